From an optimization exercise on the open Yosys and OpenROAD flow, aimed at small area; shortcuts taken in it are not production practice. At most, simulation tests tie the RTL to the original design; equivalence was not proved. Runs are listed by start time; runs that overlapped did not see each other's results, and the first one shown may already differ from the original design. Not every run is shown, and edits may drop behaviour that the tests do not exercise. Function not checked in run 1: the RTL went through the layout flow alone. Power figures rest on the tool's default switching activity, not on a simulated workload.

## flow/config.mk

```make
export PLATFORM = sky130hd
export DESIGN_NAME = ula_radas
export DESIGN_NICKNAME = ula_radas
export VERILOG_FILES = /design/flow/design.v
export SDC_FILE = /design/flow/constraint.sdc
export NUM_CORES = 4
export LEC_CHECK = 0
export CAP_MARGIN = 20
export CORE_MARGIN = 2
export CORE_UTILIZATION = 40
export SLEW_MARGIN = 20
```

## flow/constraint.sdc

```tcl
create_clock -name core_clock -period 12.0 [get_ports {sysclk}]
set_input_delay 2.4000 -clock core_clock [delete_from_list [all_inputs] [get_ports {sysclk}]]
set_output_delay 2.4000 -clock core_clock [all_outputs]
set_load 0.01 [all_outputs]
```

## flow/design.v

```verilog
  localparam COREID_STRING = {"EXP27-250820", 8'h00, 8'h00, 8'h00, 8'h00};
  localparam
    VSYNC_OPTION     = 1'b0,    
    FREQ_OPTION      = 3'b000,  
    SCANLINES_OPTION = 1'b0,    
    VIDEO_OPTION     = 1'b1;    
  localparam INITIAL_VIDEO_VALUE = {2'b00, VSYNC_OPTION, FREQ_OPTION, SCANLINES_OPTION, VIDEO_OPTION};
  localparam
    IOADDR = 16'hFC3B,
    IODATA = 16'hFD3B;
  localparam
    ULAPLUSADDR  = 16'hBF3B,
    ULAPLUSDATA  = 16'hFF3B;
  localparam
    TIMEXPORT    = 8'hFF,
    TIMEXMMU     = 8'hF4;
  localparam
    MASTERCONF   = 8'h00,
    MASTERMAPPER = 8'h01;
  localparam
      SPIPORT = 8'h02,      
      CSPIN   = 8'h03;      
  localparam
    SCANCODE = 8'h04,
    KBSTATUS = 8'h05,
    KEYMAP   = 8'h07;
  localparam
   JOYCONFADDR     = 8'h06;
  localparam NMIEVENT = 8'h08;
  localparam MOUSEDATA = 8'h09,
             MOUSESTATUS = 8'h0A;
  localparam
   KEMPSTONADDR    = 8'h1F,
   FULLERADDR      = 8'h7F;
  localparam
      SDCS    = 8'h1F,     
      SDSPI   = 8'h3F,      
      DIVCS   = 8'he7,     
      DIVSPI  = 8'heb;      
  localparam SCANDBLCTRL = 8'h0B;
  localparam PRISMSPEEDCTRL = 16'h8e3b;   
  localparam RASTERLINE = 8'h0C,
             RASTERCTRL = 8'h0D;
  localparam
  	DEVOPTIONS = 8'h0E,
    DEVOPTS2   = 8'h0F;
  localparam MEMREPORT = 8'h10;
  localparam
    RADASCTRL    = 8'h40,
    RADASOFFSET  = 8'h41,
    RADASPADDING = 8'h42,
    RADASPALBANK = 8'h43;
  localparam
    HOFFS48K     = 8'h80,
    VOFFS48K     = 8'h81,
    HOFFS128K    = 8'h82,
    VOFFS128K    = 8'h83,
    HOFFSPEN     = 8'h84,
    VOFFSPEN     = 8'h85;
  localparam
    DMACTRL = 8'hA0,
    DMASRC  = 8'hA1,
    DMADST  = 8'hA2,
    DMAPRE  = 8'hA3,
    DMALEN  = 8'hA4,
    DMAPROB = 8'hA5,
    DMASTAT = 8'hA6;
  localparam UARTDATA = 8'hC6,
             UARTSTAT = 8'hC7;
  localparam SRAMADDR      = 8'hF0,
             SRAMADDRINC   = 8'hF1,
             SRAMDATA      = 8'hF2,
             VDECKCTRL     = 8'hF3;
  localparam CTRLAD724 = 8'hFB;
  localparam ADDR_COREADDR = 8'hFC,
             ADDR_COREBOOT = 8'hFD;
  localparam SCRATCH = 8'hFE;
  localparam
	  IDSTRING = 8'hFF;
  localparam AUDIOMIXER	= 8'hF7;   
`timescale 1ns / 1ps
`default_nettype none
module lut (
    input wire clk,
    input wire load,
    input wire [7:0] din,
    input wire [5:0] a1,
    input wire [5:0] a2,
    input wire [5:0] a3,
    output wire [7:0] do1,
    output wire [7:0] do2,
    output wire [7:0] do3
    );
    reg [7:0] lut[0:63];
    assign do1 = lut[a1];
    assign do2 = lut[a2];
    assign do3 = lut[a3];
    always @(posedge clk) begin
      if (load == 1'b1)
        lut[a3] <= din;
    end
endmodule
`timescale 1ns / 1ps
`default_nettype none
module pal_sync_generator (
    input wire clk,
    input wire clken,
    input wire rst_n,
    input wire [1:0] mode,   
    input wire rasterint_enable,
    input wire vretraceint_disable,
    input wire [8:0] raster_line,
    output wire raster_int_in_progress,
    input wire csync_option,
    input wire [8:0] hinit48k,
    input wire [8:0] vinit48k,
    input wire [8:0] hinit128k,
    input wire [8:0] vinit128k,
    input wire [8:0] hinitpen,
    input wire [8:0] vinitpen,    
    input wire [2:0] ri,
    input wire [2:0] gi,
    input wire [2:0] bi,
    output wire [8:0] hcnt,
    output wire [8:0] vcnt,
    output reg [2:0] ro,
    output reg [2:0] go,
    output reg [2:0] bo,
    output reg hsync,
    output reg vsync,
    output reg csync,
    output wire int_n
    );
  localparam COREID_STRING = {"EXP27-250820", 8'h00, 8'h00, 8'h00, 8'h00};
  localparam
    VSYNC_OPTION     = 1'b0,    
    FREQ_OPTION      = 3'b000,  
    SCANLINES_OPTION = 1'b0,    
    VIDEO_OPTION     = 1'b1;    
  localparam INITIAL_VIDEO_VALUE = {2'b00, VSYNC_OPTION, FREQ_OPTION, SCANLINES_OPTION, VIDEO_OPTION};
  localparam
    IOADDR = 16'hFC3B,
    IODATA = 16'hFD3B;
  localparam
    ULAPLUSADDR  = 16'hBF3B,
    ULAPLUSDATA  = 16'hFF3B;
  localparam
    TIMEXPORT    = 8'hFF,
    TIMEXMMU     = 8'hF4;
  localparam
    MASTERCONF   = 8'h00,
    MASTERMAPPER = 8'h01;
  localparam
      SPIPORT = 8'h02,      
      CSPIN   = 8'h03;      
  localparam
    SCANCODE = 8'h04,
    KBSTATUS = 8'h05,
    KEYMAP   = 8'h07;
  localparam
   JOYCONFADDR     = 8'h06;
  localparam NMIEVENT = 8'h08;
  localparam MOUSEDATA = 8'h09,
             MOUSESTATUS = 8'h0A;
  localparam
   KEMPSTONADDR    = 8'h1F,
   FULLERADDR      = 8'h7F;
  localparam
      SDCS    = 8'h1F,     
      SDSPI   = 8'h3F,      
      DIVCS   = 8'he7,     
      DIVSPI  = 8'heb;      
  localparam SCANDBLCTRL = 8'h0B;
  localparam PRISMSPEEDCTRL = 16'h8e3b;   
  localparam RASTERLINE = 8'h0C,
             RASTERCTRL = 8'h0D;
  localparam
  	DEVOPTIONS = 8'h0E,
    DEVOPTS2   = 8'h0F;
  localparam MEMREPORT = 8'h10;
  localparam
    RADASCTRL    = 8'h40,
    RADASOFFSET  = 8'h41,
    RADASPADDING = 8'h42,
    RADASPALBANK = 8'h43;
  localparam
    HOFFS48K     = 8'h80,
    VOFFS48K     = 8'h81,
    HOFFS128K    = 8'h82,
    VOFFS128K    = 8'h83,
    HOFFSPEN     = 8'h84,
    VOFFSPEN     = 8'h85;
  localparam
    DMACTRL = 8'hA0,
    DMASRC  = 8'hA1,
    DMADST  = 8'hA2,
    DMAPRE  = 8'hA3,
    DMALEN  = 8'hA4,
    DMAPROB = 8'hA5,
    DMASTAT = 8'hA6;
  localparam UARTDATA = 8'hC6,
             UARTSTAT = 8'hC7;
  localparam SRAMADDR      = 8'hF0,
             SRAMADDRINC   = 8'hF1,
             SRAMDATA      = 8'hF2,
             VDECKCTRL     = 8'hF3;
  localparam CTRLAD724 = 8'hFB;
  localparam ADDR_COREADDR = 8'hFC,
             ADDR_COREBOOT = 8'hFD;
  localparam SCRATCH = 8'hFE;
  localparam
	  IDSTRING = 8'hFF;
  localparam AUDIOMIXER	= 8'hF7;   
    reg [8:0] hc;
    reg [8:0] vc;
    reg [8:0] hc_sync;
    reg [8:0] vc_sync;
    reg [8:0] end_count_h;
    reg [8:0] end_count_v;
    reg [8:0] begin_hblank;
    reg [8:0] end_hblank;
    reg [8:0] begin_hsync;
    reg [8:0] end_hsync;
    reg [8:0] begin_vblank;
    reg [8:0] end_vblank;
    reg [8:0] begin_vsync;
    reg [8:0] end_vsync;
    reg [8:0] vcint;
    reg [8:0] begin_hcint;
    reg [8:0] end_hcint;
    assign hcnt = hc;
    assign vcnt = vc;
	always @(posedge clk) begin
      if (rst_n == 1'b0) begin
        hc <= 9'h000;
        vc <= 9'h000;
        hc_sync <= 9'd104;
        vc_sync <= 9'd0;
        end_count_h <= 9'd447;
        end_count_v <= 9'd311;
        begin_hblank <= 9'd320;
        end_hblank <= 9'd415;
        begin_hsync <= 9'd344;
        end_hsync <= 9'd375;
        begin_vblank <= 9'd248;
        end_vblank <= 9'd255;
        begin_vsync <= 9'd248;
        end_vsync <= 9'd251;
        vcint <= 9'd248;
        begin_hcint <= 9'd0;
        end_hcint <= 9'd63;
      end
	  else if (clken) begin
      if (hc_sync == end_count_h) begin
         hc_sync <= 9'd0;
         if (vc_sync == end_count_v) begin
            vc_sync <= 9'd0;
         end
         else begin
            vc_sync <= vc_sync + 9'd1;
         end
      end
      else begin
         hc_sync <= hc_sync + 9'd1;
      end
      if (hc == end_count_h) begin
        hc <= 9'd0;
        if (vc == end_count_v) begin
          vc <= 9'd0;
          case (mode)
					  2'b00: begin  
								  end_count_h <= 9'd447;
								  end_count_v <= 9'd311;
								  hc_sync <= hinit48k;
								  vc_sync <= vinit48k;
								  begin_hblank <= 9'd320;
								  end_hblank <= 9'd415;
								  begin_hsync <= 9'd344;
								  end_hsync <= 9'd375;
								  begin_vblank <= 9'd248;
								  end_vblank <= 9'd255;
								  begin_vsync <= 9'd248;
								  end_vsync <= 9'd251;
								  vcint <= 9'd248;
								  begin_hcint <= 9'd4;
								  end_hcint <= 9'd67;
							  end
            2'b01: begin  
								  end_count_h <= 9'd455;
								  end_count_v <= 9'd310;
								  hc_sync <= hinit128k;
								  vc_sync <= vinit128k;
								  begin_hblank <= 9'd320;
								  end_hblank <= 9'd415;
								  begin_hsync <= 9'd344;
								  end_hsync <= 9'd375;
								  begin_vblank <= 9'd248;
								  end_vblank <= 9'd255;
								  begin_vsync <= 9'd248;
								  end_vsync <= 9'd251;
								  vcint <= 9'd248;
								  begin_hcint <= 9'd6;
								  end_hcint <= 9'd69;
							  end
					  2'b10: begin  
								  end_count_h <= 9'd447;
								  end_count_v <= 9'd319;
								  hc_sync <= hinitpen;
								  vc_sync <= vinitpen;
								  begin_hblank <= 9'd320;
								  end_hblank <= 9'd383;
								  begin_hsync <= 9'd320;
								  end_hsync <= 9'd351;
								  begin_vblank <= 9'd240;
								  end_vblank <= 9'd271;
								  begin_vsync <= 9'd240;
								  end_vsync <= 9'd255;
								  vcint <= 9'd239;
								  begin_hcint <= 9'd326;
								  end_hcint <= 9'd397;
							  end
					  2'b11: begin  
								  end_count_h <= 9'd447;
								  end_count_v <= 9'd261;
								  hc_sync <= 9'd112;
								  vc_sync <= 9'd508;
								  begin_hblank <= 9'd320;
								  end_hblank <= 9'd415;
								  begin_hsync <= 9'd344;
								  end_hsync <= 9'd375;
								  begin_vblank <= 9'd216;
								  end_vblank <= 9'd223;
								  begin_vsync <= 9'd216;
								  end_vsync <= 9'd219;
								  vcint <= 9'd216;
								  begin_hcint <= 9'd4;
								  end_hcint <= 9'd67;
							  end
				  endcase
        end
        else
          vc <= vc + 9'd1;
      end
      else
        hc <= hc + 9'd1;
     end
	 end
    reg vretrace_int_n, raster_int_n;
    assign int_n = vretrace_int_n & raster_int_n;
    assign raster_int_in_progress = ~raster_int_n;
    always @* begin
      vretrace_int_n = 1'b1;
      if (vretraceint_disable == 1'b0) begin
        if (vc == vcint && hc >= begin_hcint && hc <= end_hcint) 
            vretrace_int_n = 1'b0;
      end
    end
    always @* begin
      raster_int_n = 1'b1;
      if (rasterint_enable == 1'b1 && hc >= 256 && hc <= 319) begin
        if (raster_line == 9'd0 && vc == end_count_v) 
          raster_int_n = 1'b0;
        if (raster_line != 9'd0 && vc == (raster_line - 9'd1))
          raster_int_n = 1'b0;
      end
    end
    reg hblank;  
    reg vblank;  
    always @* begin
      if (hc >= begin_hblank && hc <= end_hblank)
        hblank = 1'b1;
      else
        hblank = 1'b0; 
      if (vc >= begin_vblank && vc <= end_vblank)
        vblank = 1'b1;
      else
        vblank = 1'b0;
      if (hc >= begin_hsync && hc <= end_hsync)
        hsync = 1'b0;
      else
        hsync = 1'b1;
      if (vc >= begin_vsync && vc <= end_vsync)
        vsync = 1'b0;
      else
        vsync = 1'b1;
    end
    always @* begin
      if (hblank == 1'b1 || vblank == 1'b1) begin
        ro = 3'b000;
        go = 3'b000;
        bo = 3'b000;
      end
      else begin
        ro = ri;
        go = gi;
        bo = bi;
      end
    end
    always @* begin
      csync = 1'b1;
      if (csync_option == 1'b1 && mode != 2'b11) begin   
         if (vc_sync < 9'd248 || vc_sync > 9'd255) begin
            if (hc_sync >= 9'd0 && hc_sync <= 9'd27)
               csync = 1'b0;
         end
         else if (vc_sync == 9'd248 || vc_sync == 9'd249 || vc_sync == 9'd250 || vc_sync == 9'd254 || vc_sync == 9'd255) begin
            if ((hc_sync >= 9'd0 && hc_sync <= 9'd13) || (hc_sync >= 9'd224 && hc_sync <= 9'd237))
               csync = 1'b0;
         end
         else if (vc_sync == 9'd251 || vc_sync == 9'd252) begin
            if ((hc_sync >= 9'd0 && hc_sync <= 9'd210) || (hc_sync >= 9'd224 && hc_sync <= 9'd433))
               csync = 1'b0;
         end
         else begin  
            if ((hc_sync >= 9'd0 && hc_sync <= 9'd210) || (hc_sync >= 9'd224 && hc_sync <= 9'd237))
               csync = 1'b0;
         end
      end
      else if (mode != 2'b11) begin
         if ((hc_sync >= 9'd0 && hc_sync <= 9'd27) || (vc_sync >= 9'd248 && vc_sync <= 9'd251))   
            csync = 1'b0;
      end
      else begin
         if ((hc_sync >= 9'd0 && hc_sync <= 9'd27) || (vc_sync >= 9'd216 && vc_sync <= 9'd219))   
            csync = 1'b0;
      end
    end    
endmodule
`timescale 1ns / 1ps
`default_nettype none
module ula_radas (
    input wire sysclk,
    input wire clk14en,
    input wire clk7en,
    input wire clk7en_n,
    input wire clk35en,
    input wire clk35en_n,
    input wire clk35en_ca,
    input wire clk35en_ca_n,
    output wire CPUContention,
    input wire rst_n,   
    input wire [15:0] a,
    input wire mreq_n,
    input wire iorq_n,
    input wire rd_n,
    input wire wr_n,
    input wire rfsh_n,
    output wire int_n,
    input wire [7:0] din,
    output reg [7:0] dout,
    input wire rasterint_enable,
    input wire vretraceint_disable,
    input wire [8:0] raster_line,
    output wire raster_int_in_progress,
    output reg [13:0] va,   
    input wire [7:0] vramdata,
    input wire [7:0] zxuno_addr,
    input wire zxuno_regrd,
    input wire zxuno_regwr,
    input wire regaddr_changed,
    input wire ear,
    input wire [4:0] kbd,
    output reg mic,
    output reg spk,
    input wire issue2_keyboard,
    input wire [1:0] mode,
    input wire ioreqbank,
    input wire disable_contention,
    input wire access_to_contmem,
    output wire doc_ext_option,
    input wire enable_timexmmu,
    input wire disable_timexscr,
    input wire disable_ulaplus,    
    input wire disable_radas,
    input wire csync_option,
    output wire [2:0] r,
    output wire [2:0] g,
    output wire [2:0] b,
    output wire [8:0] hcnt,
    output wire [8:0] vcnt,
    output wire hsync,
    output wire vsync,
    output wire csync
    );
  localparam COREID_STRING = {"EXP27-250820", 8'h00, 8'h00, 8'h00, 8'h00};
  localparam
    VSYNC_OPTION     = 1'b0,    
    FREQ_OPTION      = 3'b000,  
    SCANLINES_OPTION = 1'b0,    
    VIDEO_OPTION     = 1'b1;    
  localparam INITIAL_VIDEO_VALUE = {2'b00, VSYNC_OPTION, FREQ_OPTION, SCANLINES_OPTION, VIDEO_OPTION};
  localparam
    IOADDR = 16'hFC3B,
    IODATA = 16'hFD3B;
  localparam
    ULAPLUSADDR  = 16'hBF3B,
    ULAPLUSDATA  = 16'hFF3B;
  localparam
    TIMEXPORT    = 8'hFF,
    TIMEXMMU     = 8'hF4;
  localparam
    MASTERCONF   = 8'h00,
    MASTERMAPPER = 8'h01;
  localparam
      SPIPORT = 8'h02,      
      CSPIN   = 8'h03;      
  localparam
    SCANCODE = 8'h04,
    KBSTATUS = 8'h05,
    KEYMAP   = 8'h07;
  localparam
   JOYCONFADDR     = 8'h06;
  localparam NMIEVENT = 8'h08;
  localparam MOUSEDATA = 8'h09,
             MOUSESTATUS = 8'h0A;
  localparam
   KEMPSTONADDR    = 8'h1F,
   FULLERADDR      = 8'h7F;
  localparam
      SDCS    = 8'h1F,     
      SDSPI   = 8'h3F,      
      DIVCS   = 8'he7,     
      DIVSPI  = 8'heb;      
  localparam SCANDBLCTRL = 8'h0B;
  localparam PRISMSPEEDCTRL = 16'h8e3b;   
  localparam RASTERLINE = 8'h0C,
             RASTERCTRL = 8'h0D;
  localparam
  	DEVOPTIONS = 8'h0E,
    DEVOPTS2   = 8'h0F;
  localparam MEMREPORT = 8'h10;
  localparam
    RADASCTRL    = 8'h40,
    RADASOFFSET  = 8'h41,
    RADASPADDING = 8'h42,
    RADASPALBANK = 8'h43;
  localparam
    HOFFS48K     = 8'h80,
    VOFFS48K     = 8'h81,
    HOFFS128K    = 8'h82,
    VOFFS128K    = 8'h83,
    HOFFSPEN     = 8'h84,
    VOFFSPEN     = 8'h85;
  localparam
    DMACTRL = 8'hA0,
    DMASRC  = 8'hA1,
    DMADST  = 8'hA2,
    DMAPRE  = 8'hA3,
    DMALEN  = 8'hA4,
    DMAPROB = 8'hA5,
    DMASTAT = 8'hA6;
  localparam UARTDATA = 8'hC6,
             UARTSTAT = 8'hC7;
  localparam SRAMADDR      = 8'hF0,
             SRAMADDRINC   = 8'hF1,
             SRAMDATA      = 8'hF2,
             VDECKCTRL     = 8'hF3;
  localparam CTRLAD724 = 8'hFB;
  localparam ADDR_COREADDR = 8'hFC,
             ADDR_COREBOOT = 8'hFD;
  localparam SCRATCH = 8'hFE;
  localparam
	  IDSTRING = 8'hFF;
  localparam AUDIOMIXER	= 8'hF7;   
    localparam
      BHPIXEL =  0,
      EHPIXEL =  255,
      BVPIXEL =  0,
      EVPIXEL =  191,
      BVSYNC  =  248;    
    localparam
      ULA48K   = 2'b00,
      ULA128K  = 2'b01,
      PENTAGON = 2'b10,
      NTSC     = 2'b11;
	 reg [2:0] ri;
	 reg [2:0] gi;
	 reg [2:0] bi;
	 wire [8:0] hc;
	 wire [8:0] vc;
	 assign hcnt = hc;
	 assign vcnt = vc;
    reg radasborderpalettehalf;
    reg [1:0] radaspixelpalettequarter;
    reg [8:0] hinit48k;
    reg [8:0] vinit48k;
    reg [8:0] hinit128k;
    reg [8:0] vinit128k;
    reg [8:0] hinitpen;
    reg [8:0] vinitpen;    
    reg [13:0] radasoffset;
    reg [7:0] radaspadding;
    reg ffbitmapofs;
    reg [7:0] lastdatatoradasoffset;
   wire in_int_line;
   pal_sync_generator syncs (
    .clk(sysclk),
    .clken(clk7en),
    .rst_n(rst_n),
    .mode(mode),
    .rasterint_enable(rasterint_enable),
    .vretraceint_disable(vretraceint_disable),
    .raster_line(raster_line),
    .raster_int_in_progress(raster_int_in_progress),
    .csync_option(csync_option),
    .hinit48k(hinit48k),
    .vinit48k(vinit48k),
    .hinit128k(hinit128k),
    .vinit128k(vinit128k),
    .hinitpen(hinitpen),
    .vinitpen(vinitpen),
    .ri(ri),
    .gi(gi),
    .bi(bi),
    .hcnt(hc),
    .vcnt(vc),
    .ro(r),
    .go(g),
    .bo(b),
    .hsync(hsync),
    .vsync(vsync),
    .csync(csync),
    .int_n(int_n)
    );
    reg BitmapDataLoad;
    reg AttrDataLoad;
    reg WriteToPortFE;
    reg SerializerLoad;
    reg TimexConfigLoad;
    reg AttrOutputLoad;
    reg PaletteRegLoad;
    reg ConfigRegLoad;
    reg PaletteLoad;
    reg BitmapAddr;
    reg AttrAddr;
    reg CALoad;
    reg VideoEnable;
    wire RadasEnabled;   
    reg [7:0] BitmapData;
    always @(posedge sysclk) begin
      if (rst_n == 1'b0)
         BitmapData <= 8'h00;
      else if (BitmapDataLoad && clk7en)
         BitmapData <= vramdata;
    end
    reg [7:0] AttrData;
    always @(posedge sysclk) begin
      if (rst_n == 1'b0)
         AttrData <= 8'h00;
      else if (AttrDataLoad && clk7en)
         AttrData <= vramdata;
    end
    reg [2:0] Border;   
    always @(posedge sysclk) begin
      if (rst_n == 1'b0)
         Border <= 3'b010;
      else if (WriteToPortFE)
         Border <= din[2:0];
    end
    reg [7:0] BitmapSerializer;
    wire SerialOutput = BitmapSerializer[7];
    always @(posedge sysclk) begin
      if (rst_n == 1'b0)
        BitmapSerializer <= 8'h00;
      else if (clk7en == 1'b1) begin
        if (SerializerLoad == 1'b1)
           BitmapSerializer <= BitmapData;
        else
           BitmapSerializer <= {BitmapSerializer[6:0],1'b0};
      end
    end
    reg clkhalf14;
    always @(posedge sysclk)
      if (rst_n == 1'b0)
        clkhalf14 <= 1'b0;
      else if (clk14en == 1'b1)
        clkhalf14 <= ~clkhalf14;    
    reg [15:0] BitmapSerializerHR;
    wire SerialOutputHR = BitmapSerializerHR[15];
    always @(posedge sysclk) begin
      if (rst_n == 1'b0)
        BitmapSerializerHR <= 16'h0000;
      else if (clk14en == 1'b1) begin
        if (SerializerLoad == 1'b1 && clkhalf14 == 1'b1)
          BitmapSerializerHR <= {BitmapData,AttrData};
        else
          BitmapSerializerHR <= {BitmapSerializerHR[14:0],1'b0};
      end
    end
    reg [7:0] TimexConfigReg;
    wire PG  = TimexConfigReg[0];
    wire HCL = TimexConfigReg[1];
    wire HR  = TimexConfigReg[2];
    assign doc_ext_option = enable_timexmmu & TimexConfigReg[7];
    wire [2:0] HRInk = TimexConfigReg[5:3];
    always @(posedge sysclk) begin
      if (rst_n == 1'b0)
         TimexConfigReg <= 8'h00;
      else if (TimexConfigLoad)
         TimexConfigReg <= din;
    end
    reg [7:0] InputToAttrOutput;
    always @* begin
      InputToAttrOutput = AttrData;
      case ({VideoEnable,HR})
         2'b00 : InputToAttrOutput = (RadasEnabled)? {radasborderpalettehalf,Border,radasborderpalettehalf,Border} : {2'b00,Border,3'b000};
         2'b01,
         2'b11 : InputToAttrOutput = {2'b01,~HRInk,HRInk};
         2'b10 : InputToAttrOutput = AttrData;
      endcase
    end
    reg [7:0] AttrOutput;
    reg [7:0] BorderColorDelayed;   
    wire [2:0] StdPaperColour = AttrOutput[5:3];
    wire [2:0] StdInkColour = AttrOutput[2:0];
    wire Bright = AttrOutput[6];
    wire Flash = AttrOutput[7];
    always @(posedge sysclk) begin
      if (rst_n == 1'b0) begin
        BorderColorDelayed <= 8'h00;
        AttrOutput <= 8'h00;
      end
      else if (clk7en) begin
        BorderColorDelayed <= {2'b00,Border,3'b000};   
        if (mode == PENTAGON && (hc<(BHPIXEL+12) || hc>(EHPIXEL+12) || vc<BVPIXEL || vc>EVPIXEL))
           AttrOutput <= BorderColorDelayed;   
        else if (AttrOutputLoad)
           AttrOutput <= InputToAttrOutput;
      end
    end
    reg Pixel;
    always @* begin
      if (HR)
         Pixel = SerialOutputHR;
      else
         Pixel = SerialOutput;
    end
    reg [4:0] FlashCounter;
    wire FlashFF = FlashCounter[4];
    wire PixelWFlash = Pixel ^ (Flash & FlashFF);
    always @(posedge sysclk) begin
		if (rst_n == 1'b0)
			FlashCounter <= 5'h00;
		else if (vc==BVSYNC && hc==0 && clk7en)
			FlashCounter <= FlashCounter + 5'd1;
	  end
   reg [3:0] StdPixelColour;
   always @* begin
      if (PixelWFlash)
         StdPixelColour = {Bright,StdInkColour};
      else
         StdPixelColour = {Bright,StdPaperColour};
   end
   reg [8:0] Std9bitColour;
	always @* begin
 	  case (StdPixelColour)   
				0,8: Std9bitColour = {3'b000,3'b000,3'b000};
				1:   Std9bitColour = {3'b000,3'b000,3'b101};
				2:   Std9bitColour = {3'b000,3'b101,3'b000};
				3:   Std9bitColour = {3'b000,3'b101,3'b101};
				4:   Std9bitColour = {3'b101,3'b000,3'b000};
				5:   Std9bitColour = {3'b101,3'b000,3'b101};
				6:   Std9bitColour = {3'b101,3'b101,3'b000};
				7:   Std9bitColour = {3'b101,3'b101,3'b101};
				9:   Std9bitColour = {3'b000,3'b000,3'b111};
				10:  Std9bitColour = {3'b000,3'b111,3'b000};
				11:  Std9bitColour = {3'b000,3'b111,3'b111};
				12:  Std9bitColour = {3'b111,3'b000,3'b000};
				13:  Std9bitColour = {3'b111,3'b000,3'b111};
				14:  Std9bitColour = {3'b111,3'b111,3'b000};
				15:  Std9bitColour = {3'b111,3'b111,3'b111};
				default: Std9bitColour = {3'b000,3'b000,3'b000};
	  endcase
	end
   reg [6:0] PaletteReg;
   always @(posedge sysclk) begin
      if (rst_n == 1'b0)
        PaletteReg <= 7'h00;
      else if (PaletteRegLoad)
        PaletteReg <= din[6:0];
   end
   reg ConfigReg;
   always @(posedge sysclk) begin
      if (rst_n == 1'b0)
         ConfigReg <= 1'b0;
      else if (ConfigRegLoad)
         ConfigReg <= din[0];
   end
   reg [1:0] RadasCtrl;
   always @(posedge sysclk) begin
      if (rst_n == 1'b0)
         RadasCtrl <= 2'b00;
      else if (zxuno_addr == RADASCTRL && zxuno_regwr == 1'b1 && disable_radas == 1'b0)
         RadasCtrl <= din[1:0];
   end
   assign RadasEnabled = &RadasCtrl[1:0];
   wire ULAplusEnabled = ConfigReg | RadasEnabled;
   wire [7:0] PaletteEntryToCPU;
   wire [7:0] ULAplusPaperColour;
   wire [7:0] ULAplusInkColour;
   wire [5:0] AddressA1 = (RadasEnabled)? {radaspixelpalettequarter,InputToAttrOutput[7:4]} :
                                          {InputToAttrOutput[7:6],1'b1,InputToAttrOutput[5:3]};
   wire [5:0] AddressA2 = (RadasEnabled)? {radaspixelpalettequarter,InputToAttrOutput[3:0]} :
                                          {InputToAttrOutput[7:6],1'b0,InputToAttrOutput[2:0]};
   lut palette (
      .clk(sysclk),
      .load(PaletteLoad),
      .din(din),
      .a1(AddressA1),
      .a2(AddressA2),
      .a3(PaletteReg[5:0]),
      .do1(ULAplusPaperColour),
      .do2(ULAplusInkColour),
      .do3(PaletteEntryToCPU)
      );
   reg [15:0] AttrPlusOutput;
   always @(posedge sysclk) begin
      if (rst_n == 1'b0)
         AttrPlusOutput <= 16'h0000;
      else if (AttrOutputLoad && clk7en)
         AttrPlusOutput <= {ULAplusPaperColour,ULAplusInkColour};
   end
   reg [7:0] ULAplusPixelColour;
   always @* begin
      case ({RadasEnabled,hc[1],Pixel})
         3'b000,
         3'b010 : ULAplusPixelColour = AttrPlusOutput[15:8];
         3'b001,
         3'b011 : ULAplusPixelColour = AttrPlusOutput[7:0];
         3'b100,
         3'b101 : ULAplusPixelColour = AttrPlusOutput[15:8];   
         3'b110,
         3'b111 : ULAplusPixelColour = AttrPlusOutput[7:0];    
         default : ULAplusPixelColour = AttrPlusOutput[15:8];
      endcase
   end
   wire [8:0] ULAplus9bitColour = {ULAplusPixelColour,ULAplusPixelColour[1] | ULAplusPixelColour[0]};
   always @* begin
      if (ULAplusEnabled) begin
         gi = ULAplus9bitColour[8:6];
         ri = ULAplus9bitColour[5:3];
         bi = ULAplus9bitColour[2:0];
      end
      else begin
         gi = Std9bitColour[8:6];
         ri = Std9bitColour[5:3];
         bi = Std9bitColour[2:0];
      end
   end
   reg [4:0] CA;
   always @(posedge sysclk) begin
      if (rst_n == 1'b0)
         CA <= 5'h00;
      else if (CALoad && clk7en)
         CA <= hc[7:3];
   end
   reg [6:0] dram_row_for_ula_snow;
   reg snow_is_about_to_happen;
   reg [6:0] latched_row_from_first_burst;
   always @(posedge sysclk) begin
     if (rst_n == 1'b0) begin
       dram_row_for_ula_snow <= 7'h00;
       snow_is_about_to_happen <= 1'b0;
       latched_row_from_first_burst <= 7'h00;
     end
     else if (clk7en) begin
       if ((hc[3:0] == 4'd7 || hc[3:0] == 4'd8 || hc[3:0] == 4'd11) && rfsh_n == 1'b0 && mreq_n == 1'b0 && a[15:14]==2'b01) begin
         if (snow_is_about_to_happen == 1'b0)
           dram_row_for_ula_snow <= a[6:0];   
         snow_is_about_to_happen <= (mode == ULA48K);   
       end
       else if ((hc[3:0] == 4'd10) && rfsh_n == 1'b0 && mreq_n == 1'b0 && a[15:14]==2'b01) begin
         dram_row_for_ula_snow <= latched_row_from_first_burst;   
         snow_is_about_to_happen <= (mode == ULA48K);   
       end
       else if (hc[3:0] == 4'd15 || (hc[3:0] == 4'd11 && (rfsh_n == 1'b1 || mreq_n == 1'b1 || a[15:14]!=2'b01)))
         snow_is_about_to_happen <= 1'b0;
       if (hc[3:0] == 4'd9)
         latched_row_from_first_burst <= va[6:0];   
     end
   end
   wire [8:0] hcd = hc + 9'hFF8;   
   always @* begin
     if (!RadasEnabled) begin
         if (BitmapAddr) begin
            va = {PG,vc[7:6],vc[2:0],vc[5:3],CA};
            if (snow_is_about_to_happen == 1'b1)   
               va[6:0] = dram_row_for_ula_snow;
         end
         else if (AttrAddr) begin
            if (HCL==1'b0) begin
               va = {PG,3'b110,vc[7:3],CA};
               if (snow_is_about_to_happen == 1'b1)   
                  va[6:0] = dram_row_for_ula_snow;
            end
            else begin
               va = {1'b1,vc[7:6],vc[2:0],vc[5:3],CA};
            end
         end
         else
            va = 14'h0000;
     end
     else begin         
         va = {PG,vc[7:1],hcd[7:2]} + radasoffset + vc[7:1]*radaspadding;
     end
  end
   reg Border_n;
   always @* begin
     if (vc>=BVPIXEL && vc<=EVPIXEL && hc>=BHPIXEL && hc<=EHPIXEL)
        Border_n = 1;
    else
        Border_n = 0;
	end
   always @* begin
      BitmapDataLoad = 1'b0;
      AttrDataLoad = 1'b0;
      SerializerLoad = 1'b0;
      VideoEnable = 1'b0;
      AttrOutputLoad = 1'b0;
      BitmapAddr = 1'b0;
      AttrAddr = 1'b0;
      CALoad = 1'b0;
      if (!RadasEnabled) begin    
         if (hc>=(BHPIXEL+8) && hc<=(EHPIXEL+8) && vc>=BVPIXEL && vc<=EVPIXEL) begin   
            VideoEnable = 1'b1;
            if (hc[2:0]==3'd4) begin
                SerializerLoad = 1'b1;   
            end
         end
         if (hc[2:0] == 3'd4) begin         
            AttrOutputLoad = 1'b1;   
         end
         if (hc[2:0]==3'd3) begin
            CALoad = 1'b1;
         end
         if (hc>=BHPIXEL && hc<=EHPIXEL && vc>=BVPIXEL && vc<=EVPIXEL) begin
            if (hc[3:0]==4'd8 || hc[3:0]==4'd12) begin
               BitmapAddr = 1'b1;
            end
            if (hc[3:0]==4'd9 || hc[3:0]==4'd13) begin
               BitmapAddr = 1'b1;
               BitmapDataLoad = 1'b1;
            end
            if (hc[3:0]==4'd10 || hc[3:0]==4'd14) begin
               AttrAddr = 1'b1;
            end
            if (hc[3:0]==4'd11 || hc[3:0]==4'd15) begin
               AttrAddr = 1'b1;
               AttrDataLoad = 1'b1;
            end
         end
      end
      else begin   
         if (hc[1:0]==2'b11) begin    
            AttrOutputLoad = 1'b1;
         end
         if (hc>=(BHPIXEL+8) && hc<=(EHPIXEL+8) && vc>=BVPIXEL && vc<=EVPIXEL) begin   
            VideoEnable = 1'b1;
            if (hc[1:0]==2'b01) begin   
               AttrDataLoad = 1'b1;
            end
         end
      end
   end
   always @(posedge sysclk) begin
      if (rst_n == 1'b0) begin
         {spk,mic} <= 2'b00;
      end
      else if (WriteToPortFE) begin
         {spk,mic} <= din[4:3];
      end
   end
   always @* begin
      TimexConfigLoad = 1'b0;
      PaletteRegLoad = 1'b0;
      ConfigRegLoad = 1'b0;
      PaletteLoad = 1'b0;
      WriteToPortFE = 1'b0;
      if (iorq_n==1'b0 && wr_n==1'b0) begin
         if (a[0]==1'b0 && (!enable_timexmmu || a[7:0]!=TIMEXMMU))
            WriteToPortFE = 1'b1;
         else if (a[7:0]==TIMEXPORT && !disable_timexscr)
            TimexConfigLoad = 1'b1;
         else if (a==ULAPLUSADDR && !disable_ulaplus)
            PaletteRegLoad = 1'b1;
         else if (a==ULAPLUSDATA && !disable_ulaplus) begin
            if (PaletteReg[6]==1'b0)   
               PaletteLoad = 1'b1;
            else
               ConfigRegLoad = 1'b1;   
         end
      end
   end
   always @(posedge sysclk) begin
      if (rst_n == 1'b0) begin
        radasborderpalettehalf <= 1'b0;
        radaspixelpalettequarter <= 2'b00;
        hinit48k  <= 9'd112;
        vinit48k  <= 9'd0;
        hinit128k <= 9'd116;
        vinit128k <= 9'd0;
        hinitpen  <= 9'd116;
        vinitpen  <= 9'd0;
      end
      else if (zxuno_regwr == 1'b1) begin
         case (zxuno_addr)
            HOFFS48K:  hinit48k  <= {din,1'b0};
            VOFFS48K:  vinit48k  <= {din,1'b0};
            HOFFS128K: hinit128k <= {din,1'b0};
            VOFFS128K: vinit128k <= {din,1'b0};
            HOFFSPEN:  hinitpen  <= {din,1'b0};
            VOFFSPEN:  vinitpen  <= {din,1'b0};
            RADASPALBANK: {radasborderpalettehalf,radaspixelpalettequarter} <= din[2:0];
         endcase
      end
   end
   reg offset_reg_accessed;
   always @(posedge sysclk) begin
      if (rst_n == 1'b0) begin
         ffbitmapofs <= 1'b0;
         radasoffset <= 14'h0000;
         radaspadding <= 8'h00;
         lastdatatoradasoffset <= 8'h00;
         offset_reg_accessed <= 1'b0;                  
      end
      else begin
         if (regaddr_changed && zxuno_addr == RADASOFFSET)
            ffbitmapofs <= 1'b0;
         else if (offset_reg_accessed == 1'b0 && zxuno_addr == RADASOFFSET && (zxuno_regrd == 1'b1 || zxuno_regwr == 1'b1)) begin
            if (zxuno_regwr == 1'b1 && ffbitmapofs == 1'b0) begin
               radasoffset[7:0] <= din;
            end
            else if (zxuno_regwr == 1'b1 && ffbitmapofs == 1'b1) begin
               radasoffset[13:8] <= din[5:0];
            end
            else if (zxuno_regrd == 1'b1 && ffbitmapofs == 1'b0) begin
               lastdatatoradasoffset <= radasoffset[7:0];
            end
            else if (zxuno_regrd == 1'b1 && ffbitmapofs == 1'b1) begin
               lastdatatoradasoffset <= {2'b00,radasoffset[13:8]};
            end
            ffbitmapofs <= ~ffbitmapofs;
            offset_reg_accessed <= 1'b1;
         end
         else if (zxuno_regwr == 1'b1 && zxuno_addr == RADASPADDING) begin
            radaspadding <= din;
         end
         if (offset_reg_accessed == 1'b1 && zxuno_regwr == 1'b0 && zxuno_regwr == 1'b0)
            offset_reg_accessed <= 1'b0;
      end
   end
	reg post_processed_ear;   
	always @* begin
		if (issue2_keyboard)
			post_processed_ear = ear ^ (spk | mic);
		else
			post_processed_ear = ear ^ spk;
    end
   always @* begin
      dout = 8'hFF;
      if (iorq_n==1'b0 && rd_n==1'b0) begin
         if (a[0]==1'b0 && (a[7:0]!=TIMEXMMU || !enable_timexmmu))
            dout = {1'b1,post_processed_ear,1'b1,kbd};
         else if (a==ULAPLUSADDR && !disable_ulaplus)
            dout = {1'b0,PaletteReg};
         else if (a==ULAPLUSDATA && PaletteReg[6]==1'b0 && !disable_ulaplus)
            dout = PaletteEntryToCPU;
         else if (a==ULAPLUSDATA && PaletteReg[6]==1'b1 && !disable_ulaplus)
            dout = {7'b0000000,ConfigReg};
         else if (a[7:0]==TIMEXPORT && enable_timexmmu && !disable_timexscr)
            dout = TimexConfigReg;
         else if (zxuno_addr == HOFFS48K && zxuno_regrd == 1'b1)
            dout = hinit48k[8:1];
         else if (zxuno_addr == VOFFS48K && zxuno_regrd == 1'b1)
            dout = vinit48k[8:1];
         else if (zxuno_addr == HOFFS128K && zxuno_regrd == 1'b1)
            dout = hinit128k[8:1];
         else if (zxuno_addr == VOFFS128K && zxuno_regrd == 1'b1)
            dout = vinit128k[8:1];
         else if (zxuno_addr == HOFFSPEN && zxuno_regrd == 1'b1)
            dout = hinitpen[8:1];
         else if (zxuno_addr == VOFFSPEN && zxuno_regrd == 1'b1)
            dout = vinitpen[8:1];
         else if (zxuno_addr == RADASCTRL && zxuno_regrd == 1'b1 && !disable_radas)
            dout = {6'b000000,RadasCtrl};
         else if (zxuno_addr == RADASOFFSET && zxuno_regrd == 1'b1 && !disable_radas)
            dout = lastdatatoradasoffset;
         else if (zxuno_addr == RADASPADDING && zxuno_regrd == 1'b1 && !disable_radas)
            dout = radaspadding;
         else if (zxuno_addr == RADASPALBANK && zxuno_regrd == 1'b1 && !disable_radas)
            dout = {5'b00000, radasborderpalettehalf,radaspixelpalettequarter};
         else begin
            if (BitmapAddr || AttrAddr)
                dout = vramdata;
            else
                dout = 8'hFF;
         end
      end
   end
   wire iorequla = !iorq_n && (a[0]==0);
   wire iorequlaplus = !iorq_n && !disable_ulaplus && (a==ULAPLUSADDR || a==ULAPLUSDATA);
   wire ioreqall_n = !(iorequlaplus || iorequla || ioreqbank);
    reg MayContend_n;
    always @(posedge sysclk) begin   
      if (rst_n == 1'b0)
        MayContend_n <= 1'b1;
      else if (clk7en_n) begin
        if (hc[3:0]>=4'd4 && Border_n==1'b1)
          MayContend_n <= 1'b0;
        else
          MayContend_n <= 1'b1;
      end
    end
    reg CauseContention_n;
    always @* begin
        if ((access_to_contmem || !ioreqall_n) && !RadasEnabled && !disable_contention)
            CauseContention_n = 1'b0;
        else
            CauseContention_n = 1'b1;
    end
    reg CancelContention;
    reg CancelContention_cycle_before;
    always @(posedge sysclk) begin
      if (rst_n == 1'b0) begin
        CancelContention_cycle_before <= 1'b1;
        CancelContention <= 1'b1;
      end
      else begin
      if (clk35en && !CPUContention) begin        
        if (!mreq_n || !ioreqall_n)
            CancelContention_cycle_before <= 1'b1;
        else
            CancelContention_cycle_before <= 1'b0;
      end
      if (clk35en_n)
        CancelContention <= CancelContention_cycle_before;
      end
    end
    assign CPUContention = (~(MayContend_n | CauseContention_n | CancelContention));
endmodule
```

## flow/run.sh

```bash
#!/bin/bash
# synth_recipe.tcl (not shown) runs the flow's synth.tcl, then flattens the netlist and writes it again
# the make line also repeats each setting of config.mk as NAME=value (left out here)
make -C /OpenROAD-flow-scripts/flow DESIGN_CONFIG=/design/flow/config.mk WORK_HOME=/design/flow/orfs CLKGATE_MAP_FILE= SYNTH_SCRIPT=/design/flow/synth_recipe.tcl finish
```

==> impl_metrics.tcl, run 1 <==
set metrics [dict create \
    cp_data_required_time_ns 9.60 \
    yosysUniqueCellTypes 84 \
    cts_resized 0 \
    synth_top_cell_by_area "edfxtp_1" \
    critical-path-top-delay-family "adder cells" \
    hold_path_class "register to register" \
    drcViolationCount 0 \
    wl_per_cell_um 28.2 \
    crit_start "syncs.hc[3]" \
    syn-cell-area_sq_um 45600 \
    fin_crit_ns 10.02 \
    finalMaxSlewViolations 0 \
    grt_overflow 0 \
    avgSynthCellArea_sq_um 10.5 \
    ys_async_sr_fraction 0 \
    clock-sinks 771 \
    maxCapViolations 0 \
    p_leak_nw 18.8 \
    cp.arrival_ns 7.62 \
    worst_slack_ns 1.98 \
    ctsLongestPathBuffers 3 \
    slew-limit-headroom 0.188 \
    utilization 0.453 \
    via_count 37800 \
    clk_latency_ns 0.68 \
    synthCells 4339 \
    htree_num_levels 3 \
    root_buffer "clkbuf_16" \
    synth_top_area_share 0.337 \
    dr.pass1.iters 6 \
    hold_ws_ns 0.452 \
    cts_tree "done" \
    cts_hold_buf 0 \
    status "finished clean" \
    grt_pass1_vias 35100 \
    power_mw 5.80 \
    synth_ff_type "edfxtp_1" \
    fmax_ghz 0.0998 \
    core_sq_um 113000 \
    dieHeight_um 342 \
    antenna_found_initial 12 \
    cts_setup_buffers 0 \
    rsz0062_at_grt "no" \
    skew_ns 0.0329 \
    hp-start "AttrOutput[4]" \
    synth_edf_count 512 \
    die_width_um 342 \
    critPathMaxFanout 20 \
    ant_nets 0 \
    synth_area_leaders "edfxtp_1 (34%), dfxtp_1 (11%), mux4_2 (11%), mux2i_1 (6.5%), nand2_1 (5.4%)" \
    final_common_cell "nand2_1" \
    seq_area_sq_um 20600 \
    r2r_start "syncs.hc[1]" \
    max_slew.worst_pin.slew_ns 1.21 \
    synth-seq-cells 771 \
    multi_input_area_sq_um 23400 \
    path_class "register to output port" \
    setup-tns-final_ns 0 \
    rows 123 \
    endpoint_kind "output port" \
    dpl.hpwl_um 111000 \
    dieArea_sq_um 117000 \
    synth.yosys.seq_area_share 0.451 \
    area_growth_syn_to_layout_pct 12.0 \
    slowest_delay_ns 0.81 \
    numCtsBuffers 85 \
    fill_cells 10400 \
    synth_nets 4561 \
    start_kind "register" \
    globalplace.congestion 0.975 \
    crit_slowest_cell "dfxtp_1" \
    via_per_inst 6.42 \
    power.density_nw_per_um2 113 \
    path_cells "inv_1 > ha_1 > or4b_4 > nand2_1 > fa_1 > inv_1 > fa_1 > fa_1 > fa_1 > inv_1 > ha_1 > nor2b_1 > o21ai_0 > a21boi_0 > o21ai_0 > a21boi_0 > o21ai_0 > a21boi_0 > o21ai_0 > and3_1 > o32ai_1 > clkdlybuf4s50_1" \
    finalCritPeriodShare 0.835 \
    post-place-ws_ns 2.77 \
    ir_drop_v 0.000113 \
    wl_um 166000 \
    clk_pin_slew_ns 0.06 \
    track_usage 0.277 \
    hold_viol 0 \
    grt_pass1_wl_um 241000 \
    layout_common_cells "nand2_1 (662), edfxtp_1 (512), mux2i_1 (295)" \
    initial_utilization 0.404 \
    yosys_warnings 4 \
    port_buffers 140 \
    cp_num_buf_inv 4 \
    setup_viol_count_final 0 \
    fin_nets 4547 \
    drive_gt1_frac 0.113 \
    grt_max_degree 104 \
    io_pins 143 \
    drt_iter0_drc 5267 \
]
[area by class of cell]
cell class	count	share of cell area
Multi-Input combinational cell	3130	0.459
Sequential cell	771	0.403
Clock buffer	113	0.0465
Timing Repair Buffer	223	0.0396
Tap cell	1500	0.0367
Inverter	114	0.00840
Clock inverter	41	0.00693
Antenna cell	3	0.000147
[worst min-delay path, cell delays in order, from the launching register on]
cell and delay (ns):
dfxtp_1 0.30, nand2_1 0.05, a21oi_1 0.05
[through the flow]
stage / area [sq um] / instances
after floorplan: 45600 / 4339
after global placement: 48300 / 5736
after detailed placement: 48300 / 5738
after CTS: 51100 / 5892
after global routing: 51100 / 5892
final: 51100 / 5895
[cells in the mapped netlist, types with 12 or more instances]
cell	count
nand4_1	35
mux2i_1	295
o22ai_1	95
mux2_2	12
clkbuf_1	218
or4_1	18
a311oi_1	17
a31oi_1	46
nor2b_1	70
dfxtp_1	259
nor3_1	39
buf_1	43
o21ai_0	205
o211ai_1	21
edfxtp_1	512
xnor2_1	34
and2_1	52
nand2_1	662
a211oi_1	40
o211a_1	17
or3_1	16
nor4_1	38
xor2_1	16
nor2_1	269
a21oi_1	243
and3_1	28
inv_1	113
ha_1	84
buf_4	12
fa_1	53
nand3_1	226
a22oi_1	22
a32oi_1	20
nand2b_1	18
buf_2	48
a21boi_0	25
mux4_2	221
a221oi_1	17
[routing by layer]
| layer | global-route usage | vias up | part of all wire |
|---|---|---|---|
| met5 | 0 | - | 0.00058 |
| met4 | 0.114 | 16 | 0.046 |
| met3 | 0.0619 | 409 | 0.12 |
| met2 | 0.423 | 2516 | 0.44 |
| met1 | 0.380 | 18700 | 0.39 |
| li1 | - | 16200 | - |
[kinds of logic after synthesis]
kind of cell               Yosys count  synth area share
DFF                                771             0.451
buffers and inverters              438            0.0388
and+or+nand+nor                   1524             0.154
xor gates and xnor gates            50           0.00960
muxes                              528             0.177
AOI/OAI and AO/OA                  891             0.124
adders and majority gates          137            0.0463
[power breakdown]
part | switching (mW) | internal (mW)
registers | 0.0134 | 2.84
logic | 0.217 | 0.100
clock network | 1.13 | 1.50
[final timing paths]
kind	endpoint	slack, ns	depth (start not counted)
max	va[13]	1.98	22
min	AttrOutput[4]	0.45	2
min reg2reg	AttrOutput[4]	0.45	2
max reg2reg	AttrPlusOutput[13]	5.16	13
[sequential cells by signal, summed over array words and instances, names as in the netlist, 9 cells and up, named ones only]
signal              cells
palette.lut           512
AttrPlusOutput         16
BitmapSerializerHR     16
radasoffset            14
syncs.hc                9
syncs.hc_sync           9
syncs.vc                9
syncs.vc_sync           9
==> run 2: changes to the inputs <==
--- a/flow/design.v
+++ b/flow/design.v
@@ -84,21 +84,32 @@
     input wire clk,
     input wire load,
     input wire [7:0] din,
-    input wire [5:0] a1,
-    input wire [5:0] a2,
-    input wire [5:0] a3,
+    input wire [5:0] wa,
+    input wire [1:0] ahi,       
+    input wire [3:0] a1lo,
+    input wire [3:0] a2lo,
     output wire [7:0] do1,
     output wire [7:0] do2,
-    output wire [7:0] do3
+    output wire [7:0] d0
     );
-    reg [7:0] lut[0:63];
-    assign do1 = lut[a1];
-    assign do2 = lut[a2];
-    assign do3 = lut[a3];
-    always @(posedge clk) begin
-      if (load == 1'b1)
-        lut[a3] <= din;
-    end
+    reg [511:0] m;
+    wire [127:0] grp;
+    genvar i;
+    generate
+      for (i = 0; i < 64; i = i + 1) begin : ent
+        always @(posedge clk) begin
+          if (load == 1'b1 && wa == i)
+            m[8*i +: 8] <= din;
+        end
+      end
+      for (i = 0; i < 16; i = i + 1) begin : g
+        assign grp[8*i +: 8] = ahi[1] ? (ahi[0] ? m[8*(48+i) +: 8] : m[8*(32+i) +: 8])
+                                      : (ahi[0] ? m[8*(16+i) +: 8] : m[8*i +: 8]);
+      end
+    endgenerate
+    assign do1 = grp[8*a1lo +: 8];
+    assign do2 = grp[8*a2lo +: 8];
+    assign d0 = (load == 1'b1 && wa == 6'd0) ? din : m[7:0];
 endmodule
 `timescale 1ns / 1ps
 `default_nettype none
@@ -215,45 +226,39 @@
     reg [8:0] vc;
     reg [8:0] hc_sync;
     reg [8:0] vc_sync;
-    reg [8:0] end_count_h;
-    reg [8:0] end_count_v;
-    reg [8:0] begin_hblank;
-    reg [8:0] end_hblank;
-    reg [8:0] begin_hsync;
-    reg [8:0] end_hsync;
-    reg [8:0] begin_vblank;
-    reg [8:0] end_vblank;
-    reg [8:0] begin_vsync;
-    reg [8:0] end_vsync;
-    reg [8:0] vcint;
-    reg [8:0] begin_hcint;
-    reg [8:0] end_hcint;
+    reg [1:0] tm;
+    reg tr;
     assign hcnt = hc;
     assign vcnt = vc;
+    wire [8:0] hc_inc = hc + 9'd1;
+    wire [8:0] vc_inc = vc + 9'd1;
+    wire tm48  = (tm == 2'b00);
+    wire tm128 = (tm == 2'b01);
+    wire tmpen = (tm == 2'b10);
+    wire tmntsc = (tm == 2'b11);
+    wire end_h = tm128 ? (hc == 9'd455) : (hc == 9'd447);
+    reg end_v;
+    always @* begin
+      case (tm)
+        2'b00: end_v = (vc == 9'd311);
+        2'b01: end_v = (vc == 9'd310);
+        2'b10: end_v = (vc == 9'd319);
+        default: end_v = (vc == 9'd261);
+      endcase
+    end
 	always @(posedge clk) begin
       if (rst_n == 1'b0) begin
         hc <= 9'h000;
         vc <= 9'h000;
         hc_sync <= 9'd104;
         vc_sync <= 9'd0;
-        end_count_h <= 9'd447;
-        end_count_v <= 9'd311;
-        begin_hblank <= 9'd320;
-        end_hblank <= 9'd415;
-        begin_hsync <= 9'd344;
-        end_hsync <= 9'd375;
-        begin_vblank <= 9'd248;
-        end_vblank <= 9'd255;
-        begin_vsync <= 9'd248;
-        end_vsync <= 9'd251;
-        vcint <= 9'd248;
-        begin_hcint <= 9'd0;
-        end_hcint <= 9'd63;
+        tm <= 2'b00;
+        tr <= 1'b1;
       end
 	  else if (clken) begin
-      if (hc_sync == end_count_h) begin
+      if (hc_sync == (tm128 ? 9'd455 : 9'd447)) begin
          hc_sync <= 9'd0;
-         if (vc_sync == end_count_v) begin
+         if (vc_sync == (tm48 ? 9'd311 : tm128 ? 9'd310 : tmpen ? 9'd319 : 9'd261)) begin
             vc_sync <= 9'd0;
          end
          else begin
@@ -263,126 +268,74 @@
       else begin
          hc_sync <= hc_sync + 9'd1;
       end
-      if (hc == end_count_h) begin
+      if (end_h) begin
         hc <= 9'd0;
-        if (vc == end_count_v) begin
+        if (end_v) begin
           vc <= 9'd0;
+          tm <= mode;
+          tr <= 1'b0;
           case (mode)
-					  2'b00: begin  
-								  end_count_h <= 9'd447;
-								  end_count_v <= 9'd311;
-								  hc_sync <= hinit48k;
-								  vc_sync <= vinit48k;
-								  begin_hblank <= 9'd320;
-								  end_hblank <= 9'd415;
-								  begin_hsync <= 9'd344;
-								  end_hsync <= 9'd375;
-								  begin_vblank <= 9'd248;
-								  end_vblank <= 9'd255;
-								  begin_vsync <= 9'd248;
-								  end_vsync <= 9'd251;
-								  vcint <= 9'd248;
-								  begin_hcint <= 9'd4;
-								  end_hcint <= 9'd67;
-							  end
-            2'b01: begin  
-								  end_count_h <= 9'd455;
-								  end_count_v <= 9'd310;
-								  hc_sync <= hinit128k;
-								  vc_sync <= vinit128k;
-								  begin_hblank <= 9'd320;
-								  end_hblank <= 9'd415;
-								  begin_hsync <= 9'd344;
-								  end_hsync <= 9'd375;
-								  begin_vblank <= 9'd248;
-								  end_vblank <= 9'd255;
-								  begin_vsync <= 9'd248;
-								  end_vsync <= 9'd251;
-								  vcint <= 9'd248;
-								  begin_hcint <= 9'd6;
-								  end_hcint <= 9'd69;
-							  end
-					  2'b10: begin  
-								  end_count_h <= 9'd447;
-								  end_count_v <= 9'd319;
-								  hc_sync <= hinitpen;
-								  vc_sync <= vinitpen;
-								  begin_hblank <= 9'd320;
-								  end_hblank <= 9'd383;
-								  begin_hsync <= 9'd320;
-								  end_hsync <= 9'd351;
-								  begin_vblank <= 9'd240;
-								  end_vblank <= 9'd271;
-								  begin_vsync <= 9'd240;
-								  end_vsync <= 9'd255;
-								  vcint <= 9'd239;
-								  begin_hcint <= 9'd326;
-								  end_hcint <= 9'd397;
-							  end
-					  2'b11: begin  
-								  end_count_h <= 9'd447;
-								  end_count_v <= 9'd261;
-								  hc_sync <= 9'd112;
-								  vc_sync <= 9'd508;
-								  begin_hblank <= 9'd320;
-								  end_hblank <= 9'd415;
-								  begin_hsync <= 9'd344;
-								  end_hsync <= 9'd375;
-								  begin_vblank <= 9'd216;
-								  end_vblank <= 9'd223;
-								  begin_vsync <= 9'd216;
-								  end_vsync <= 9'd219;
-								  vcint <= 9'd216;
-								  begin_hcint <= 9'd4;
-								  end_hcint <= 9'd67;
-							  end
-				  endcase
+            2'b00: begin hc_sync <= hinit48k;  vc_sync <= vinit48k;  end
+            2'b01: begin hc_sync <= hinit128k; vc_sync <= vinit128k; end
+            2'b10: begin hc_sync <= hinitpen;  vc_sync <= vinitpen;  end
+            2'b11: begin hc_sync <= 9'd112;    vc_sync <= 9'd508;    end
+          endcase
         end
         else
-          vc <= vc + 9'd1;
+          vc <= vc_inc;
       end
       else
-        hc <= hc + 9'd1;
+        hc <= hc_inc;
      end
 	 end
     reg vretrace_int_n, raster_int_n;
     assign int_n = vretrace_int_n & raster_int_n;
     assign raster_int_in_progress = ~raster_int_n;
+    reg in_vcint, in_hcint;
     always @* begin
-      vretrace_int_n = 1'b1;
-      if (vretraceint_disable == 1'b0) begin
-        if (vc == vcint && hc >= begin_hcint && hc <= end_hcint) 
-            vretrace_int_n = 1'b0;
-      end
+      case (tm)
+        2'b10: in_vcint = (vc == 9'd239);
+        2'b11: in_vcint = (vc == 9'd216);
+        default: in_vcint = (vc == 9'd248);
+      endcase
+      if (tr)
+        in_hcint = (hc <= 9'd63);
+      else case (tm)
+        2'b00: in_hcint = (hc >= 9'd4 && hc <= 9'd67);
+        2'b01: in_hcint = (hc >= 9'd6 && hc <= 9'd69);
+        2'b10: in_hcint = (hc >= 9'd326 && hc <= 9'd397);
+        default: in_hcint = (hc >= 9'd4 && hc <= 9'd67);
+      endcase
+      vretrace_int_n = ~(~vretraceint_disable & in_vcint & in_hcint);
     end
     always @* begin
       raster_int_n = 1'b1;
-      if (rasterint_enable == 1'b1 && hc >= 256 && hc <= 319) begin
-        if (raster_line == 9'd0 && vc == end_count_v) 
-          raster_int_n = 1'b0;
-        if (raster_line != 9'd0 && vc == (raster_line - 9'd1))
+      if (rasterint_enable == 1'b1 && hc[8:6] == 3'b100) begin
+        if (raster_line == 9'd0 ? end_v : (vc_inc == raster_line))
           raster_int_n = 1'b0;
       end
     end
-    reg hblank;  
-    reg vblank;  
+    reg hblank;
+    reg vblank;
     always @* begin
-      if (hc >= begin_hblank && hc <= end_hblank)
-        hblank = 1'b1;
-      else
-        hblank = 1'b0; 
-      if (vc >= begin_vblank && vc <= end_vblank)
-        vblank = 1'b1;
-      else
-        vblank = 1'b0;
-      if (hc >= begin_hsync && hc <= end_hsync)
-        hsync = 1'b0;
-      else
-        hsync = 1'b1;
-      if (vc >= begin_vsync && vc <= end_vsync)
-        vsync = 1'b0;
-      else
-        vsync = 1'b1;
+      if (tmpen) begin
+        hblank = (hc >= 9'd320 && hc <= 9'd383);
+        hsync = ~(hc >= 9'd320 && hc <= 9'd351);
+        vblank = (vc >= 9'd240 && vc <= 9'd271);
+        vsync = ~(vc >= 9'd240 && vc <= 9'd255);
+      end
+      else begin
+        hblank = (hc >= 9'd320 && hc <= 9'd415);
+        hsync = ~(hc >= 9'd344 && hc <= 9'd375);
+        if (tmntsc) begin
+          vblank = (vc >= 9'd216 && vc <= 9'd223);
+          vsync = ~(vc >= 9'd216 && vc <= 9'd219);
+        end
+        else begin
+          vblank = (vc >= 9'd248 && vc <= 9'd255);
+          vsync = ~(vc >= 9'd248 && vc <= 9'd251);
+        end
+      end
     end
     always @* begin
       if (hblank == 1'b1 || vblank == 1'b1) begin
@@ -710,20 +663,20 @@
       endcase
     end
     reg [7:0] AttrOutput;
-    reg [7:0] BorderColorDelayed;   
+    reg [2:0] BorderColorDelayed;   
     wire [2:0] StdPaperColour = AttrOutput[5:3];
     wire [2:0] StdInkColour = AttrOutput[2:0];
     wire Bright = AttrOutput[6];
     wire Flash = AttrOutput[7];
     always @(posedge sysclk) begin
       if (rst_n == 1'b0) begin
-        BorderColorDelayed <= 8'h00;
+        BorderColorDelayed <= 3'b000;
         AttrOutput <= 8'h00;
       end
       else if (clk7en) begin
-        BorderColorDelayed <= {2'b00,Border,3'b000};   
+        BorderColorDelayed <= Border;   
         if (mode == PENTAGON && (hc<(BHPIXEL+12) || hc>(EHPIXEL+12) || vc<BVPIXEL || vc>EVPIXEL))
-           AttrOutput <= BorderColorDelayed;   
+           AttrOutput <= {2'b00,BorderColorDelayed,3'b000};   
         else if (AttrOutputLoad)
            AttrOutput <= InputToAttrOutput;
       end
@@ -802,17 +755,34 @@
                                           {InputToAttrOutput[7:6],1'b1,InputToAttrOutput[5:3]};
    wire [5:0] AddressA2 = (RadasEnabled)? {radaspixelpalettequarter,InputToAttrOutput[3:0]} :
                                           {InputToAttrOutput[7:6],1'b0,InputToAttrOutput[2:0]};
+   wire PaletteBusy = AttrOutputLoad & clk7en;
+   wire [5:0] CPUPaletteAddr = PaletteRegLoad ? din[5:0] : PaletteReg[5:0];
+   wire [5:0] AddressP1 = PaletteBusy ? AddressA1 : CPUPaletteAddr;
+   wire [7:0] PaletteEntry0Next;
+   reg [7:0] PaletteEntryShadow;
    lut palette (
       .clk(sysclk),
       .load(PaletteLoad),
       .din(din),
-      .a1(AddressA1),
-      .a2(AddressA2),
-      .a3(PaletteReg[5:0]),
+      .wa(PaletteReg[5:0]),
+      .ahi(AddressP1[5:4]),
+      .a1lo(AddressP1[3:0]),
+      .a2lo(AddressA2[3:0]),
       .do1(ULAplusPaperColour),
       .do2(ULAplusInkColour),
-      .do3(PaletteEntryToCPU)
+      .d0(PaletteEntry0Next)
       );
+   always @(posedge sysclk) begin
+      if (!PaletteBusy) begin
+         if (rst_n == 1'b0)
+            PaletteEntryShadow <= PaletteEntry0Next;
+         else if (PaletteLoad)
+            PaletteEntryShadow <= din;
+         else
+            PaletteEntryShadow <= ULAplusPaperColour;
+      end
+   end
+   assign PaletteEntryToCPU = PaletteBusy ? PaletteEntryShadow : ULAplusPaperColour;
    reg [15:0] AttrPlusOutput;
    always @(posedge sysclk) begin
       if (rst_n == 1'b0)
==> run 2 against run 1 <==
- still clean on timing, DRC and antenna
- count of clock-buffer cells in the layout grew 7
- setup slack got worse by 1.0 ns
- sequential share of layout area up 5.8 points
- clock skew is 0.0067 ns lower
- core utilization up 0.52 points
- non-clock buffer count decreased by 16
- critical path depth decreased by 9
- area after synthesis fell by 15%
- combinational power is 22% higher
- clock power about the same
- synthesized cell count is 17% lower
==> impl_metrics.tcl, run 2 <==
set metrics [dict create \
    status "finished clean" \
    io_pins 143 \
    synth.yosys.seq_area_share 0.524 \
    layout_common_cells "edfxtp_1 (512), nand2_1 (447), mux2i_1 (394)" \
    start_kind "input port" \
    initial_utilization 0.403 \
    core_sq_um 96400 \
    power.density_nw_per_um2 132 \
    ctsLongestPathBuffers 3 \
    fin_nets 3855 \
    wl_met2_um 56500 \
    via_count 29800 \
    reg_top3 "palette.m: 512 flops, AttrPlusOutput: 16 flops, BitmapSerializerHR: 16 flops" \
    rsz0062_at_grt "no" \
    power_mw 5.82 \
    drcViolationCount 0 \
    grt_overflow 0 \
    largest_register_ff_count 512 \
    cts_tree "done" \
    num_antenna_cells 0 \
    skew_ns 0.0262 \
    met3RoutedLength_um 11300 \
    finalCritPeriodShare 0.919 \
    setup_viol_count_final 0 \
    dr.max_layer_used "met5" \
    htree_num_levels 3 \
    die_width_um 316 \
    path_class "input port to output port" \
    synth-seq-cells 761 \
    yosysUniqueCellTypes 95 \
    fmax_ghz 0.0906 \
    fill_cells 8981 \
    synth_area_leaders "edfxtp_1 (40%), dfxtp_1 (13%), mux2i_1 (10%), nand2_1 (4.3%), nor2_1 (3.0%)" \
    ant_nets 0 \
    hold_viol 0 \
    rows 114 \
    dpl.hpwl_um 87800 \
    path_common_cell "clkdlybuf4s50_1" \
    regMostFlops "palette.m" \
    place_area_sq_um 41400 \
    crit_start "a[2]" \
    port_buffers 140 \
    r2r_start "syncs.hc[4]" \
    ys_async_sr_fraction 0 \
    dieHeight_um 316 \
    yosys_warnings 4 \
    ir_drop_v 0.000103 \
    area_growth_syn_to_layout_pct 13.6 \
    root_buffer "clkbuf_16" \
    syn-cell-area_sq_um 38900 \
    postLayoutCellArea_sq_um 44200 \
    numCtsBuffers 83 \
    max_slew.worst_pin.slew_ns 1.08 \
    clock-sinks 761 \
    cp_data_required_time_ns 9.60 \
    fin_crit_ns 11.03 \
    drive_gt1_frac 0.0722 \
    synth_most_common_cell "edfxtp_1" \
    p_leak_nw 15.2 \
    cts_hold_buf 0 \
    utilization 0.458 \
    slowest_delay_ns 0.80 \
    synth_top_cell_by_area "edfxtp_1" \
    cp.arrival_ns 8.63 \
    synthCells 3602 \
    dieArea_sq_um 99700 \
    wl_met1_um 57000 \
    wl_per_cell_um 25.9 \
    clk_latency_ns 0.66 \
    synth_ff_type "edfxtp_1" \
    critical-path-top-delay-family "simple AND/OR/NAND/NOR gates" \
    hold_ws_ns 0.454 \
    cts_resized 0 \
    globalplace.congestion 1.02 \
    wl_um 129000 \
    maxCapViolations 0 \
    worst_slack_ns 0.968 \
    hp-start "AttrPlusOutput[11]" \
    synth_top_area_share 0.396 \
    cp_num_buf_inv 2 \
    slew-limit-headroom 0.283 \
    dr.pass1.iters 5 \
    grt_pass1_vias 27700 \
    drt_iter0_drc 3085 \
    place_inst 4850 \
    clk_pin_slew_ns 0.07 \
    post-place-ws_ns 1.27 \
    path_cells "clkdlybuf4s50_1 > or3_1 > nor3_2 > nand3_1 > mux2_2 > o221a_2 > nor2_1 > a22oi_1 > and3_1 > nor4_1 > o21ai_1 > o211ai_1 > clkdlybuf4s50_1" \
    setup-tns-final_ns 0 \
    synth_edf_count 512 \
    endpoint_kind "output port" \
    critPathMaxFanout 27 \
    avgSynthCellArea_sq_um 10.8 \
    final_common_cell "edfxtp_1" \
    crit_slowest_cell "nor2_1" \
    synth_nets 3798 \
    synthTopCellsByCount "edfxtp_1 (512), nand2_1 (448), mux2i_1 (394), nor2_1 (307), dfxtp_1 (249)" \
    hold_path_class "register to register" \
    final_cell_count_no_fill 5004 \
    cts_setup_buffers 0 \
    grt_max_degree 86 \
    finalMaxSlewViolations 0 \
    grt_pass1_wl_um 189000 \
    track_usage 0.254 \
    via_per_inst 5.95 \
    antenna_found_initial 1 \
]
## run 2: cell types whose count changed in the layout (fill, tap and decap cells not counted), sizes merged, moves of 40 or more
cell,before,now
nor2,269,309
nand3,226,122
mux4,221,5
o22ai,95,51
mux2i,295,394
nand2,663,448
o21ai,209,128
a21oi,243,139
## run 2: power by group
part           switching [mW]  internal [mW]
logic                   0.263          0.124
clock network            1.10           1.51
registers              0.0140           2.81
## run 2: worst register-to-register path: cells and delay by family (launching register included)
family	cells	cell delay [ns]
compound gates	6	2.77
simple gates	3	1.42
buf+inv	2	0.69
mux	2	0.51
flops	1	0.50
fa+ha+maj	1	0.35
## run 2: cell type report
| type | instances | area [sq um] | share of cell area |
|---|---|---|---|
| Timing Repair Buffer | 207 | 1960 | 0.0445 |
| Inverter | 96 | 363 | 0.00822 |
| Sequential cell | 761 | 20400 | 0.461 |
| Clock inverter | 34 | 428 | 0.00969 |
| Tap cell | 1276 | 1600 | 0.0362 |
| Clock buffer | 120 | 2320 | 0.0525 |
| Multi-Input combinational cell | 2510 | 17100 | 0.388 |
## run 2: cell families after synthesis
kind of cell | count (synthesis) | share of synthesized area
AO/OA/AOI/OAI | 711 | 0.127
XOR/XNOR | 46 | 0.0104
adder cells (fa/ha/maj) | 111 | 0.0460
buffers and inverters | 331 | 0.0379
flip-flops | 761 | 0.524
multiplexers | 422 | 0.111
AND/OR/NAND/NOR | 1220 | 0.144
## run 2: layer usage
layer / GRT usage / vias up
li1: - / 13400
met1: 0.363 / 14700
met2: 0.386 / 1392
met3: 0.0527 / 254
met4: 0.0822 / 2
met5: 0 / -
## run 2: path summary, 6_finish.rpt
| check | to | slack (ns) | depth (start not counted) |
|---|---|---|---|
| setup / recovery | dout[3] | 0.97 | 13 |
| hold reg to reg | AttrPlusOutput[11] | 0.45 | 2 |
| hold / removal | AttrPlusOutput[11] | 0.45 | 2 |
| setup reg to reg | PaletteEntryShadow[4] | 5.59 | 14 |
==> run 3: changes to the inputs <==
==> flow/config.mk (replaced) <==
export PLATFORM = sky130hd
export DESIGN_NAME = ula_radas
export DESIGN_NICKNAME = ula_radas
export VERILOG_FILES = /design/flow/design.v
export SDC_FILE = /design/flow/constraint.sdc
export NUM_CORES = 4
export LEC_CHECK = 0
export CAP_MARGIN = 0
export CORE_MARGIN = 2
export CORE_UTILIZATION = 65
export CTS_BUF_LIST = sky130_fd_sc_hd__clkbuf_4 sky130_fd_sc_hd__clkbuf_8
export CTS_CLUSTER_SIZE = 30
export PLACE_DENSITY = 0.75
export SLEW_MARGIN = 0
==> run 3 against run 2 <==
- area after synthesis stayed put
- highest routed layer is now met4
- cell area is 2.3% lower
- cell count is 8.8% lower
==> impl_metrics.tcl, run 3 <==
set metrics [dict create \
    antenna_found_initial 3 \
    maxCapViolations 0 \
    synth.yosys.seq_area_share 0.524 \
    drcViolationCount 0 \
    yosys_warnings 4 \
    endpoint_kind "output port" \
    cts_setup_buffers 0 \
    finalCritPeriodShare 0.900 \
    via_per_inst 6.85 \
    wl_um 127000 \
    initial_utilization 0.658 \
    globalplace.congestion 1.07 \
    regMostFlops "palette.m" \
    numCtsBuffers 116 \
    skew_ns 0.0524 \
    start_kind "input port" \
    synth_edf_count 512 \
    hold_viol 0 \
    r2r_start "syncs.hc[3]" \
    reg_top3 "palette.m: 512 flops, AttrPlusOutput: 16 flops, BitmapSerializerHR: 16 flops" \
    synth_most_common_cell "edfxtp_1" \
    die_width_um 249 \
    max_slew.worst_pin.slew_ns 1.13 \
    fmax_ghz 0.0925 \
    p_leak_nw 15.1 \
    grt_max_degree 107 \
    cts_hold_buf 0 \
    ir_drop_v 0.000186 \
    synth_nets 3798 \
    core_sq_um 59000 \
    layout_common_cells "edfxtp_1 (512), nand2_1 (447), mux2i_1 (394)" \
    setup-tns-final_ns 0 \
    synth_area_leaders "edfxtp_1 (40%), dfxtp_1 (13%), mux2i_1 (10%), nand2_1 (4.3%), nor2_1 (3.0%)" \
    slew-limit-headroom 0.240 \
    track_usage 0.405 \
    ctsLongestPathBuffers 3 \
    cts_tree "done" \
    ant_nets 0 \
    htree_num_levels 3 \
    wl_per_cell_um 27.9 \
    dieArea_sq_um 61800 \
    cts_resized 0 \
    cp.arrival_ns 8.41 \
    area_growth_syn_to_layout_pct 11.0 \
    via_count 31200 \
    hold_end "AttrPlusOutput[10]" \
    postLayoutCellArea_sq_um 43100 \
    hp-start "AttrPlusOutput[10]" \
    synth_top_area_share 0.396 \
    rows 89 \
    reg2reg_depth 15 \
    synth_ff_type "edfxtp_1" \
    root_buffer "clkbuf_8" \
    grt_overflow 0 \
    yosysUniqueCellTypes 95 \
    grt_pass1_wl_um 190000 \
    path_class "input port to output port" \
    hold_ws_ns 0.471 \
    rr_endpoint "PaletteEntryShadow[7]" \
    port_buffers 140 \
    synthTopCellsByCount "edfxtp_1 (512), nand2_1 (448), mux2i_1 (394), nor2_1 (307), dfxtp_1 (249)" \
    setup_viol_count_final 0 \
    power_mw 5.45 \
    synthCells 3602 \
    final_common_cell "edfxtp_1" \
    place_area_sq_um 40700 \
    clock-sinks 761 \
    largest_register_ff_count 512 \
    avgSynthCellArea_sq_um 10.8 \
    reg2reg_setup_slack_ns 5.36 \
    fin_crit_ns 10.81 \
    cp_data_required_time_ns 9.60 \
    dr.pass1.iters 9 \
    finalMaxSlewViolations 0 \
    drt_iter0_drc 3752 \
    clk_latency_ns 0.78 \
    dieHeight_um 249 \
    ys_async_sr_fraction 0 \
    hold_path_class "register to register" \
    status "finished clean" \
    grt_pass1_vias 30600 \
    syn-cell-area_sq_um 38900 \
    rsz0062_at_grt "no" \
    synth_top_cell_by_area "edfxtp_1" \
    min_path_cells 2 \
    io_pins 143 \
    critPathMaxFanout 75 \
    drive_gt1_frac 0.0922 \
    synth-seq-cells 761 \
    power.density_nw_per_um2 126 \
    dpl.hpwl_um 86800 \
    fin_nets 3889 \
    clk_pin_slew_ns 0.06 \
]
==> run 3: cell counts after synthesis <==
No cell type changed its count.
==> run 3: layer usage <==
layer  wire length, um  track usage
met3             12500       0.0822
met5                 0      0.00232
met1             45300        0.493
met2             58900        0.647
met4             10500        0.286
==> run 3: worst max-delay path: stages <==
cell and delay [ns]:
clkdlybuf4s50_1 0.70, nand3_1 0.17, nor2_1 0.71, a41o_1 0.36
o221a_4 0.73, buf_12 0.45, buf_4 0.34, mux2i_1 0.10
mux2i_1 0.50, o22ai_1 0.24, a21oi_1 0.18, nand4_1 0.32
o21ai_1 0.27, o31a_1 0.25, clkdlybuf4s50_1 0.57
==> run 3: report_power, final <==
group / internal, mW / leakage [nW] / switching (mW) / total, mW
clock: 1.19 / 1.30 / 1.06 / 2.24
sequential: 2.81 / 6.63 / 0.0170 / 2.83
combinational: 0.121 / 7.21 / 0.256 / 0.377
total: 4.12 / 15.1 / 1.33 / 5.45
==> run 3: area by class of cell <==
cell class,count,area (sq um)
fill,4042,15900
clock inverter,36,332
tap,773,967
clock buffer,176,2120
antenna,2,5.00
inverter,96,362
multi-input combinational,2510,17100
sequential,761,20400
timing repair buffer,208,1890
==> run 3: kinds of logic (layout without fill, tap and decap cells) <==
kind of cell | Yosys count | in the layout | share of synthesized area
compound gates | 711 | 711 | 0.127
xor+xnor | 46 | 46 | 0.0104
flops | 761 | 761 | 0.524
other cells | 0 | 2 | 0
simple gates | 1220 | 1220 | 0.144
mux | 422 | 422 | 0.111
fa+ha+maj | 111 | 111 | 0.0460
buf+inv | 331 | 516 | 0.0379
==> run 3: worst max-delay path by stage <==
stage / from / end / slack, ns / depth (start not counted)
final: a[0] / dout[5] / 1.19 / 15
after global placement: a[0] / dout[5] / 1.63 / 15
after CTS: a[0] / dout[5] / 1.39 / 15
after detailed placement: a[0] / dout[5] / 1.48 / 15
after global routing: syncs.hc[3] / va[13] / 0.99 / 23
after floorplan: syncs.hc[3] / va[13] / 4.03 / 23
==> run 3: through the flow <==
step,instances,worst slack [ns],utilization
6_report,4562,1.19,0.731
5_1_grt,4561,0.994,0.731
4_1_cts,4560,1.39,0.731
3_3_place_gp,4348,1.63,0.689
2_1_floorplan,3602,4.03,-
3_5_place_dp,4348,1.48,0.689

==> static timing again, ports no longer ideal <==
The flow's constraints put no driver on any port. The routed layouts listed below were extracted and timed again, unchanged, in two steps.
Step 1 assumes that a clkbuf_16 drives the clock port and a buf_2 every other input.
Step 2 times the ports against the registers' clock, not the clock port: input delays grow and output delays shrink by t, the midpoint of the rising clock arrivals with the driver on.
Three values: no drivers, after step 1, after step 2; two values: the first two.
run | t (ns) | setup slack, ns | worst setup path after step 2 | slew at the worst register clock pin (ns) | worst slew at a driven data input, ns
run 1 | 0.730 | 1.982 / 1.912 / 2.642 | register to output | 0.07 / 0.07 | 0.08
run 2 | 0.712 | 0.968 / 0.942 / 0.942 | input to output | 0.07 / 0.07 | 0.09
run 3 | 0.816 | 1.194 / 1.161 / 1.161 | input to output | 0.07 / 0.07 | 0.10
After both steps setup and hold are still met in every run listed. For run 3, which loses most, drivers alone change the setup slack by -0.033 ns; drivers and shift together by -0.033 ns.
